Context: an optimization exercise on an open-source flow, tuned for small area. The choices shown serve that exercise and are no tape-out recipe.
The RTL was checked by simulation tests, not by an equivalence proof against the original design.
The runs stand in the order in which they began. Some may have run side by side, so a run need not build on the results above it, and the first need not be the original design.
The series may have gaps, and a smaller design here may also do less where the tests do not look.
Power and IR drop assume default switching activity.

[flow/run.sh]
#!/bin/bash
# synth_recipe.tcl (not shown) runs the flow's synth.tcl, then flattens the netlist and writes it again
# the make line also repeats each setting of config.mk as NAME=value (left out here)
make -C /OpenROAD-flow-scripts/flow DESIGN_CONFIG=/design/flow/config.mk WORK_HOME=/design/flow/orfs CLKGATE_MAP_FILE= SYNTH_SCRIPT=/design/flow/synth_recipe.tcl finish
[flow/config.mk]
export PLATFORM = sky130hd
export DESIGN_NAME = Single_Cycle_Computer
export DESIGN_NICKNAME = Single_Cycle_Computer
export VERILOG_FILES = /design/flow/design.v
export SDC_FILE = /design/flow/constraint.sdc
export NUM_CORES = 4
export LEC_CHECK = 0
export CAP_MARGIN = 20
export CORE_MARGIN = 2
export CORE_UTILIZATION = 40
export SETUP_SLACK_MARGIN = 0.2
export SLEW_MARGIN = 20
[flow/constraint.sdc]
create_clock -name core_clock -period 11.0 [get_ports {clk}]
set_input_delay 2.2000 -clock core_clock [delete_from_list [all_inputs] [get_ports {clk}]]
set_output_delay 2.2000 -clock core_clock [all_outputs]
set_load 0.01 [all_outputs]
[flow/design.v]
module RegisterWithWE #(parameter W= 4) (clk, reset, we, load, out);
	input clk, reset, we;
	input [W-1:0] load;
	output reg [W-1:0] out;
	always @ (posedge clk)
	begin
		if(reset == 1) begin
			out <= 0;
		end else begin
			if(we == 1) begin
				out <= load;
			end
		end
	end
endmodule
module Simple_Register #(parameter W=32)(clk, reset, load, out);
	input [W-1:0] load;
	input clk, reset;
	output reg [W-1:0] out;
	always @ (posedge clk)
	begin
		if(reset == 1) begin
			out <= 0;
		end else begin
			out <= load;
		end
	end
endmodule
module Mux_2x1 #(parameter W=32) (in0, in1, s0, out);
	input s0;
	input [W-1:0] in0, in1;		
	output reg [W-1:0] out;
	always @ (*)
	begin
		if(s0 == 1) begin
			out = in1;
		end else begin
			out = in0;
		end
	end
endmodule
module Mux_4x1 #(parameter W=32) (s0,s1,in0,in1,in2,in3,out);
	input s0,s1;
	input [W-1:0] in0,in1,in2,in3;
	output reg [W-1:0] out;
	always @ (*) 
	begin
		case({s1,s0})					
			2'b00: out = in0;
			2'b01: out = in1;
			2'b10: out = in2;
			2'b11: out = in3;
			default: out = 0;
		endcase
	end
endmodule
module adder4 (adder_4_in, adder_4_out);
input [31:0] adder_4_in;
output reg [31:0] adder_4_out;
always@(*)
begin
	adder_4_out<=adder_4_in + 32'd4;
end
endmodule
module ZeroExtend(input_,output_);
	input [11:0] input_;
	output reg [31:0] output_;
	always @ (*)
	begin
		output_ = {20'b0, input_};			 
	end
endmodule
module Left_Right_Shifter(data, sh_amnt, sh_dir, out);
	input [31:0] data;
	input [31:0] sh_amnt;
	input sh_dir;
	output reg [31:0] out;
	always @(*)
	begin
		if(sh_dir) begin					 
			out = data >> sh_amnt;
		end else begin						 
			out = data << sh_amnt;
		end
	end
endmodule
module ALU #(parameter W=32)(input1, input2, ALUControl2, ALUControl1, ALUControl0, CarryOut, overflow, Negative, Zero, out);
	input [W-1:0] input1, input2;
	input ALUControl2, ALUControl1, ALUControl0;	
	output reg [W-1:0] out;
	output reg CarryOut, overflow, Negative, Zero;
	reg [W-1:0] opr_1, opr_2;
	reg [W:0] result;
	reg nz_reg, oc_reg;
	always @ (*) 
	begin
		opr_1 = input1;
		opr_2 = input2;
		result = 0;
		Negative = 0;
		Zero = 0;
		if({ALUControl2,ALUControl1,ALUControl0} > 3'b010) begin
			nz_reg = 1;
			oc_reg = 0;
		end else begin
			nz_reg = 1;
			oc_reg = 1;
		end
		if({ALUControl2,ALUControl1,ALUControl0} == 3'b000) begin
			opr_1 = input1;
			opr_2 = input2;
			result = input1 + input2;
		end else if({ALUControl2,ALUControl1,ALUControl0}== 3'b001) begin
			opr_1 = input1;
			opr_2 = ~input2 + 1'b1; 
			result = input1 + ~input2 + 1'b1;
		end else if({ALUControl2,ALUControl1,ALUControl0} == 3'b010) begin
			opr_1 = input2;
			opr_2 = ~input1 + 1'b1;
			result = input2 + ~input1 + 1'b1;
		end else if({ALUControl2,ALUControl1,ALUControl0} == 3'b011) begin
			result = input1 & ~input2;
		end else if({ALUControl2,ALUControl1,ALUControl0} == 3'b100) begin
			result = input1 & input2;
		end else if({ALUControl2,ALUControl1,ALUControl0} == 3'b101) begin
			result = input1 | input2;
		end else if({ALUControl2,ALUControl1,ALUControl0} == 3'b110) begin
			result = input1 ^ input2;
		end else if({ALUControl2,ALUControl1,ALUControl0} == 3'b111) begin
			result = ~(input1 ^ input2);
		end
		if(nz_reg == 1) begin
			if(result[W-1] == 1) begin
				Negative = 1;
			end else begin
				Negative = 0;
			end
			if(result[W-1:0] == 0) begin
				Zero = 1;
			end else begin
				Zero = 0;
			end
		end
		if(oc_reg == 1) begin
			CarryOut	= result[W];
			overflow = ((opr_1[W-1] == 0 & opr_2[W-1] == 0 & result[W-1] == 1) | (opr_1[W-1] == 1 & opr_2[W-1] == 1 & result[W-1] == 0)) ? 1 : 0;  
		end else begin
			CarryOut= 0;
			overflow = 0;
		end
		out = result[W-1:0];
	end
endmodule
module Reg_File #(parameter W=32) (clk, RegWrite, A1, A2, A3, WD3, R15_in, RD1, RD2, Reg0_out, Reg1_out, Reg2_out,Reg3_out,Reg4_out);
	input clk, RegWrite;
	input [3:0] A1, A2, A3;
	input [W-1:0] WD3, R15_in;
	output reg [W-1:0] RD1,RD2;
	output wire [W-1:0] Reg0_out, Reg1_out, Reg2_out,Reg3_out,Reg4_out;
	wire [15:0] write_enable;
	reg [15:0] decoder_out;   
	wire [W-1:0] Reg5_out, Reg6_out, Reg7_out,Reg8_out, Reg9_out, Reg10_out, Reg11_out, Reg12_out, Reg13_out, Reg14_out, Reg15_out;
	RegisterWithWE #(W) R0(clk, 0, write_enable[0], WD3, Reg0_out);
	RegisterWithWE #(W) R1(clk, 0, write_enable[1], WD3, Reg1_out);
	RegisterWithWE #(W) R2(clk, 0, write_enable[2], WD3, Reg2_out);
	RegisterWithWE #(W) R3(clk, 0, write_enable[3], WD3, Reg3_out);
	RegisterWithWE #(W) R4(clk, 0, write_enable[4], WD3, Reg4_out);
	RegisterWithWE #(W) R5(clk, 0, write_enable[5], WD3, Reg5_out);
	RegisterWithWE #(W) R6(clk, 0, write_enable[6], WD3, Reg6_out);
	RegisterWithWE #(W) R7(clk, 0, write_enable[7], WD3, Reg7_out);
	RegisterWithWE #(W) R8(clk, 0, write_enable[8], WD3, Reg8_out);
	RegisterWithWE #(W) R9(clk, 0, write_enable[9], WD3, Reg9_out);
	RegisterWithWE #(W) R10(clk, 0, write_enable[10], WD3, Reg10_out);
	RegisterWithWE #(W) R11(clk, 0, write_enable[11], WD3, Reg11_out);
	RegisterWithWE #(W) R12(clk, 0, write_enable[12], WD3, Reg12_out);
	RegisterWithWE #(W) R13(clk, 0, write_enable[13], WD3, Reg13_out);
	RegisterWithWE #(W) R14(clk, 0, write_enable[14], WD3, Reg14_out);
	RegisterWithWE #(W) R15(clk, 0, 1, R15_in, Reg15_out);
	always@(*)
	begin
		case(A3)
			4'b0000 : decoder_out<= 16'b0000_0000_0000_0001;	
			4'b0001 : decoder_out<= 16'b0000_0000_0000_0010;
			4'b0010 : decoder_out<= 16'b0000_0000_0000_0100;
			4'b0011 : decoder_out<= 16'b0000_0000_0000_1000;
			4'b0100 : decoder_out<= 16'b0000_0000_0001_0000;
			4'b0101 : decoder_out<= 16'b0000_0000_0010_0000;
			4'b0110 : decoder_out<= 16'b0000_0000_0100_0000;
			4'b0111 : decoder_out<= 16'b0000_0000_1000_0000;
			4'b1000 : decoder_out<= 16'b0000_0001_0000_0000;
			4'b1001 : decoder_out<= 16'b0000_0010_0000_0000;
			4'b1010 : decoder_out<= 16'b0000_0100_0000_0000;
			4'b1011 : decoder_out<= 16'b0000_1000_0000_0000;
			4'b1100 : decoder_out<= 16'b0001_0000_0000_0000;
			4'b1101 : decoder_out<= 16'b0010_0000_0000_0000;
			4'b1110 : decoder_out<= 16'b0100_0000_0000_0000;
			4'b1111 : decoder_out<= 16'b1000_0000_0000_0000;		
		endcase
	end
assign write_enable[0]= RegWrite && decoder_out[0]; 
assign write_enable[1]= RegWrite && decoder_out[1]; 
assign write_enable[2]= RegWrite && decoder_out[2]; 
assign write_enable[3]= RegWrite && decoder_out[3]; 
assign write_enable[4]= RegWrite && decoder_out[4]; 
assign write_enable[5]= RegWrite && decoder_out[5]; 
assign write_enable[6]= RegWrite && decoder_out[6]; 
assign write_enable[7]= RegWrite && decoder_out[7]; 
assign write_enable[8]= RegWrite && decoder_out[8]; 
assign write_enable[9]= RegWrite && decoder_out[9]; 
assign write_enable[10]= RegWrite && decoder_out[10]; 
assign write_enable[11]= RegWrite && decoder_out[11]; 
assign write_enable[12]= RegWrite && decoder_out[12]; 
assign write_enable[13]= RegWrite && decoder_out[13]; 
assign write_enable[14]= RegWrite && decoder_out[14];
assign write_enable[15]= RegWrite && decoder_out[15];  
always @ (*) 
	begin
		case({A1[3],A1[2],A1[1],A1[0]})					
			4'b0000: RD1 = Reg0_out;
			4'b0001: RD1 = Reg1_out;
			4'b0010: RD1 = Reg2_out;
			4'b0011: RD1 = Reg3_out;
			4'b0100: RD1 = Reg4_out;
			4'b0101: RD1 = Reg5_out;
			4'b0110: RD1 = Reg6_out;
			4'b0111: RD1 = Reg7_out;
			4'b1000: RD1 = Reg8_out;
			4'b1001: RD1 = Reg9_out;
			4'b1010: RD1 = Reg10_out;
			4'b1011: RD1 = Reg11_out;
			4'b1100: RD1 = Reg12_out;
			4'b1101: RD1 = Reg13_out;
			4'b1110: RD1 = Reg14_out;
			4'b1111: RD1 = Reg15_out;
			default: RD1 = 0;
		endcase
	end
always @ (*) 
	begin
		case({A2[3],A2[2],A2[1],A2[0]})					
			4'b0000: RD2 = Reg0_out;
			4'b0001: RD2 = Reg1_out;
			4'b0010: RD2 = Reg2_out;
			4'b0011: RD2 = Reg3_out;
			4'b0100: RD2 = Reg4_out;
			4'b0101: RD2 = Reg5_out;
			4'b0110: RD2 = Reg6_out;
			4'b0111: RD2 = Reg7_out;
			4'b1000: RD2 = Reg8_out;
			4'b1001: RD2 = Reg9_out;
			4'b1010: RD2 = Reg10_out;
			4'b1011: RD2 = Reg11_out;
			4'b1100: RD2 = Reg12_out;
			4'b1101: RD2 = Reg13_out;
			4'b1110: RD2 = Reg14_out;
			4'b1111: RD2 = Reg15_out;
			default: RD2 = 0;
		endcase
	end	
endmodule
module Main_Decoder(funct,Op,RD,PCS,RegisterW,MemoryW,ResultSrc,ALUSrc,RegSrc,ALUOp,sh_dir);
	input [5:0] funct;
	input [1:0] Op;
	input [3:0] RD;
	output reg [1:0] ResultSrc;
	output reg PCS, RegisterW, MemoryW, ALUSrc, RegSrc, ALUOp, sh_dir;
	always @ (*)
	begin
		ResultSrc = 2'b01;
		MemoryW = 0;
		ALUSrc = 0;
		RegisterW = 0;
		RegSrc = 0;
		ALUOp = 0;
		sh_dir = 0;
		if(Op[1:0] == 2'b00) begin
			if(funct[5] == 0 & (funct[4:1] == 4'b0100 | funct[4:1] == 4'b0010 | funct[4:1] == 4'b0000 | funct[4:1] == 4'b1100)) begin
				ResultSrc = 2'b01;
				MemoryW = 0;
				ALUSrc = 0; 
				RegisterW = 1;
				RegSrc = 0;
				ALUOp = 1;
			end else if(funct[5] == 1 & funct[4:1] == 4'b0011) begin
				ResultSrc = 2'b10;
				MemoryW = 0; 
				RegisterW = 1;
				ALUOp = 0;
				sh_dir = 0;
			end else if(funct[5] == 1 & funct[4:1] == 4'b0001) begin
				ResultSrc = 2'b10;
				MemoryW = 0; 
				RegisterW = 1;
				ALUOp = 0;
				sh_dir = 1;
			end else if(funct[5] == 0 & funct[4:1] == 4'b1010) begin
				MemoryW = 0;
				ALUSrc = 0;
				RegisterW = 0;
				RegSrc = 0;
				ALUOp = 1;
		 	end
		end else if(Op[1:0] == 2'b01) begin
			if(funct[0] == 1 & funct[5] == 0) begin
				ResultSrc = 2'b00;
				MemoryW = 0;
				ALUSrc = 1; 
				RegisterW = 1;
				ALUOp = 0;
			end else if(funct[0] == 0 & funct[5] == 0) begin
				MemoryW = 1;
				ALUSrc = 1; 
				RegisterW = 0;
				RegSrc = 1;
				ALUOp = 0;
			end
		end
	end
	always @ (*)
	begin
		if(RD == 4'b1111 & RegisterW) begin
			PCS = 1;
		end else begin
			PCS = 0;
		end
	end
endmodule
module ALU_DECODER(funct, ALU_Operation, ALU_Control, Flag_W, dontWrite);
	input [4:0] funct;
	input 		ALU_Operation;
	output reg [2:0] 	ALU_Control;
	output reg [1:0] 	Flag_W;
	output reg 			dontWrite;
	always @ (*)   
	begin
		ALU_Control = 3'b000;
		dontWrite = 0;
		Flag_W = 2'b00;
		if(!ALU_Operation) begin
			ALU_Control = 3'b000;
			dontWrite = 0;
			Flag_W = 2'b00;
		end else begin
			if(funct[4:1] == 4'b0100) begin  
				ALU_Control = 3'b000;
				dontWrite = 0;
				Flag_W = funct[0] ? 2'b11 : 2'b00;
			end else if(funct[4:1] == 4'b0010) begin 
				ALU_Control = 3'b001;
				dontWrite = 0;
				Flag_W = funct[0] ? 2'b11 : 2'b00;
			end else if(funct[4:1] == 4'b0000) begin  
				ALU_Control = 3'b100;
				dontWrite = 0;
				Flag_W = funct[0] ? 2'b10 : 2'b00;
			end else if(funct[4:1] == 4'b1100) begin  
				ALU_Control = 3'b101;
				dontWrite = 0;
				Flag_W = funct[0] ? 2'b10 : 2'b00;
			end else if(funct[4:1] == 4'b1010) begin  
				ALU_Control = 3'b001;
				dontWrite = 1;
				Flag_W = 2'b11;
			end
		end
	end	
endmodule
module Conditonal_logic_Decoder(clk, Condition, ALU_flags, FlagW, PCS, RegW, MemW, dontWrite, PCSrc, Register_Write, Memory_Write);
	input [3:0] Condition,ALU_flags;
	input [1:0] FlagW;
	input clk, PCS, RegW, MemW,dontWrite;
	output wire PCSrc, Register_Write,Memory_Write;
	wire [1:0] Flags_NZ, Flags_CV, FW;
	reg cond_execution;
	always @ (*)   
	begin
		if(Condition[3:0] == 4'b1110) begin
			cond_execution = 1;
		end else if((Condition[3:0] == 4'b0000) & Flags_NZ[0] == 1) begin
			cond_execution = 1;
		end else begin
			cond_execution = 0;
		end
	end
	and a1(FW[1], FlagW[1], cond_execution);
	and a2(FW[0], FlagW[0], cond_execution);	
	and a3(PCSrc, PCS, cond_execution);
	and a4(Memory_Write, MemW, cond_execution);
	and a5(Register_Write, ~dontWrite, RegW, cond_execution);
	RegisterWithWE #(2) nZ(clk, 0, FW[1], ALU_flags[3:2], Flags_NZ[1:0]);
	RegisterWithWE #(2) CV(clk, 0, FW[0], ALU_flags[1:0], Flags_CV[1:0]);	
endmodule
module Main_Controller_(clk, cond, ALUFlags, Funct, Op, Rd, ResultSrc, ALUSrc, RegSrc, sh_dir, ALUControl, PCSrc, Reg_W, Mem_w);
	input clk;
	input [3:0] cond, ALUFlags, Rd;
	input [5:0] Funct;
	input [1:0] Op;
	output [1:0] ResultSrc;
	output ALUSrc, RegSrc, sh_dir, PCSrc, Reg_W, Mem_w;
	output [2:0] ALUControl;
	wire PCS, RegisterW, MemoryW, ALUOp, dontWrite;
	wire [1:0] Flag_W;
	Main_Decoder inst(Funct, Op, Rd, PCS, RegisterW, MemoryW, ResultSrc, ALUSrc, RegSrc, ALUOp, sh_dir);
	ALU_DECODER inst2(Funct[4:0], ALUOp, ALUControl, Flag_W, dontWrite);
	Conditonal_logic_Decoder inst3(clk, cond, ALUFlags, Flag_W, PCS, RegisterW, MemoryW, dontWrite, PCSrc, Reg_W, Mem_w);
endmodule
module Single_Cycle_Computer(clk, rst, pc, instr, mem_addr, mem_wdata, mem_we, mem_rdata);
	input clk, rst;
	output [31:0] pc;
	input [31:0] instr;
	output [31:0] mem_addr, mem_wdata;
	output mem_we;
	input [31:0] mem_rdata;
	wire [1:0] ResultSrc;
	wire ALUSrc, RegSrc, sh_dir, PCSrc, RegWrite, MemWrite;
	wire [2:0] ALUControl;
	wire [3:0] ALUFlags;
	wire [31:0] PCNext, PCPlus4, PCPlus8, Result, SrcA, RD2, SrcB, ExtImm, ALUResult, ShiftOut;
	wire [3:0] RA2;
	wire [31:0] Reg0, Reg1, Reg2, Reg3, Reg4;
	Main_Controller_ inst1(clk, instr[31:28], ALUFlags, instr[25:20], instr[27:26], instr[15:12],
		ResultSrc, ALUSrc, RegSrc, sh_dir, ALUControl, PCSrc, RegWrite, MemWrite);
	Simple_Register #(32) pc_register(clk, rst, PCNext, pc);
	adder4 adding4(pc, PCPlus4);
	adder4 adding4_(PCPlus4, PCPlus8);
	Mux_2x1 #(32) pc_selection(PCPlus4, Result, PCSrc, PCNext);
	Mux_2x1 #(4) Register_Operation_Selection(instr[3:0], instr[15:12], RegSrc, RA2);
	Reg_File #(32) inst(clk, RegWrite, instr[19:16], RA2, instr[15:12], Result, PCPlus8,
		SrcA, RD2, Reg0, Reg1, Reg2, Reg3, Reg4);
	ZeroExtend Zero_Extending(instr[11:0], ExtImm);
	Mux_2x1 #(32) Src2_selection(RD2, ExtImm, ALUSrc, SrcB);
	ALU #(32) inst11(SrcA, SrcB, ALUControl[2], ALUControl[1], ALUControl[0],
		ALUFlags[1], ALUFlags[0], ALUFlags[3], ALUFlags[2], ALUResult);
	Left_Right_Shifter Left_And_Right_Shifting(SrcA, ExtImm, sh_dir, ShiftOut);
	Mux_4x1 #(32) Result_Selection(ResultSrc[0], ResultSrc[1], mem_rdata, ALUResult, ShiftOut, 32'b0, Result);
	assign mem_addr = ALUResult;
	assign mem_wdata = RD2;
	assign mem_we = MemWrite;
endmodule
==> results of run 1 <==
==> placed cells by master, fill, tap and decap left out, types with 49 or more instances in the layout <==
master	instances
nand2_1	246
a22o_1	83
mux2i_1	82
clkdlybuf4s50_1	154
nor2_1	234
dfxtp_1	64
buf_4	386
a31oi_1	52
a22oi_1	243
nand3b_1	49
o21ai_0	118
a221oi_1	75
inv_1	88
clkbuf_16	60
ha_1	96
nor3_1	56
a21oi_1	231
nand4_1	60
nand3_1	144
edfxtp_1	481
==> cell usage after synthesis, types with 49 or more instances <==
| library cell | count |
|---|---|
| edfxtp_1 | 481 |
| nor2_1 | 265 |
| nand2_1 | 247 |
| a22oi_1 | 243 |
| a21oi_1 | 235 |
| clkbuf_1 | 191 |
| nand3_1 | 145 |
| o21ai_0 | 119 |
| ha_1 | 98 |
| inv_1 | 88 |
| mux2i_1 | 85 |
| a22o_1 | 83 |
| a221oi_1 | 77 |
| dfxtp_1 | 64 |
| nor3_1 | 61 |
| nand4_1 | 60 |
| a31oi_1 | 52 |
| nand3b_1 | 49 |
==> critical path, stage by stage <==
cell and delay (ns):
clkdlybuf4s50_1 0.47, nor2_2 0.17, nand2_2 0.14, nor2_1 0.16, buf_4 0.20, mux2_2 0.45, nor2_4 0.32, buf_4 0.23
buf_4 0.28, a21oi_1 0.15, nand4_1 0.10, o22a_2 0.26, nand2_1 0.11, ha_2 0.42, a211oi_1 0.22, o21ai_0 0.23
nor4_2 0.47, buf_4 0.19, o31ai_1 0.11, a2111oi_0 0.42, buf_4 0.18, a21oi_1 0.04, nand4_1 0.10, o21a_1 0.27
clkdlybuf4s50_1 0.60
==> cells by family after synthesis <==
logic type	count (synthesis)	synth area share, %
simple gates	1141	16.3
compound gates	1304	26.4
buf+inv	387	4.80
xor+xnor	70	1.69
mux	131	3.94
fa+ha+maj	100	3.49
flops	545	43.4
==> layer usage <==
layer / vias to the layer above / share of wire, % / GRT usage (%)
li1: 15200 / - / -
met1: 18300 / 36 / 54.5
met2: 3405 / 39 / 58.5
met3: 918 / 16 / 18.8
met4: 22 / 8.8 / 29.2
met5: - / 0.081 / 0.155
==> area by class of cell <==
| type | count | share of cell area, % |
|---|---|---|
| multi-input cells | 2746 | 43.9 |
| flip-flops and latches | 545 | 36.0 |
| repair buffers | 565 | 11.2 |
| clock buffers | 67 | 3.50 |
| well taps | 1176 | 3.37 |
| clock inverters | 43 | 1.17 |
| inverters | 92 | 0.791 |
| diodes | 9 | 0.0516 |
==> worst paths after layout <==
check | startpoint | to | slack, ns | cells past startpoint
worst max-delay path | instr[27] | mem_addr[20] | 0.28 | 25
worst min register to register | pc_register.out[1] | inst.R15.out[1] | 0.37 | 0
worst max register to register | inst.R15.out[19] | inst.R14.out[22] | 4.73 | 16
worst min-delay path | pc_register.out[1] | inst.R15.out[1] | 0.37 | 0
==> report_power, final <==
group          switching, mW  internal [mW]
sequential           0.00769           2.48
clock                  0.918           1.20
combinational           1.66          0.800
==> repair_timing <==
action	in CTS	in global routing
setup buffers	0	6
pin swaps	0	7
resized for setup	2	28
setup endpoints to repair	2	15
==> impl_metrics.env, run 1 <==
export IMPL_crit_arrival_ns=8.52
export IMPL_stdcell_count=5243
export IMPL_synthCells=3678
export IMPL_finalSetupViolations=0
export IMPL_utilization_pct=48.6
export IMPL_place_congestion=1.13
export IMPL_portBuffers=162
export IMPL_max_slew_margin_rel_pct=24.6
export IMPL_cts_root_buf="clkbuf_16"
export IMPL_cap_violations=0
export IMPL_first_iter_violations=7276
export IMPL_h_tree_depth=2
export IMPL_synth_area_leaders="edfxtp_1, a22oi_1, dfxtp_1, ha_1, a21oi_1"
export IMPL_fillers=8407
export IMPL_nets=4175
export IMPL_fin_hold_ws_ns=0.373
export IMPL_post_route_period_util_pct=97.4
export IMPL_worst_slew_pin_slew_ns=1.12
export IMPL_status="timing/DRC/antenna clean"
export IMPL_coreArea_um2=89900
export IMPL_fp_dieH_um=305
export IMPL_yosysTopAreaCell="edfxtp_1"
export IMPL_drt_wirelength_per_cell_um=39.5
export IMPL_clock_latency_ns=0.67
export IMPL_io_pins=163
export IMPL_rsz0062_at_grt="yes"
export IMPL_synth_ff_type="edfxtp_1"
export IMPL_drt_total_wl_um=207000
export IMPL_ys_types=111
export IMPL_syn_num_nets=3844
export IMPL_synth_seq_cells=545
export IMPL_period_minus_slack_ns=10.72
export IMPL_antenna_found_initial=22
export IMPL_ff_latch_area_um2=15700
export IMPL_async_reset_ff_share_pct=0
export IMPL_ys_warnings_count=33
export IMPL_critical_path_class="primary input to primary output"
export IMPL_place_detailed_hpwl_um=154000
export IMPL_clock_path_buffers=3
export IMPL_drive_gt1_share_pct=17.9
export IMPL_startpoint_type="primary input"
export IMPL_p_leak_nw=15.5
export IMPL_drc=0
export IMPL_placedCellCount=5117
export IMPL_worstPathMaxFanout=13
export IMPL_fmax_mhz=93.3
export IMPL_grt_pass1_vias=35100
export IMPL_grt_total_usage_pct=43.0
export IMPL_skew_ns=0.0322
export IMPL_avgViaCountPerCell=7.23
export IMPL_ant_nets=0
export IMPL_cts_made_buffers=59
export IMPL_synth_seq_area_share_pct=43.4
export IMPL_stdcell_area_um2=43600
export IMPL_cp_required_ns=8.80
export IMPL_place_area_um2=41400
export IMPL_worst_slack_ns=0.281
export IMPL_grt_ovfl_total=0
export IMPL_clk_pin_slew_ns=0.07
export IMPL_dieArea_um2=93100
export IMPL_cts_tree="built"
export IMPL_pre_cts_ws_ns=0.0808
export IMPL_slew_violations=0
export IMPL_grt_pass1_wl_um=282000
export IMPL_grt_max_degree=65
export IMPL_syn_avg_cell_area_um2=9.86
export IMPL_finalPower_mw=7.07
export IMPL_firstDrtPassIters=9
export IMPL_power_density_nw_per_um2=162
export IMPL_vias=37900
export IMPL_multi_input_area_um2=19200
export IMPL_finalHoldViolCount=0
export IMPL_hold_buffers=0
export IMPL_start_util_pct=40.4
export IMPL_area_growth_synth_to_final_pct=20.4
export IMPL_synth_top_cell_area_share_pct=39.8
export IMPL_clkSinkCount=545
export IMPL_synth_edf_count=481
export IMPL_synth_area_um2=36300
export IMPL_rows=110
export IMPL_setup_tns_ns=0
export IMPL_hp_class="flip-flop to flip-flop"
export IMPL_peakVddDrop_uv=144
export IMPL_die_w_um=305
export IMPL_crit_path_end_kind="primary output"
==> run 2, diff against run 1 <==
==> flow/design.v (replaced) <==
module rf_read(all, sel, out);
	input [511:0] all;
	input [3:0] sel;
	output [31:0] out;
	reg [255:0] l1; reg [127:0] l2; reg [63:0] l3;
	integer k;
	always @(*) begin
		for (k = 0; k < 8; k = k + 1) l1[32*k +: 32] = sel[0] ? all[64*k+32 +: 32] : all[64*k +: 32];
		for (k = 0; k < 4; k = k + 1) l2[32*k +: 32] = sel[1] ? l1[64*k+32 +: 32] : l1[64*k +: 32];
		for (k = 0; k < 2; k = k + 1) l3[32*k +: 32] = sel[2] ? l2[64*k+32 +: 32] : l2[64*k +: 32];
	end
	assign out = sel[3] ? l3[63:32] : l3[31:0];
endmodule
module shifter(a, imm, left, out);
	input [31:0] a;
	input [11:0] imm;
	input left;
	output [31:0] out;
	integer k;
	reg [31:0] ar, s, so;
	always @(*) begin
		for (k = 0; k < 32; k = k + 1) ar[k] = a[31-k];
		s = (left ? ar : a) >> imm[4:0];
		for (k = 0; k < 32; k = k + 1) so[k] = s[31-k];
	end
	assign out = (|imm[11:5]) ? 32'b0 : (left ? so : s);
endmodule
module Single_Cycle_Computer(clk, rst, pc, instr, mem_addr, mem_wdata, mem_we, mem_rdata);
	input clk, rst;
	output reg [31:0] pc;
	input [31:0] instr;
	output [31:0] mem_addr, mem_wdata;
	output mem_we;
	input [31:0] mem_rdata;
	reg [32*15-1:0] regs;    
	reg [31:0] r15;          
	reg z;
	wire [3:0] cond = instr[31:28];
	wire [1:0] op   = instr[27:26];
	wire [5:0] funct = instr[25:20];
	wire [3:0] cmd  = funct[4:1];
	wire [3:0] rn = instr[19:16];
	wire [3:0] rd = instr[15:12];
	wire [3:0] rm = instr[3:0];
	wire [11:0] imm = instr[11:0];
	wire ex     = (cond == 4'b1110) | ((cond == 4'b0000) & z);
	wire dp     = (op == 2'b00) & ~funct[5];
	wire is_alu = dp & ((cmd == 4'b0100) | (cmd == 4'b0010) | (cmd == 4'b0000) | (cmd == 4'b1100));
	wire is_cmp = dp & (cmd == 4'b1010);
	wire is_sh  = (op == 2'b00) & funct[5] & ((cmd == 4'b0011) | (cmd == 4'b0001));
	wire is_mem = (op == 2'b01) & ~funct[5];
	wire is_ldr = is_mem & funct[0];
	wire is_str = is_mem & ~funct[0];
	wire wr     = ex & (is_alu | is_sh | is_ldr);
	wire br     = wr & (rd == 4'b1111);
	wire setz   = ex & (is_cmp | (is_alu & funct[0]));
	wire [3:0] ra2 = op[0] ? rd : rm;
	wire [31:0] a, b;
	rf_read port_a({r15, regs}, rn, a);
	rf_read port_b({r15, regs}, ra2, b);
	wire sub = ~op[0] & cmd[1];                        
	wire [31:0] bx = op[0] ? {20'b0, imm} : (b ^ {32{sub}});
	wire [31:0] sum = a + bx + {31'b0, sub};
	wire [31:0] lg = cmd[3] ? (a | b) : (a & b);
	wire use_lg = cmd[2] ? cmd[3] : ~cmd[1];           
	wire [31:0] alu = use_lg ? lg : sum;
	wire [31:0] sh;
	shifter shift(a, imm, cmd[1], sh);
	wire [31:0] res = op[0] ? mem_rdata : (funct[5] ? sh : alu);
	wire [28:0] inc = pc[31:3] + 29'd1;
	wire [31:0] pc4 = {pc[2] ? inc : pc[31:3], ~pc[2], pc[1:0]};
	wire [31:0] pc8 = {inc, pc[2:0]};
	integer i;
	always @(posedge clk) begin
		if (rst) pc <= 32'b0;
		else pc <= br ? res : pc4;
		r15 <= pc8;
		if (setz) z <= (alu == 32'b0);
		for (i = 0; i < 15; i = i + 1)
			if (wr & (rd == i)) regs[32*i +: 32] <= res;
	end
	assign mem_addr = sum;
	assign mem_wdata = b;
	assign mem_we = ex & is_str;
endmodule
--- a/flow/config.mk
+++ b/flow/config.mk
@@ -10,3 +10,4 @@
 export CORE_UTILIZATION = 40
 export SETUP_SLACK_MARGIN = 0.2
 export SLEW_MARGIN = 20
+export SYNTH_HIERARCHICAL = 1
==> run 2 against run 1 <==
Sequential cell count stayed put. Via count is 38% lower. Cell count is 32% lower. Highest routed layer is now met4. Critical endpoint is now mem_addr[25]. Synthesized area is 13% lower. Largest power group unchanged. Still clean.
==> impl_metrics.env, run 2 <==
export IMPL_io_pins=163
export IMPL_coreArea_um2=77700
export IMPL_grt_max_degree=74
export IMPL_worstPathMaxFanout=23
export IMPL_area_growth_synth_to_final_pct=15.6
export IMPL_synth_compound_area_share_pct=11.1
export IMPL_slew_violations=0
export IMPL_crit_arrival_ns=8.13
export IMPL_synth_area_um2=31500
export IMPL_status="timing/DRC/antenna clean"
export IMPL_clk_pin_slew_ns=0.06
export IMPL_fillers=6741
export IMPL_synth_top_cell_area_share_pct=45.9
export IMPL_finalHoldViolCount=0
export IMPL_largest_reg_flops=480
export IMPL_setup_tns_ns=0
export IMPL_async_reset_ff_share_pct=0
export IMPL_synthMostInstantiatedCell="edfxtp_1"
export IMPL_synthMuxAreaShare_pct=22.9
export IMPL_drt_total_wl_um=119000
export IMPL_yosysTopAreaCell="edfxtp_1"
export IMPL_fin_hold_ws_ns=0.444
export IMPL_p_leak_nw=12.1
export IMPL_cts_made_buffers=53
export IMPL_ys_top_cells_by_count="edfxtp_1, mux4_2, nand2_1"
export IMPL_nets=2582
export IMPL_synthCells=2335
export IMPL_largestRegisters="regs: 480 flops, pc: 32 flops, r15: 32 flops"
export IMPL_drc=0
export IMPL_die_w_um=285
export IMPL_rsz0062_at_grt="no"
export IMPL_rows=102
export IMPL_worst_slack_ns=0.669
export IMPL_syn_num_nets=2434
export IMPL_postCtsSetupBuffers=0
export IMPL_mostFrequentLayoutCell="edfxtp_1"
export IMPL_clock_latency_ns=0.60
export IMPL_cp_required_ns=8.80
export IMPL_clock_power_share_pct=33.3
export IMPL_cts_tree="built"
export IMPL_synth_seq_area_share_pct=49.9
export IMPL_hold_buffers=0
export IMPL_pwr_share_comb_pct=24.8
export IMPL_fmax_mhz=96.8
export IMPL_swShare_pct=29.7
export IMPL_avgViaCountPerCell=6.55
export IMPL_finalSetupViolations=0
export IMPL_grt_pass1_wl_um=169000
export IMPL_firstDrtPassIters=5
export IMPL_peakVddDrop_uv=121
export IMPL_post_route_period_util_pct=93.9
export IMPL_p_int_mw=3.85
export IMPL_period_minus_slack_ns=10.33
export IMPL_synth_ff_type="edfxtp_1"
export IMPL_hp_class="flip-flop to flip-flop"
export IMPL_startpoint_type="primary input"
export IMPL_grt_pass1_vias=22800
export IMPL_place_congestion=1.01
export IMPL_syn_avg_cell_area_um2=13.5
export IMPL_cts_root_buf="clkbuf_16"
export IMPL_fp_dieH_um=285
export IMPL_portBuffers=162
export IMPL_ctsResizeCount=0
export IMPL_power_density_nw_per_um2=150
export IMPL_synth_edf_count=481
export IMPL_h_tree_depth=2
export IMPL_p_switching_mw=1.63
export IMPL_ys_types=98
export IMPL_ys_warnings_count=9
export IMPL_critical_path_class="primary input to primary output"
export IMPL_utilization_pct=46.8
export IMPL_top_register="regs"
export IMPL_place_detailed_hpwl_um=81500
export IMPL_worst_slew_pin_slew_ns=1.20
export IMPL_synth_xor_area_share_pct=3.00
export IMPL_start_util_pct=40.5
export IMPL_crit_path_end_kind="primary output"
export IMPL_vias=23400
export IMPL_max_slew_margin_rel_pct=19.5
export IMPL_drt_wirelength_per_cell_um=33.3
export IMPL_pre_cts_ws_ns=0.790
export IMPL_grt_ovfl_total=0
export IMPL_synthSimpleGateAreaFrac_pct=8.23
export IMPL_antenna_found_initial=1
export IMPL_grt_total_usage_pct=28.8
export IMPL_skew_ns=0.0336
export IMPL_synth_seq_cells=545
export IMPL_drive_gt1_share_pct=22.0
export IMPL_synth_top_family_by_area="multiplexers"
export IMPL_clock_path_buffers=3
export IMPL_synth_area_leaders="edfxtp_1, mux4_2, dfxtp_1, a22oi_1, nand2_1"
export IMPL_clkSinkCount=545
export IMPL_dieArea_um2=81000
export IMPL_final_cell_mix="edfxtp_1, mux4_2, nand2_1"
export IMPL_ant_nets=0
export IMPL_cap_violations=0
export IMPL_pwr_share_seq_pct=41.9
export IMPL_synthAdderAreaFrac_pct=1.74
export IMPL_first_iter_violations=3154
run 2: changes by cell type after synthesis, moves of 97 or more:
cell | before | now
mux4_2 | 5 | 273
a21oi_1 | 235 | 94
nor2_1 | 265 | 130
a22oi_1 | 243 | 137
nand3_1 | 145 | 39
clkbuf_1 | 191 | 94
run 2: Yosys stat by module (local to each module, per instance):
module	flops+latches	times used	area, µm²
Single_Cycle_Computer	545	1	21400
rf_read	0	2	3730
shifter	0	1	2580
run 2: power by group through the flow:
stage	Combinational, mW	Sequential, mW	Clock, mW
final	1.36	2.29	1.82
after global routing	1.43	2.29	1.93
after CTS	1.34	2.29	1.84
after detailed placement	1.33	2.34	0
after global placement	1.33	2.34	0
after floorplan	0.761	2.34	0
run 2: worst paths after layout:
| kind | slack, ns | to | start | depth (start not counted) |
|---|---|---|---|---|
| worst min-delay path | 0.44 | r15[1] | pc[1] | 0 |
| worst min register to register | 0.44 | r15[1] | pc[1] | 0 |
| worst max-delay path | 0.67 | mem_addr[25] | instr[12] | 18 |
| worst max register to register | 5.26 | regs[282] | regs[96] | 17 |
run 2: final cells by class:
cell class / count / area [µm²] / area share [%]
Sequential cell: 545 / 15700 / 43.2
Clock buffer: 74 / 1550 / 4.26
Antenna cell: 1 / 2.50 / 0.00687
Inverter: 30 / 113 / 0.309
Clock inverter: 23 / 191 / 0.526
Tap cell: 1040 / 1300 / 3.57
Timing Repair Buffer: 272 / 2500 / 6.87
Multi-Input combinational cell: 1581 / 15000 / 41.3
run 2: routing by layer:
| layer | global-route usage, % | up-vias | share of wire [%] |
|---|---|---|---|
| met5 | 0 | - | 0 |
| met1 | 39.6 | 12000 | 40 |
| met3 | 6.29 | 187 | 11 |
| met2 | 45.0 | 1421 | 46 |
| met4 | 10.4 | 0 | 3.8 |
| li1 | - | 9725 | - |
run 2: cell families (layout without fill, tap and decap cells):
group / count (synthesis) / in the layout
AND/OR/NAND/NOR: 556 / 556
flip-flops: 545 / 545
AO/OA/AOI/OAI: 513 / 513
multiplexers: 359 / 359
buffers and inverters: 209 / 399
XOR/XNOR: 108 / 108
adder cells (fa/ha/maj): 45 / 45
other: 0 / 1
run 2: critical path, cell delays in order:
cell,delay (ns)
clkdlybuf4s50_1,0.58
mux2_8,0.43
buf_4,0.38
buf_4,0.24
mux4_2,0.52
a22oi_1,0.20
nand2_1,0.35
xnor2_1,0.26
nor2_1,0.06
ha_1,0.42
a21o_1,0.20
a21o_1,0.12
nand3_1,0.31
a31oi_1,0.41
o211ai_1,0.12
o21ai_1,0.20
xor2_1,0.45
clkdlybuf4s50_1,0.63
run 2: through the flow:
| step | cell area [µm²] | cells | total power, mW |
|---|---|---|---|
| floorplan | 31500 | 2335 | 3.10 |
| global placement | 34600 | 3468 | 3.67 |
| detailed placement | 34600 | 3468 | 3.67 |
| CTS | 36400 | 3565 | 5.48 |
| global route | 36400 | 3565 | 5.65 |
| finish | 36400 | 3566 | 5.48 |
==> run 3, diff against run 2 <==
--- a/flow/design.v
+++ b/flow/design.v
@@ -1,15 +1,13 @@
 module rf_read(all, sel, out);
 	input [511:0] all;
 	input [3:0] sel;
-	output [31:0] out;
-	reg [255:0] l1; reg [127:0] l2; reg [63:0] l3;
+	output reg [31:0] out;
 	integer k;
 	always @(*) begin
-		for (k = 0; k < 8; k = k + 1) l1[32*k +: 32] = sel[0] ? all[64*k+32 +: 32] : all[64*k +: 32];
-		for (k = 0; k < 4; k = k + 1) l2[32*k +: 32] = sel[1] ? l1[64*k+32 +: 32] : l1[64*k +: 32];
-		for (k = 0; k < 2; k = k + 1) l3[32*k +: 32] = sel[2] ? l2[64*k+32 +: 32] : l2[64*k +: 32];
+		out = 32'b0;
+		for (k = 0; k < 16; k = k + 1)
+			out = out | ({32{sel == k}} & all[32*k +: 32]);
 	end
-	assign out = sel[3] ? l3[63:32] : l3[31:0];
 endmodule
 module shifter(a, imm, left, out);
 	input [31:0] a;
==> flow/flow/run.sh (new file) <==
#!/bin/bash
# Standard layout, except that ABC maps the logic with flow/area.abc
# (area-oriented) instead of ORFS's speed script. Synthesis is otherwise
# synth_recipe.tcl unchanged (see flow/my_synth.tcl).
set -euo pipefail
W=$PWD
sed -e "s#SYNTH_SCRIPT=[^ ]*#SYNTH_SCRIPT=$W/flow/my_synth.tcl#" standard.sh > my_standard.sh
export MY_ABC_SCRIPT=$W/flow/area.abc
bash my_standard.sh > make.log 2>&1
==> flow/flow/area.abc (new file) <==
strash
&get -n
&st
&dch
&nf -R 1000
&put
==> flow/flow/my_synth.tcl (new file) <==
proc synth {args} { yosys synth -nofsm -noshare {*}$args }
proc abc {args} {
  if { [info exists ::env(MY_ABC_SCRIPT)] && $::env(MY_ABC_SCRIPT) ne "" } {
    set i [lsearch -exact $args -script]
    if { $i >= 0 } { set args [lreplace $args [expr {$i+1}] [expr {$i+1}] $::env(MY_ABC_SCRIPT)] }
  }
  yosys abc {*}$args
}
source $::env(SCRIPTS_DIR)/synth.tcl
# left out here: clear keep_hierarchy, flatten, clean up, hide names made inside functions, write 1_2_yosys.v
==> flow/standard.sh (new file) <==
#!/bin/bash
# synth_recipe.tcl (not shown) runs the flow's synth.tcl, then flattens the netlist and writes it again
# the make line also repeats each setting of config.mk as NAME=value (left out here)
make -C /OpenROAD-flow-scripts/flow DESIGN_CONFIG=/design/flow/config.mk WORK_HOME=/design/flow/orfs CLKGATE_MAP_FILE= SYNTH_SCRIPT=/design/flow/synth_recipe.tcl "${@:-finish}"
removed: flow/run.sh
==> run 3 against run 2 <==
Critical path type unchanged. Sequential power about the same. Largest cell class unchanged. Maximum frequency down 2.7%. Wire length down 12%. First-iteration DRC count down 0.86%. Worst setup slack worse by 0.29 ns. Non-clock buffer count up 61. Cell count up 2.9%. Synthesized cell count up 0.94%. Highest routed layer is now met5.
==> impl_metrics.env, run 3 <==
export IMPL_pwr_share_comb_pct=27.1
export IMPL_swShare_pct=30.5
export IMPL_crit_path_end_kind="primary output"
export IMPL_setup_tns_ns=0
export IMPL_fp_dieH_um=266
export IMPL_period_minus_slack_ns=10.62
export IMPL_synthMuxAreaShare_pct=3.53
export IMPL_cts_made_buffers=55
export IMPL_coreArea_um2=68300
export IMPL_synthCells=2357
export IMPL_synth_area_leaders="edfxtp_1, a221o_1, nand2_1, dfxtp_1, a21oi_1"
export IMPL_die_w_um=266
export IMPL_async_reset_ff_share_pct=0
export IMPL_finalPower_mw=5.53
export IMPL_hold_buffers=0
export IMPL_crit_arrival_ns=8.42
export IMPL_synth_seq_cells=545
export IMPL_clock_latency_ns=0.60
export IMPL_synthSimpleGateAreaFrac_pct=11.7
export IMPL_synth_ff_type="edfxtp_1"
export IMPL_crit_buf_inv=5
export IMPL_rsz0062_at_grt="yes"
export IMPL_p_leak_nw=11.6
export IMPL_synth_area_um2=27500
export IMPL_power_density_nw_per_um2=164
export IMPL_place_congestion=1.05
export IMPL_syn_avg_cell_area_um2=11.7
export IMPL_skew_ns=0.0168
export IMPL_final_cell_mix="edfxtp_1, nand2_1, a221o_1"
export IMPL_peakVddDrop_uv=135
export IMPL_top_register="regs"
export IMPL_drt_total_wl_um=105000
export IMPL_grt_ovfl_total=0
export IMPL_finalHoldViolCount=0
export IMPL_p_int_mw=3.84
export IMPL_max_slew_margin_rel_pct=28.6
export IMPL_fmax_mhz=94.1
export IMPL_p_switching_mw=1.69
export IMPL_drt_wirelength_per_cell_um=28.5
export IMPL_start_util_pct=40.2
export IMPL_worst_slew_pin_slew_ns=1.07
export IMPL_h_tree_depth=2
export IMPL_cap_violations=0
export IMPL_cp_required_ns=8.80
export IMPL_grt_max_degree=59
export IMPL_firstDrtPassIters=8
export IMPL_synth_compound_area_share_pct=22.9
export IMPL_avgViaCountPerCell=6.45
export IMPL_grt_pass1_wl_um=152000
export IMPL_reg2reg_slack_ns=4.62
export IMPL_ys_types=46
export IMPL_area_growth_synth_to_final_pct=22.4
export IMPL_drive_gt1_share_pct=11.9
export IMPL_synthMostInstantiatedCell="edfxtp_1"
export IMPL_largest_reg_flops=480
export IMPL_drc=0
export IMPL_place_area_um2=31800
export IMPL_post_route_period_util_pct=96.6
export IMPL_largestRegisters="regs: 480 flops, pc: 32 flops, r15: 32 flops"
export IMPL_finalSetupViolations=0
export IMPL_clock_power_share_pct=31.3
export IMPL_rows=96
export IMPL_place_detailed_hpwl_um=76200
export IMPL_synth_top_cell_area_share_pct=52.5
export IMPL_synth_top_family_by_area="compound AO/OA/AOI/OAI gates"
export IMPL_ys_top_cells_by_count="edfxtp_1, nand2_1, a221o_1"
export IMPL_portBuffers=162
export IMPL_fin_hold_ws_ns=0.393
export IMPL_crit_family="compound AO/OA/AOI/OAI gates"
export IMPL_slowest_stage="clkdlybuf4s50_1"
export IMPL_hp_class="flip-flop to flip-flop"
export IMPL_critical_path_class="primary input to primary output"
export IMPL_clock_path_buffers=3
export IMPL_grt_total_usage_pct=28.7
export IMPL_ant_nets=0
export IMPL_io_pins=163
export IMPL_antenna_found_initial=1
export IMPL_mostFrequentLayoutCell="edfxtp_1"
export IMPL_critPathMaxStageDelay_ns=0.64
export IMPL_grt_pass1_vias=22700
export IMPL_first_iter_violations=3127
export IMPL_yosysTopAreaCell="edfxtp_1"
export IMPL_pwr_share_seq_pct=41.7
export IMPL_slew_violations=0
export IMPL_synth_xor_area_share_pct=2.83
export IMPL_nets=2846
export IMPL_startpoint_type="primary input"
export IMPL_synthAdderAreaFrac_pct=1.56
export IMPL_cts_root_buf="clkbuf_16"
export IMPL_synth_seq_area_share_pct=57.2
export IMPL_utilization_pct=49.3
export IMPL_status="timing/DRC/antenna clean"
export IMPL_ys_warnings_count=9
export IMPL_clk_pin_slew_ns=0.06
export IMPL_crit_top_cell="a221o_1"
export IMPL_vias=23700
export IMPL_worstPathMaxFanout=31
export IMPL_stdcell_area_um2=33700
export IMPL_syn_num_nets=2456
export IMPL_synth_edf_count=481
export IMPL_cts_tree="built"
export IMPL_dieArea_um2=70900
export IMPL_clkSinkCount=545
## run 3: cell count changes after synthesis, sizes merged, moves of 37 or more
| cell | before | now |
|---|---|---|
| clkbuf | 95 | 0 |
| buf | 84 | 0 |
| a21oi | 94 | 205 |
| a221o | 2 | 320 |
| a22oi | 137 | 24 |
| o21ai | 80 | 160 |
| nand4 | 16 | 77 |
| mux4 | 283 | 1 |
| o22ai | 37 | 0 |
| nor2 | 132 | 190 |
| nand2 | 222 | 366 |
| a222oi | 1 | 64 |
## run 3: cells by family (layout without fill, tap and decap cells)
family,Yosys count,in the layout
compound gates,831,831
simple gates,746,746
flops,545,545
mux,91,91
xor+xnor,89,89
fa+ha+maj,33,33
buf+inv,22,453
other cells,0,1
## run 3: what timing repair did
item	4_1_cts	5_1_grt
pin swaps	0	1
setup buffers	0	1
endpoints found under the setup margin	5	22
resized for setup	3	40
## run 3: layer usage
layer	wire length, µm	track usage, %	vias up	share of wire [%]
li1	-	-	10600	-
met1	42800	38.0	11700	41
met2	49300	47.2	1222	47
met3	7240	3.11	182	6.9
met4	5330	13.6	2	5.1
met5	13	0	-	0.012
## run 3: power groups by stage
stage	logic, mW	clock network (mW)	registers, mW
after floorplan	0.693	0	2.35
final	1.50	1.73	2.30
after detailed placement	1.45	0	2.35
after CTS	1.45	1.75	2.30
after global placement	1.44	0	2.35
after global routing	1.57	1.82	2.30
## run 3: cell type report
class                   instances  area, µm²
diodes                          1       2.50
clock buffers                  68       1450
clock inverters                30        179
fillers                      6032      34700
inverters                      22       82.6
multi-input cells            1790      12100
flip-flops and latches        545      15700
well taps                     882       1100
repair buffers                333       3060
## run 3: metrics by stage
stage / instances / setup slack, ns
4_1_cts: 3669 / 0.214
3_3_place_gp: 3569 / 0.132
2_1_floorplan: 2357 / 0.220
5_1_grt: 3670 / 0.194
3_5_place_dp: 3571 / 0.0531
6_report: 3671 / 0.378
## run 3: final timing paths
kind | start | end | cells after the start
worst max-delay path | instr[13] | mem_addr[13] | 25
worst min-delay path | pc[0] | r15[0] | 0
worst max register to register | regs[64] | pc[30] | 26
worst min register to register | pc[0] | r15[0] | 0
## run 3: modules after synthesis (local to each module, per instance)
module,times used,cells inside,flops+latches
Single_Cycle_Computer,1,1327,545
rf_read,2,342,0
shifter,1,346,0
==> run 4, diff against run 3 <==
==> flow/flow/area.abc (replaced) <==
strash
&get -n
&st
&syn2
&dch
&nf
&put
==> run 4 against run 3 <==
Still clean on timing, DRC and antenna. Worst setup slack gained 0.00056 ns. Final area grew 0.85%. Synthesized cell count shrank 3.0%. Die area grew 1.6%. Sequential power is essentially flat. Wire length grew 7.0%. Clock power grew 18%. Clock-buffer cell count grew 5. Worst hold slack lost 0.026 ns. Sequential cell count is the same. Maximum frequency is essentially flat. Largest power group unchanged.
==> impl_metrics.env, run 4 <==
export IMPL_clk_pin_slew_ns=0.06
export IMPL_clock_latency_ns=0.63
export IMPL_cts_root_buf="clkbuf_16"
export IMPL_grt_max_degree=66
export IMPL_slowest_stage="nor3_1"
export IMPL_async_reset_ff_share_pct=0
export IMPL_start_util_pct=40.5
export IMPL_clock_power_share_pct=35.8
export IMPL_hold_start="pc[0]"
export IMPL_p_leak_nw=11.1
export IMPL_startpoint_type="primary input"
export IMPL_die_w_um=268
export IMPL_avgViaCountPerCell=6.83
export IMPL_fin_hold_ws_ns=0.368
export IMPL_crit_arrival_ns=8.42
export IMPL_worst_slack_ns=0.379
export IMPL_top_register="regs"
export IMPL_critical_path_class="primary input to primary output"
export IMPL_critPathCapture="mem_addr[27]"
export IMPL_clkSinkCount=545
export IMPL_crit_path_end_kind="primary output"
export IMPL_worstPathMaxFanout=27
export IMPL_firstDrtPassIters=10
export IMPL_slew_violations=0
export IMPL_crit_family="simple AND/OR/NAND/NOR gates"
export IMPL_ys_types=60
export IMPL_power_density_nw_per_um2=168
export IMPL_synth_seq_cells=545
export IMPL_grt_total_usage_pct=30.4
export IMPL_pwr_share_seq_pct=40.4
export IMPL_worstPathCellList="clkdlybuf4s50_1 -> mux2_1 -> and4b_1 -> buf_4 -> a222oi_1 -> nand3_1 -> or4b_1 -> xor2_1 -> mux2_1 -> ha_1 -> a21oi_1 -> o21ai_0 -> nor3_1 -> o31ai_2 -> a221oi_1 -> xnor2_1 -> clkdlybuf4s50_1"
export IMPL_setup_tns_ns=0
export IMPL_post_route_period_util_pct=96.6
export IMPL_grt_pass1_wl_um=161000
export IMPL_cts_made_buffers=54
export IMPL_pwr_share_comb_pct=23.8
export IMPL_synth_top_cell_area_share_pct=51.7
export IMPL_reg2reg_slack_ns=5.44
export IMPL_synth_edf_count=481
export IMPL_fp_dieH_um=268
export IMPL_h_tree_depth=2
export IMPL_worst_path_stages=17
export IMPL_utilization_pct=49.2
export IMPL_ys_warnings_count=9
export IMPL_fillers=6034
export IMPL_nets=2726
export IMPL_drc=0
export IMPL_reg2reg_depth=18
export IMPL_place_congestion=1.02
export IMPL_largestRegisters="regs: 480 flops, pc: 32 flops, r15: 32 flops"
export IMPL_dieArea_um2=72000
export IMPL_synth_area_um2=28000
export IMPL_yosysTopAreaCell="edfxtp_1"
export IMPL_synthMostInstantiatedCell="edfxtp_1"
export IMPL_p_int_mw=4.01
export IMPL_hold_path_depth=0
export IMPL_crit_buf_inv=3
export IMPL_synthCells=2286
export IMPL_syn_num_nets=2385
export IMPL_largest_reg_flops=480
export IMPL_clock_path_buffers=3
export IMPL_drive_gt1_share_pct=11.0
export IMPL_pre_cts_ws_ns=0.0615
export IMPL_period_minus_slack_ns=10.62
export IMPL_cp_required_ns=8.80
export IMPL_critPathMaxStageDelay_ns=0.71
export IMPL_area_growth_synth_to_final_pct=21.4
export IMPL_ys_top_cells_by_count="edfxtp_1, a22oi_1, a21oi_1"
export IMPL_synth_area_leaders="edfxtp_1, a22oi_1, dfxtp_1, a222oi_1, a21oi_1"
export IMPL_drt_total_wl_um=112000
export IMPL_peakVddDrop_uv=118
export IMPL_coreArea_um2=68900
export IMPL_cts_tree="built"
export IMPL_fmax_mhz=94.2
export IMPL_mostFrequentLayoutCell="edfxtp_1"
export IMPL_first_iter_violations=4104
export IMPL_final_cell_mix="edfxtp_1, a22oi_1, a21oi_1"
export IMPL_finalPower_mw=5.71
export IMPL_io_pins=163
export IMPL_skew_ns=0.0413
export IMPL_cap_violations=0
export IMPL_place_detailed_hpwl_um=76900
export IMPL_grt_ovfl_total=0
export IMPL_status="timing/DRC/antenna clean"
export IMPL_synth_ff_type="edfxtp_1"
export IMPL_worst_slew_pin_slew_ns=1.09
export IMPL_rsz0062_at_grt="no"
export IMPL_r2r_start="regs[417]"
export IMPL_vias=24600
export IMPL_grt_pass1_vias=23400
export IMPL_synth_seq_area_share_pct=56.2
export IMPL_syn_avg_cell_area_um2=12.2
export IMPL_p_switching_mw=1.70
export IMPL_drt_wirelength_per_cell_um=31.1
export IMPL_rr_endpoint="z"
export IMPL_hp_class="flip-flop to flip-flop"
export IMPL_portBuffers=162
export IMPL_critPathLaunch="instr[14]"
export IMPL_finalSetupViolations=0
export IMPL_antenna_found_initial=2
export IMPL_hold_buffers=0
export IMPL_max_slew_margin_rel_pct=27.2
export IMPL_rows=96
export IMPL_ant_nets=0
export IMPL_swShare_pct=29.8
export IMPL_finalHoldViolCount=0
==> run 4: cell types whose count changed after synthesis, sizes merged, moves of 54 or more <==
cell / previous run / this run
nand4: 77 / 21
o22ai: 0 / 92
o21ai: 160 / 106
nor2: 190 / 123
nand3: 19 / 101
a22oi: 24 / 390
a221o: 320 / 2
nand2: 366 / 152
==> run 4: Yosys stat by module, one instance, submodules excluded <==
module                 cells inside  area [µm²]  times used
Single_Cycle_Computer          1257       20100           1
shifter                         235        2150           1
rf_read                         397        2840           2
==> run 4: per-stage QoR <==
stage,cells,cell area (µm²)
after global routing,3604,33900
after global placement,3499,31900
final,3604,33900
after detailed placement,3500,31900
after CTS,3601,33900
after floorplan,2286,28000
==> run 4: worst register-to-register path: stages (launching register included) <==
cell	delay [ns]
edfxtp_1	0.41
a222oi_1	0.32
nand3_1	0.26
or4b_1	0.65
xor2_1	0.19
mux2_1	0.35
ha_1	0.27
nor2b_1	0.15
and4_1	0.26
nor2_1	0.09
o21ai_1	0.29
a221oi_1	0.13
buf_4	0.18
o31ai_2	0.44
xor2_1	0.19
o21ai_0	0.40
and4_1	0.33
nand4_1	0.23
nor4_1	0.28
==> run 4: worst min path at each step <==
stage	endpoint	slack, ns
after floorplan	r15[0]	0.39
after global placement	r15[0]	0.36
after detailed placement	r15[0]	0.36
after CTS	r15[0]	0.37
after global routing	r15[0]	0.38
final	r15[0]	0.37
==> run 4: layout make-up <==
type	count	area [µm²]	area share, %
sequential	545	15700	46.3
multi-input combinational	1720	12500	36.7
timing repair buffer	285	2540	7.48
clock inverter	28	373	1.10
inverter	21	78.8	0.232
clock buffer	73	1600	4.71
antenna	1	2.50	0.00737
tap	931	1160	3.43
==> run 4: repair_timing <==
item / 4_1_cts / 5_1_grt
setup buffers: 0 / 2
pin swaps: 0 / 1
setup endpoints to repair: 3 / 8
gates resized for setup: 2 / 9
==> run 4: power groups by stage <==
stage / clock network, mW / logic (mW) / registers (mW)
2_1_floorplan: 0 / 0.660 / 2.35
3_3_place_gp: 0 / 1.32 / 2.35
3_5_place_dp: 0 / 1.32 / 2.35
4_1_cts: 2.05 / 1.33 / 2.31
5_1_grt: 2.12 / 1.43 / 2.31
6_report: 2.04 / 1.36 / 2.31
==> run 4: kinds of logic (layout without fill, tap and decap cells) <==
family                     Yosys count  count (layout)  share of synthesized area, %
AOI/OAI and AO/OA                  947             947                          23.7
xor gates and xnor gates            90              90                          2.82
adders and majority gates           34              34                          1.57
buffers and inverters               21             407                         0.282
DFF                                545             545                          56.2
muxes                               91              91                          4.95
other                                0               1                             0
and+or+nand+nor                    558             558                          10.4
==> run 4: metal layers <==
metal	share of wire (%)	vias to the layer above	wire [µm]	track usage, %
met4	4.8	0	5370	12.4
met1	38	12000	43000	40.8
li1	-	10500	-	-
met3	13	296	14400	8.08
met2	44	1851	49300	46.7
met5	0	-	0	0
==> run 5, diff against run 4 <==
--- a/flow/design.v
+++ b/flow/design.v
@@ -22,6 +22,31 @@
 		for (k = 0; k < 32; k = k + 1) so[k] = s[31-k];
 	end
 	assign out = (|imm[11:5]) ? 32'b0 : (left ? so : s);
+endmodule
+module adder32(a, b, cin, s);
+	input [31:0] a, b;
+	input cin;
+	output [31:0] s;
+	reg [31:0] g, p, G, P;
+	integer i, d;
+	always @(*) begin
+		g = a & b;
+		p = a ^ b;
+		G = g;
+		P = p;
+		G[0] = g[0] | (p[0] & cin);
+		for (d = 1; d < 32; d = d * 2)
+			for (i = 2*d - 1; i < 32; i = i + 2*d) begin
+				G[i] = G[i] | (P[i] & G[i-d]);
+				P[i] = P[i] & P[i-d];
+			end
+		for (d = 8; d >= 1; d = d / 2)
+			for (i = 3*d - 1; i < 32; i = i + 2*d) begin
+				G[i] = G[i] | (P[i] & G[i-d]);
+				P[i] = P[i] & P[i-d];
+			end
+	end
+	assign s = p ^ {G[30:0], cin};
 endmodule
 module Single_Cycle_Computer(clk, rst, pc, instr, mem_addr, mem_wdata, mem_we, mem_rdata);
 	input clk, rst;
@@ -58,7 +83,8 @@
 	rf_read port_b({r15, regs}, ra2, b);
 	wire sub = ~op[0] & cmd[1];                        
 	wire [31:0] bx = op[0] ? {20'b0, imm} : (b ^ {32{sub}});
-	wire [31:0] sum = a + bx + {31'b0, sub};
+	wire [31:0] sum;
+	adder32 add(a, bx, sub, sum);
 	wire [31:0] lg = cmd[3] ? (a | b) : (a & b);
 	wire use_lg = cmd[2] ? cmd[3] : ~cmd[1];           
 	wire [31:0] alu = use_lg ? lg : sum;
==> flow/flow/run.sh (replaced) <==
#!/bin/bash
# Standard layout with two changes:
#  - ABC maps the logic with flow/area.abc (area-oriented) instead of
#    ORFS's speed script; synthesis is otherwise synth_recipe.tcl unchanged
#    (see flow/my_synth.tcl);
#  - ports are buffered with buf_1 instead of the default delay cell.
set -euo pipefail
W=$PWD
sed -e "s#SYNTH_SCRIPT=[^ ]*#SYNTH_SCRIPT=$W/flow/my_synth.tcl#" standard.sh > my_standard.sh
export MY_ABC_SCRIPT=$W/flow/area.abc
bash my_standard.sh "BUFFER_PORTS_ARGS=-buffer_cell sky130_fd_sc_hd__buf_1" finish > make.log 2>&1
==> flow/flow/area.abc (replaced) <==
strash
&get -n
&st
&dch
&nf -R 1000
&put
--- a/flow/config.mk
+++ b/flow/config.mk
@@ -8,6 +8,7 @@
 export CAP_MARGIN = 20
 export CORE_MARGIN = 2
 export CORE_UTILIZATION = 40
+export CTS_BUF_LIST = sky130_fd_sc_hd__clkbuf_4 sky130_fd_sc_hd__clkbuf_8
 export SETUP_SLACK_MARGIN = 0.2
 export SLEW_MARGIN = 20
 export SYNTH_HIERARCHICAL = 1
==> run 5 against run 4 <==
Still clean on timing, DRC and antenna. Cell count shrank 0.78%. Worst setup slack better by 0.14 ns. Sequential share of layout area is 3.4 points higher. Sequential power is essentially flat. Critical path depth rose by 11. Sequential cell count stayed put. Combinational power is 18% lower. Clock skew fell by 0.0063 ns. Clock-buffer cell count grew 45. Synthesized area decreased by 3.1%. Global-route usage shrank 3.4 points. Critical path type unchanged. Critical endpoint is now mem_addr[31].
==> impl_metrics.env, run 5 <==
export IMPL_status="timing/DRC/antenna clean"
export IMPL_place_detailed_hpwl_um=66500
export IMPL_ant_nets=0
export IMPL_worstPathMaxFanout=31
export IMPL_async_reset_ff_share_pct=0
export IMPL_clock_path_buffers=3
export IMPL_synth_edf_count=481
export IMPL_clk_pin_slew_ns=0.06
export IMPL_finalSetupViolations=0
export IMPL_finalHoldViolCount=0
export IMPL_worst_slack_ns=0.519
export IMPL_utilization_pct=47.1
export IMPL_synthAdderAreaFrac_pct=2.60
export IMPL_grt_pass1_wl_um=143000
export IMPL_start_util_pct=40.3
export IMPL_crit_top_cell="a221o_1"
export IMPL_coreArea_um2=67200
export IMPL_drc=0
export IMPL_grt_ovfl_total=0
export IMPL_period_minus_slack_ns=10.48
export IMPL_p_int_mw=3.58
export IMPL_clock_power_share_pct=33.4
export IMPL_syn_num_nets=2394
export IMPL_synth_area_leaders="edfxtp_1, a221o_1, dfxtp_1, nand2_1, a21oi_1"
export IMPL_firstDrtPassIters=8
export IMPL_r2r_start="regs[64]"
export IMPL_cts_root_buf="clkbuf_8"
export IMPL_rsz0062_at_grt="no"
export IMPL_nets=2751
export IMPL_cp_required_ns=8.80
export IMPL_hold_start="pc[1]"
export IMPL_crit_family="compound AO/OA/AOI/OAI gates"
export IMPL_hp_class="flip-flop to flip-flop"
export IMPL_synth_top_family_by_area="compound AO/OA/AOI/OAI gates"
export IMPL_avgViaCountPerCell=6.40
export IMPL_synthMostInstantiatedCell="edfxtp_1"
export IMPL_setup_tns_ns=0
export IMPL_swShare_pct=30.0
export IMPL_synth_compound_area_share_pct=22.2
export IMPL_crit_arrival_ns=8.28
export IMPL_clkSinkCount=545
export IMPL_final_cell_mix="edfxtp_1, nand2_1, a221o_1"
export IMPL_yosysTopAreaCell="edfxtp_1"
export IMPL_slowest_stage="a222oi_1"
export IMPL_post_route_period_util_pct=95.3
export IMPL_hold_path_depth=0
export IMPL_h_tree_depth=3
export IMPL_max_slew_margin_rel_pct=21.1
export IMPL_drt_total_wl_um=96800
export IMPL_critPathLaunch="instr[26]"
export IMPL_startpoint_type="primary input"
export IMPL_io_pins=163
export IMPL_synth_top_cell_area_share_pct=53.3
export IMPL_synthSimpleGateAreaFrac_pct=11.8
export IMPL_slew_violations=0
export IMPL_p_switching_mw=1.53
export IMPL_area_growth_synth_to_final_pct=16.8
export IMPL_grt_max_degree=113
export IMPL_antenna_found_initial=2
export IMPL_mostFrequentLayoutCell="edfxtp_1"
export IMPL_drive_gt1_share_pct=11.4
export IMPL_top_register="regs"
export IMPL_p_leak_nw=10.5
export IMPL_rows=95
export IMPL_power_density_nw_per_um2=162
export IMPL_largest_reg_flops=480
export IMPL_die_w_um=264
export IMPL_syn_avg_cell_area_um2=11.9
export IMPL_synthCells=2282
export IMPL_synth_area_um2=27100
export IMPL_vias=22900
export IMPL_cts_made_buffers=88
export IMPL_fp_dieH_um=264
export IMPL_fillers=6039
export IMPL_dieArea_um2=69800
export IMPL_ys_top_cells_by_count="edfxtp_1, nand2_1, a221o_1"
export IMPL_synth_seq_area_share_pct=58.0
export IMPL_clock_latency_ns=0.68
export IMPL_skew_ns=0.0351
export IMPL_grt_pass1_vias=22500
export IMPL_pwr_share_seq_pct=44.9
export IMPL_first_iter_violations=2689
export IMPL_place_congestion=0.983
export IMPL_cap_violations=0
export IMPL_ys_types=48
export IMPL_grt_total_usage_pct=27.0
export IMPL_worst_path_stages=28
export IMPL_reg2reg_depth=29
export IMPL_crit_buf_inv=5
export IMPL_pre_cts_ws_ns=0.0543
export IMPL_finalPower_mw=5.11
export IMPL_synth_ff_type="edfxtp_1"
export IMPL_pwr_share_comb_pct=21.6
export IMPL_peakVddDrop_uv=68.6
export IMPL_synth_seq_cells=545
export IMPL_critical_path_class="primary input to primary output"
export IMPL_fmax_mhz=95.4
export IMPL_synthMuxAreaShare_pct=2.46
export IMPL_drt_wirelength_per_cell_um=27.1
export IMPL_worst_slew_pin_slew_ns=1.18
export IMPL_ys_warnings_count=10
export IMPL_cts_tree="built"
export IMPL_portBuffers=162
export IMPL_critPathMaxStageDelay_ns=0.41
export IMPL_largestRegisters="regs: 480 flops, pc: 32 flops, r15: 32 flops"
export IMPL_crit_path_end_kind="primary output"
export IMPL_synth_xor_area_share_pct=2.42
-- run 5: cell count changes after synthesis, moves of 56 or more --
cell and delta:
a21oi_1 +56, a22oi_1 -363, nand3_1 -87, nor2_1 +76, nand2_1 +187, a221o_1 +318, o22ai_1 -92, nand4_1 +58
-- run 5: area by class of cell --
class / count / area [µm²] / share of cell area (%)
diodes: 2 / 5.00 / 0.0158
clock buffers: 118 / 1460 / 4.62
clock inverters: 34 / 220 / 0.696
inverters: 34 / 128 / 0.403
multi-input cells: 1703 / 11500 / 36.5
flip-flops and latches: 545 / 15700 / 49.7
well taps: 873 / 1090 / 3.45
repair buffers: 267 / 1460 / 4.60
-- run 5: kinds of logic (layout without fill, tap and decap cells) --
| kind of cell | Yosys count | after routing |
|---|---|---|
| buffers and inverters | 34 | 453 |
| multiplexers | 62 | 62 |
| XOR/XNOR | 75 | 75 |
| flip-flops | 545 | 545 |
| AND/OR/NAND/NOR | 737 | 737 |
| AO/OA/AOI/OAI | 783 | 783 |
| other | 0 | 2 |
| adder cells (fa/ha/maj) | 46 | 46 |
-- run 5: final timing paths --
path	end	slack (ns)
setup reg to reg	z	4.00
hold reg to reg	r15[1]	0.38
setup / recovery	mem_addr[31]	0.52
hold / removal	r15[1]	0.38
-- run 5: layer usage --
layer / wire length [µm] / up-vias / track usage, % / part of all wire, %
li1: - / 10200 / - / -
met1: 39300 / 11400 / 34.3 / 41
met2: 46600 / 1122 / 45.3 / 48
met3: 7130 / 198 / 4.66 / 7.4
met4: 3720 / 2 / 11.5 / 3.8
met5: 13 / - / 0 / 0.013
-- run 5: power groups by stage --
| stage | Sequential [mW] | Combinational, mW | Clock [mW] |
|---|---|---|---|
| after floorplan | 2.34 | 0.631 | 0 |
| after global placement | 2.34 | 1.06 | 0 |
| after detailed placement | 2.34 | 1.07 | 0 |
| after CTS | 2.30 | 1.08 | 1.74 |
| after global routing | 2.30 | 1.19 | 1.83 |
| final | 2.30 | 1.11 | 1.71 |
-- run 5: metrics by stage --
step	instance area (µm²)	instances	hold slack, ns
finish	31600	3576	0.383
global route	31600	3575	0.388
CTS	31600	3574	0.380
detailed placement	29900	3422	0.377
global placement	29800	3420	0.379
floorplan	27100	2282	0.394
-- run 5: modules after synthesis, one instance, submodules excluded --
module                 flops+latches  times used  area, µm²  cells inside
Single_Cycle_Computer            545           1      18700          1112
shifter                            0           1       2010           346
rf_read                            0           2       2580           342
adder32                            0           1       1200           140
-- run 5: what timing repair did --
item                                    4_1_cts  5_1_grt
endpoints found under the setup margin        3        4
setup buffers                                 0        0
hold endpoints to repair                      0        0
resized for setup                             2       10
pin swaps                                     0        4
hold buffers                                  0        0
==> run 6, diff against run 5 <==
--- a/flow/design.v
+++ b/flow/design.v
@@ -23,11 +23,12 @@
 	end
 	assign out = (|imm[11:5]) ? 32'b0 : (left ? so : s);
 endmodule
-module adder32(a, b, cin, s);
+module adder32(a, b, cin, s, g, p);
 	input [31:0] a, b;
 	input cin;
 	output [31:0] s;
-	reg [31:0] g, p, G, P;
+	output reg [31:0] g, p;    
+	reg [31:0] G, P;
 	integer i, d;
 	always @(*) begin
 		g = a & b;
@@ -83,9 +84,9 @@
 	rf_read port_b({r15, regs}, ra2, b);
 	wire sub = ~op[0] & cmd[1];                        
 	wire [31:0] bx = op[0] ? {20'b0, imm} : (b ^ {32{sub}});
-	wire [31:0] sum;
-	adder32 add(a, bx, sub, sum);
-	wire [31:0] lg = cmd[3] ? (a | b) : (a & b);
+	wire [31:0] sum, g, p;
+	adder32 add(a, bx, sub, sum, g, p);
+	wire [31:0] lg = g | (p & {32{cmd[3]}});          
 	wire use_lg = cmd[2] ? cmd[3] : ~cmd[1];           
 	wire [31:0] alu = use_lg ? lg : sum;
 	wire [31:0] sh;
==> flow/flow/run.sh (replaced) <==
#!/bin/bash
# Standard layout with two changes:
#  - ABC maps the logic with area-oriented scripts instead of ORFS's speed
#    script: flow/fast.abc for the adder (kept fast: it is on the critical
#    path), flow/area.abc for the other modules. Synthesis is otherwise
#    synth_recipe.tcl unchanged (see flow/my_synth.tcl).
#  - ports are buffered with buf_1 instead of the default delay cell.
# make's output goes to make.log; each ORFS step logs under orfs/logs.
set -euo pipefail
W=$PWD
sed -e "s#SYNTH_SCRIPT=[^ ]*#SYNTH_SCRIPT=$W/flow/my_synth.tcl#" standard.sh > my_standard.sh
export MY_ABC_SCRIPT=$W/flow/area.abc
export MY_ABC_AREA_MODS="Single_Cycle_Computer rf_read shifter"
export MY_ABC_FAST_SCRIPT=$W/flow/fast.abc
export MY_ABC_FAST_MODS="adder32"
bash my_standard.sh "BUFFER_PORTS_ARGS=-buffer_cell sky130_fd_sc_hd__buf_1" finish > make.log 2>&1
==> flow/flow/area.abc (replaced) <==
strash
&get -n
&st
&dch
&nf -R 1000
&put
strash
&get -n
&st
&dch
&nf -R 1000
&put
strash
&get -n
&st
&dch
&nf -R 1000
&put
==> flow/flow/fast.abc (new file) <==
strash
&get -n
&st
&dch
&nf
&put
==> flow/flow/my_synth.tcl (replaced) <==
# synth_recipe.tcl with one change: ABC's script is chosen per module.
# MY_ABC_SCRIPT maps the modules listed in MY_ABC_AREA_MODS (or the whole
# design if that is empty); MY_ABC_FAST_SCRIPT maps the modules listed in
# MY_ABC_FAST_MODS.
proc synth {args} { yosys synth -nofsm -noshare {*}$args }
proc abc_with_script {script argl sel} {
  set i [lsearch -exact $argl -script]
  if { $i >= 0 } { set argl [lreplace $argl [expr {$i+1}] [expr {$i+1}] $script] }
  yosys abc {*}$argl {*}$sel
}
proc abc {args} {
  set area [expr {[info exists ::env(MY_ABC_SCRIPT)] ? $::env(MY_ABC_SCRIPT) : ""}]
  set amods [expr {[info exists ::env(MY_ABC_AREA_MODS)] ? $::env(MY_ABC_AREA_MODS) : ""}]
  set fast [expr {[info exists ::env(MY_ABC_FAST_SCRIPT)] ? $::env(MY_ABC_FAST_SCRIPT) : ""}]
  set fmods [expr {[info exists ::env(MY_ABC_FAST_MODS)] ? $::env(MY_ABC_FAST_MODS) : ""}]
  if { $area eq "" } { yosys abc {*}$args; return }
  if { $fmods ne "" } { abc_with_script $fast $args $fmods }
  abc_with_script $area $args $amods
}
source $::env(SCRIPTS_DIR)/synth.tcl
# left out here: clear keep_hierarchy, flatten, clean up, hide names made inside functions, write 1_2_yosys.v
==> flow/config.mk (replaced) <==
export PLATFORM = sky130hd
export DESIGN_NAME = Single_Cycle_Computer
export DESIGN_NICKNAME = Single_Cycle_Computer
export VERILOG_FILES = /design/flow/design.v
export SDC_FILE = /design/flow/constraint.sdc
export NUM_CORES = 4
export LEC_CHECK = 0
export CAP_MARGIN = 10
export CORE_MARGIN = 2
export CORE_UTILIZATION = 70
export CTS_BUF_LIST = sky130_fd_sc_hd__clkbuf_16
export CTS_CLUSTER_DIAMETER = 60
export CTS_CLUSTER_SIZE = 20
export SETUP_SLACK_MARGIN = 0.2
export SLEW_MARGIN = 10
export SYNTH_HIERARCHICAL = 1
==> run 6 against run 5 <==
Critical path depth decreased by 4. Final area fell by 6.7%. Sequential cell count unchanged. Wire length down 1.8%. Via count is 4.1% higher. Combinational power shrank 12%. Sequential share of layout area rose by 3.6 points. Global-route usage is 21 points higher. Maximum frequency down 0.77%. Sequential power barely moved. Largest cell class unchanged.
==> impl_metrics.env, run 6 <==
export IMPL_max_slew_margin_rel_pct=8.95
export IMPL_synthSimpleGateAreaFrac_pct=9.23
export IMPL_cts_root_buf="clkbuf_16"
export IMPL_rows=70
export IMPL_synthMostInstantiatedCell="edfxtp_1"
export IMPL_wl_met2_um=42200
export IMPL_finalHoldViolCount=0
export IMPL_synth_seq_cells=545
export IMPL_drt_total_wl_um=95000
export IMPL_crit_family="compound AO/OA/AOI/OAI gates"
export IMPL_first_iter_violations=5718
export IMPL_hold_start="pc[0]"
export IMPL_ant_nets=0
export IMPL_synthAdderAreaFrac_pct=2.87
export IMPL_vias=23800
export IMPL_antenna_found_initial=2
export IMPL_portBuffers=162
export IMPL_synth_ff_type="edfxtp_1"
export IMPL_period_minus_slack_ns=10.56
export IMPL_synthMuxAreaShare_pct=2.13
export IMPL_synth_edf_count=481
export IMPL_worst_slew_pin_slew_ns=1.37
export IMPL_drt_met1_wl_um=29700
export IMPL_synth_top_family_by_area="compound AO/OA/AOI/OAI gates"
export IMPL_yosysTopAreaCell="edfxtp_1"
export IMPL_wl_met3_um=15300
export IMPL_synth_compound_area_share_pct=22.9
export IMPL_cts_tree="built"
export IMPL_startpoint_type="primary input"
export IMPL_ys_warnings_count=10
export IMPL_hold_end="r15[0]"
export IMPL_area_growth_synth_to_final_pct=12.3
export IMPL_grt_pass1_vias=22500
export IMPL_top_register="regs"
export IMPL_die_w_um=198
export IMPL_start_util_pct=71.4
export IMPL_grt_max_degree=83
export IMPL_power_density_nw_per_um2=157
export IMPL_cts_made_buffers=37
export IMPL_reg2reg_depth=22
export IMPL_finalSetupViolations=0
export IMPL_syn_num_nets=2238
export IMPL_ys_types=44
export IMPL_r2r_start="regs[96]"
export IMPL_synthCells=2122
export IMPL_synth_seq_area_share_pct=59.8
export IMPL_mostFrequentLayoutCell="edfxtp_1"
export IMPL_final_cell_mix="edfxtp_1, a22oi_1, buf_1"
export IMPL_synth_xor_area_share_pct=2.47
export IMPL_rsz0062_at_grt="no"
export IMPL_grt_pass1_wl_um=139000
export IMPL_dr_max_layer_used="met5"
export IMPL_largestRegisters="regs: 480 flops, pc: 32 flops, r15: 32 flops"
export IMPL_slew_violations=0
export IMPL_synth_area_um2=26300
export IMPL_slowest_stage="mux2_1"
export IMPL_grt_total_usage_pct=48.4
export IMPL_largest_reg_flops=480
export IMPL_post_route_period_util_pct=96.0
export IMPL_clock_latency_ns=0.57
export IMPL_rr_endpoint="regs[156]"
export IMPL_hp_class="flip-flop to flip-flop"
export IMPL_fp_dieH_um=198
export IMPL_syn_avg_cell_area_um2=12.4
export IMPL_setup_tns_ns=0
export IMPL_ys_top_cells_by_count="edfxtp_1, a22oi_1, nor2_1"
export IMPL_status="timing/DRC/antenna clean"
export IMPL_cap_violations=0
export IMPL_h_tree_depth=2
export IMPL_place_detailed_hpwl_um=60400
export IMPL_avgViaCountPerCell=8.23
export IMPL_crit_top_cell="fa_1"
export IMPL_dieArea_um2=39100
export IMPL_pre_cts_ws_ns=0.218
export IMPL_coreArea_um2=36800
export IMPL_clock_path_buffers=3
export IMPL_fmax_mhz=94.7
export IMPL_worstPathMaxFanout=7
export IMPL_hold_path_depth=0
export IMPL_async_reset_ff_share_pct=0
export IMPL_clk_pin_slew_ns=0.07
export IMPL_reg2reg_slack_ns=3.93
export IMPL_nets=2523
export IMPL_firstDrtPassIters=16
export IMPL_io_pins=163
export IMPL_worstPathCellList="buf_2 -> mux2_1 -> nand2b_1 -> nor3_2 -> a222oi_1 -> nand4_1 -> a221oi_1 -> nand3_1 -> xnor2_1 -> o21ai_0 -> clkinv_1 -> fa_1 -> clkinv_1 -> fa_1 -> nand3_1 -> nand2_1 -> a41oi_2 -> o41ai_1 -> buf_4 -> a31oi_2 -> o31ai_4 -> a31o_1 -> fa_1 -> buf_1"
export IMPL_crit_arrival_ns=8.36
export IMPL_cp_required_ns=8.80
export IMPL_clkSinkCount=545
export IMPL_crit_buf_inv=5
export IMPL_drt_wirelength_per_cell_um=32.8
export IMPL_grt_ovfl_total=0
export IMPL_critical_path_class="primary input to primary output"
export IMPL_place_congestion=1.07
export IMPL_skew_ns=0.0236
export IMPL_p_leak_nw=9.36
export IMPL_synth_area_leaders="edfxtp_1, a22oi_1, a222oi_1, dfxtp_1, a21oi_1"
export IMPL_crit_path_end_kind="primary output"
export IMPL_peakVddDrop_uv=157
export IMPL_drc=0
export IMPL_drive_gt1_share_pct=8.08
export IMPL_hold_buffers=0
export IMPL_worst_slack_ns=0.437
export IMPL_critPathMaxStageDelay_ns=0.49
export IMPL_synth_top_cell_area_share_pct=55.0
==> run 6: worst reg2reg max path: cells and delay by family, from the launching register on <==
family	cells	cell delay (ns)
AOI/OAI and AO/OA	9	3.09
xor gates and xnor gates	1	0.20
adders and majority gates	3	1.10
buffers and inverters	4	1.06
DFF	1	0.42
and+or+nand+nor	5	0.75
==> run 6: how the worst max path moves through the flow <==
| stage | start | to | slack [ns] | cells after the start |
|---|---|---|---|---|
| after floorplan | instr[26] | mem_addr[30] | 0.28 | 21 |
| after global placement | instr[26] | mem_addr[31] | 0.42 | 23 |
| after global routing | instr[26] | mem_addr[30] | 0.17 | 24 |
| after detailed placement | instr[15] | mem_addr[31] | 0.22 | 23 |
| final | instr[26] | mem_addr[30] | 0.44 | 24 |
| after CTS | instr[15] | mem_addr[30] | 0.35 | 22 |
==> run 6: stage by stage <==
step	total power, mW	cell area [µm²]	utilization, %	std cells	hold WS (ns)
detailed placement	3.26	28400	77.1	2836	0.365
floorplan	2.88	26300	-	2122	0.394
global route	4.74	29500	80.2	2894	0.388
finish	4.63	29500	80.3	2895	0.374
global placement	3.24	28400	77.1	2836	0.360
CTS	4.56	29500	80.2	2894	0.373
==> run 6: timing repair <==
item                       4_1_cts  5_1_grt
gates resized for setup          1        4
setup endpoints to repair        1        7
pin swaps                        0        0
buffers inserted                 0        0
==> run 6: cells by family after synthesis <==
| logic type | count (synthesis) |
|---|---|
| DFF | 545 |
| buffers and inverters | 41 |
| adders and majority gates | 50 |
| and+or+nand+nor | 524 |
| muxes | 53 |
| xor gates and xnor gates | 74 |
| AOI/OAI and AO/OA | 835 |
==> run 6: modules after synthesis (local to each module, per instance) <==
module                 cells inside  cell area [µm²]  flip-flops and latches
Single_Cycle_Computer          1019            18400                     545
adder32                         143             1250                       0
rf_read                         310             2340                       0
shifter                         340             1940                       0
==> run 6: power by group <==
| group | leakage [nW] | switching [mW] | total [mW] | internal (mW) |
|---|---|---|---|---|
| sequential | 4.88 | 0.00366 | 2.30 | 2.29 |
| clock | 0.573 | 0.706 | 1.36 | 0.658 |
| combinational | 3.90 | 0.684 | 0.974 | 0.290 |
| total | 9.36 | 1.39 | 4.63 | 3.24 |
==> run 6: final cells by class <==
type / instances / area (µm²)
Antenna cell: 1 / 2.50
Clock buffer: 39 / 976
Clock inverter: 19 / 149
Fill cell: 2174 / 7260
Inverter: 40 / 150
Multi-Input combinational cell: 1536 / 10700
Sequential cell: 545 / 15700
Tap cell: 468 / 586
Timing Repair Buffer: 247 / 1250
==> run 6: metal layers <==
layer / global-route usage [%] / up-vias
li1: - / 9589
met1: 61.9 / 11000
met2: 73.5 / 2665
met3: 13.3 / 619
met4: 31.4 / 2
met5: 0 / -
==> run 7, diff against run 6 <==
--- a/flow/config.mk
+++ b/flow/config.mk
@@ -8,9 +8,9 @@
 export CAP_MARGIN = 10
 export CORE_MARGIN = 2
 export CORE_UTILIZATION = 70
-export CTS_BUF_LIST = sky130_fd_sc_hd__clkbuf_16
-export CTS_CLUSTER_DIAMETER = 60
-export CTS_CLUSTER_SIZE = 20
+export CTS_BUF_LIST = sky130_fd_sc_hd__clkbuf_8
+export CTS_CLUSTER_DIAMETER = 50
+export CTS_CLUSTER_SIZE = 12
 export SETUP_SLACK_MARGIN = 0.2
 export SLEW_MARGIN = 10
 export SYNTH_HIERARCHICAL = 1
==> run 7 against run 6 <==
Still clean. Non-clock buffer count grew 2. Worst hold slack gained 0.0086 ns. Via count shrank 1.3%. Clock power shrank 14%. Final area shrank 0.63%. Clock-buffer cell count grew 16. Largest power group unchanged.
==> impl_metrics.env, run 7 <==
export IMPL_pwr_share_comb_pct=21.9
export IMPL_setup_tns_ns=0
export IMPL_fmax_mhz=95.1
export IMPL_place_area_um2=28400
export IMPL_rr_endpoint="regs[348]"
export IMPL_worstPathMaxFanout=7
export IMPL_io_pins=163
export IMPL_ys_warnings_count=10
export IMPL_synthCells=2122
export IMPL_ys_types=44
export IMPL_ys_top_cells_by_count="edfxtp_1, a22oi_1, nor2_1"
export IMPL_finalHoldViolCount=0
export IMPL_crit_arrival_ns=8.32
export IMPL_critPathLaunch="instr[26]"
export IMPL_cap_violations=0
export IMPL_clock_path_buffers=3
export IMPL_drt_wirelength_per_cell_um=31.9
export IMPL_finalSetupViolations=0
export IMPL_grt_pass1_wl_um=136000
export IMPL_synth_seq_cells=545
export IMPL_first_iter_violations=5634
export IMPL_clkSinkCount=545
export IMPL_worst_slack_ns=0.484
export IMPL_hp_class="flip-flop to flip-flop"
export IMPL_place_congestion=1.07
export IMPL_grt_total_usage_pct=47.6
export IMPL_multi_input_area_um2=10700
export IMPL_start_util_pct=71.4
export IMPL_fillers=2232
export IMPL_grt_pass1_vias=22400
export IMPL_grt_util_met3_pct=12.9
export IMPL_skew_ns=0.0563
export IMPL_max_slew_margin_rel_pct=21.4
export IMPL_utilization_pct=79.7
export IMPL_h_tree_depth=2
export IMPL_drive_gt1_share_pct=8.61
export IMPL_pwr_share_seq_pct=51.8
export IMPL_avgViaCountPerCell=8.06
export IMPL_synth_edf_count=481
export IMPL_p_int_mw=3.07
export IMPL_synth_top_cell_area_share_pct=55.0
export IMPL_use_met2_pct=71.3
export IMPL_p_leak_nw=9.33
export IMPL_synth_seq_area_share_pct=59.8
export IMPL_swShare_pct=30.7
export IMPL_cts_tree="built"
export IMPL_final_cell_mix="edfxtp_1, a22oi_1, buf_1"
export IMPL_top_register="regs"
export IMPL_met1_usage_pct=61.4
export IMPL_grt_ovfl_total=0
export IMPL_die_w_um=198
export IMPL_post_route_period_util_pct=95.6
export IMPL_reg2reg_slack_ns=3.96
export IMPL_grt_max_degree=83
export IMPL_portBuffers=162
export IMPL_drc=0
export IMPL_pre_cts_ws_ns=0.218
export IMPL_nets=2542
export IMPL_cp_required_ns=8.80
export IMPL_synth_area_leaders="edfxtp_1, a22oi_1, a222oi_1, dfxtp_1, a21oi_1"
export IMPL_period_minus_slack_ns=10.52
export IMPL_crit_path_end_kind="primary output"
export IMPL_top_usage_layer="met2"
export IMPL_synthMostInstantiatedCell="edfxtp_1"
export IMPL_dieArea_um2=39100
export IMPL_rows=70
export IMPL_vias=23500
export IMPL_stdcell_area_um2=29300
export IMPL_hold_buffers=0
export IMPL_synth_ff_type="edfxtp_1"
export IMPL_cts_root_buf="clkbuf_8"
export IMPL_place_detailed_hpwl_um=60400
export IMPL_antenna_found_initial=0
export IMPL_synth_area_um2=26300
export IMPL_finalPower_mw=4.43
export IMPL_syn_num_nets=2238
export IMPL_p_switching_mw=1.36
export IMPL_fp_dieH_um=198
export IMPL_clock_latency_ns=0.70
export IMPL_mostFrequentLayoutCell="edfxtp_1"
export IMPL_power_density_nw_per_um2=151
export IMPL_reg2reg_depth=22
export IMPL_critPathCapture="mem_addr[30]"
export IMPL_coreArea_um2=36800
export IMPL_rsz0062_at_grt="no"
export IMPL_critical_path_class="primary input to primary output"
export IMPL_startpoint_type="primary input"
export IMPL_ant_nets=0
export IMPL_cts_made_buffers=54
export IMPL_area_growth_synth_to_final_pct=11.6
export IMPL_async_reset_ff_share_pct=0
export IMPL_worst_slew_pin_slew_ns=1.18
export IMPL_r2r_start="regs[64]"
export IMPL_drt_total_wl_um=93000
export IMPL_syn_avg_cell_area_um2=12.4
export IMPL_insertedDiodeCount=0
export IMPL_clk_pin_slew_ns=0.08
export IMPL_clock_power_share_pct=26.3
export IMPL_slew_violations=0
export IMPL_status="timing/DRC/antenna clean"
export IMPL_largestRegisters="regs: 480 flops, pc: 32 flops, r15: 32 flops"
export IMPL_ff_latch_area_um2=15700
export IMPL_peakVddDrop_uv=187
export IMPL_firstDrtPassIters=13
export IMPL_largest_reg_flops=480
export IMPL_yosysTopAreaCell="edfxtp_1"
-- run 7: critical path: stages --
cell      delay (ns)
buf_2           0.23
mux2_1          0.50
nand2b_1        0.25
nor3_2          0.08
a222oi_1        0.37
nand4_1         0.16
a221oi_1        0.27
nand3_1         0.25
xnor2_1         0.19
o21ai_0         0.35
clkinv_1        0.16
fa_1            0.41
clkinv_1        0.07
fa_1            0.20
nand3_1         0.08
nand2_1         0.14
a41oi_2         0.29
o41ai_1         0.47
buf_4           0.20
a31oi_2         0.19
o31ai_4         0.41
a31o_1          0.23
fa_1            0.44
buf_1           0.15
-- run 7: layout make-up --
cell class	count	area share (%)
Sequential cell	545	53.6
Multi-Input combinational cell	1536	36.4
Timing Repair Buffer	249	4.32
Clock buffer	55	2.58
Tap cell	468	2.00
Clock inverter	26	0.546
Inverter	40	0.512
-- run 7: repair_timing --
| item | 4_1_cts | 5_1_grt |
|---|---|---|
| setup endpoints to repair | 0 | 13 |
| resized for setup | 0 | 6 |
| buffers inserted | 0 | 0 |
-- run 7: per-module statistics from Yosys, one instance, submodules excluded --
module	cells	copies in the design
Single_Cycle_Computer	1019	1
rf_read	310	2
shifter	340	1
adder32	143	1
-- run 7: logic make-up (layout without fill, tap and decap cells) --
kind of cell / count (synthesis) / after routing / synth area share, %
buffers and inverters: 41 / 370 / 0.600
xor gates and xnor gates: 74 / 74 / 2.47
AOI/OAI and AO/OA: 835 / 835 / 22.9
muxes: 53 / 53 / 2.13
adders and majority gates: 50 / 50 / 2.87
DFF: 545 / 545 / 59.8
and+or+nand+nor: 524 / 524 / 9.23
-- run 7: per-stage QoR --
| stage | std cells | hold slack, ns |
|---|---|---|
| floorplan | 2122 | 0.394 |
| global placement | 2836 | 0.360 |
| detailed placement | 2836 | 0.365 |
| CTS | 2917 | 0.382 |
| global route | 2919 | 0.398 |
| finish | 2919 | 0.383 |
-- run 7: how the worst min path moves through the flow --
stage	from	endpoint	slack (ns)	cells after the start
floorplan	pc[0]	r15[0]	0.39	0
global placement	pc[0]	r15[0]	0.36	0
detailed placement	pc[1]	r15[1]	0.37	0
CTS	pc[1]	r15[1]	0.38	0
global route	pc[0]	r15[0]	0.40	0
finish	pc[1]	r15[1]	0.38	0
-- run 7: power groups by stage --
stage          combinational, mW  clock [mW]  sequential (mW)
2_1_floorplan              0.541           0             2.34
3_3_place_gp               0.897           0             2.34
3_5_place_dp               0.916           0             2.34
4_1_cts                    0.921        1.15             2.30
5_1_grt                     1.03        1.23             2.30
6_report                   0.970        1.17             2.30
-- run 7: per-layer routing --
layer  vias to the layer above  part of all wire, %
li1                       9612                    -
met1                     10900                   32
met2                      2486                   44
met3                       517                   16
met4                         0                  8.0
met5                         -                    0
==> run 8, diff against run 7 <==
--- a/flow/config.mk
+++ b/flow/config.mk
@@ -5,12 +5,12 @@
 export SDC_FILE = /design/flow/constraint.sdc
 export NUM_CORES = 4
 export LEC_CHECK = 0
-export CAP_MARGIN = 10
+export CAP_MARGIN = 0
 export CORE_MARGIN = 2
 export CORE_UTILIZATION = 70
 export CTS_BUF_LIST = sky130_fd_sc_hd__clkbuf_8
 export CTS_CLUSTER_DIAMETER = 50
-export CTS_CLUSTER_SIZE = 12
+export CTS_CLUSTER_SIZE = 14
 export SETUP_SLACK_MARGIN = 0.2
-export SLEW_MARGIN = 10
+export SLEW_MARGIN = 0
 export SYNTH_HIERARCHICAL = 1
==> run 8 against run 7 <==
Via count is 0.40% higher. Sequential share of layout area is 0.25 points higher. Final area is 0.47% lower. Clock-buffer cell count is 7 lower. Die area stayed put. Synthesized area stayed put. Worst setup slack worse by 0.022 ns. Combinational power hardly changed. Total power is 1.5% lower. Largest cell class unchanged. Highest routed layer is now met5.
==> impl_metrics.env, run 8 <==
export IMPL_insertedDiodeCount=0
export IMPL_first_iter_violations=5611
export IMPL_async_reset_ff_share_pct=0
export IMPL_synth_edf_count=481
export IMPL_start_util_pct=71.4
export IMPL_drive_gt1_share_pct=8.29
export IMPL_fmax_mhz=94.9
export IMPL_clkSinkCount=545
export IMPL_cp_required_ns=8.80
export IMPL_ys_top_cells_by_count="edfxtp_1, a22oi_1, nor2_1"
export IMPL_skew_ns=0.0327
export IMPL_finalHoldViolCount=0
export IMPL_clock_path_buffers=3
export IMPL_status="timing/DRC/antenna clean"
export IMPL_grt_pass1_wl_um=136000
export IMPL_p_switching_mw=1.35
export IMPL_fp_dieH_um=198
export IMPL_worstPathMaxFanout=7
export IMPL_h_tree_depth=2
export IMPL_synthCells=2122
export IMPL_pwr_share_seq_pct=52.6
export IMPL_max_slew_margin_rel_pct=1.42
export IMPL_ys_warnings_count=10
export IMPL_avgViaCountPerCell=8.13
export IMPL_synth_seq_area_share_pct=59.8
export IMPL_p_int_mw=3.01
export IMPL_portBuffers=162
export IMPL_peakVddDrop_uv=180
export IMPL_synth_top_cell_area_share_pct=55.0
export IMPL_largest_reg_flops=480
export IMPL_hp_class="flip-flop to flip-flop"
export IMPL_cts_made_buffers=47
export IMPL_rsz0062_at_grt="no"
export IMPL_syn_num_nets=2238
export IMPL_drc=0
export IMPL_startpoint_type="primary input"
export IMPL_firstDrtPassIters=22
export IMPL_io_pins=163
export IMPL_slew_violations=0
export IMPL_synth_seq_cells=545
export IMPL_antenna_found_initial=4
export IMPL_worst_slew_pin_slew_ns=1.48
export IMPL_mostFrequentLayoutCell="edfxtp_1"
export IMPL_synthAdderAreaFrac_pct=2.87
export IMPL_fin_hold_ws_ns=0.380
export IMPL_swShare_pct=31.0
export IMPL_synthMostInstantiatedCell="edfxtp_1"
export IMPL_die_w_um=198
export IMPL_synthSimpleGateAreaFrac_pct=9.23
export IMPL_place_congestion=1.07
export IMPL_cts_tree="built"
export IMPL_grt_max_degree=83
export IMPL_largestRegisters="regs: 480 flops, pc: 32 flops, r15: 32 flops"
export IMPL_final_cell_mix="edfxtp_1, a22oi_1, buf_1"
export IMPL_rows=70
export IMPL_dieArea_um2=39100
export IMPL_synth_top_family_by_area="compound AO/OA/AOI/OAI gates"
export IMPL_pwr_share_comb_pct=22.2
export IMPL_cap_violations=0
export IMPL_finalSetupViolations=0
export IMPL_synth_xor_area_share_pct=2.47
export IMPL_grt_ovfl_total=0
export IMPL_ant_nets=0
export IMPL_crit_path_end_kind="primary output"
export IMPL_setup_tns_ns=0
export IMPL_syn_avg_cell_area_um2=12.4
export IMPL_clock_power_share_pct=25.2
export IMPL_top_register="regs"
export IMPL_place_detailed_hpwl_um=60400
export IMPL_synth_area_um2=26300
export IMPL_grt_total_usage_pct=47.5
export IMPL_drt_total_wl_um=93500
export IMPL_post_route_period_util_pct=95.8
export IMPL_clk_pin_slew_ns=0.08
export IMPL_synth_area_leaders="edfxtp_1, a22oi_1, a222oi_1, dfxtp_1, a21oi_1"
export IMPL_fillers=2247
export IMPL_vias=23600
export IMPL_synthMuxAreaShare_pct=2.13
export IMPL_power_density_nw_per_um2=150
export IMPL_area_growth_synth_to_final_pct=11.1
export IMPL_drt_wirelength_per_cell_um=32.2
export IMPL_yosysTopAreaCell="edfxtp_1"
export IMPL_period_minus_slack_ns=10.54
export IMPL_crit_arrival_ns=8.34
export IMPL_grt_pass1_vias=22300
export IMPL_synth_compound_area_share_pct=22.9
export IMPL_coreArea_um2=36800
export IMPL_synth_ff_type="edfxtp_1"
export IMPL_critical_path_class="primary input to primary output"
export IMPL_clock_latency_ns=0.68
export IMPL_nets=2533
export IMPL_cts_root_buf="clkbuf_8"
export IMPL_ys_types=44
export IMPL_p_leak_nw=9.24
[run 8: kinds of logic (layout without fill, tap and decap cells)]
kind of cell	after synthesis	count (layout)
xor+xnor	74	74
buf+inv	41	357
compound gates	835	835
flops	545	545
simple gates	524	524
fa+ha+maj	50	50
mux	53	53
[run 8: cell type report]
class | instances | area, µm² | area share, %
repair buffers | 247 | 1250 | 4.30
clock buffers | 48 | 661 | 2.26
multi-input cells | 1536 | 10700 | 36.6
inverters | 40 | 150 | 0.514
well taps | 468 | 586 | 2.01
clock inverters | 22 | 140 | 0.480
flip-flops and latches | 545 | 15700 | 53.9
[run 8: per-layer routing]
metal | track usage [%] | vias to the layer above | share of wire, %
met2 | 71.7 | 2541 | 44
met5 | 0.511 | - | 0.043
met1 | 61.7 | 11000 | 32
li1 | - | 9563 | -
met3 | 13.0 | 539 | 16
met4 | 29.4 | 6 | 7.8
[run 8: final timing paths]
path         startpoint      endpoint  slack (ns)  cells after the start
min               pc[1]        r15[1]        0.38                      0
max            instr[3]  mem_addr[30]        0.46                     24
max reg2reg    regs[96]     regs[348]        3.97                     22
min reg2reg       pc[1]        r15[1]        0.38                      0
[run 8: power groups by stage]
stage	sequential, mW	clock [mW]	combinational, mW
floorplan	2.34	0	0.541
global placement	2.34	0	0.897
detailed placement	2.34	0	0.916
CTS	2.30	1.08	0.922
global route	2.30	1.16	1.03
finish	2.30	1.10	0.970
[run 8: repair_timing]
action	in CTS	in global routing
gates resized for setup	1	4
setup endpoints to repair	1	7
buffers inserted	0	0
hold buffers	0	0
[run 8: stage by stage]
step	setup slack [ns]	total power, mW	area (µm²)	util [%]	std cells
2_1_floorplan	0.277	2.88	26300	-	2122
3_3_place_gp	0.424	3.24	28400	77.1	2836
3_5_place_dp	0.218	3.26	28400	77.1	2836
4_1_cts	0.402	4.30	29200	79.3	2906
5_1_grt	0.211	4.48	29200	79.4	2906
6_report	0.463	4.37	29200	79.4	2906
[run 8: per-module statistics from Yosys, one instance, submodules excluded]
module	cells	times used
Single_Cycle_Computer	1019	1
rf_read	310	2
shifter	340	1
adder32	143	1
[run 8: worst max-delay path, cell delays in order]
cell,delay (ns)
buf_1,0.34
mux2_1,0.43
nand2b_1,0.28
nor2_2,0.07
a222oi_1,0.27
nand4_1,0.16
a221oi_1,0.28
nand3_1,0.24
xnor2_1,0.19
o21ai_0,0.32
clkinv_1,0.15
fa_1,0.41
clkinv_1,0.07
fa_1,0.20
nand3_1,0.08
nand2_1,0.14
a41oi_2,0.30
o41ai_1,0.46
buf_4,0.20
a31oi_2,0.18
o31ai_2,0.51
a31o_1,0.25
fa_1,0.44
buf_1,0.15

[what the ideal ports hide]
No port has a modelled driver above. Below, the same layouts with a new extraction and two added sets of constraints. Step 1 sets driving cells, clkbuf_16 on the clock port and buf_2 on the other inputs (assumed; they add their load-dependent delay and slew). Step 2 times the ports against the registers' clock, not the clock port: input delays grow and output delays shrink by t, the midpoint of the rising clock arrivals with the driver on. Three values: no drivers, after step 1, after step 2; two values: the first two.
run | t (ns) | setup WS [ns] | worst setup path after step 2 | worst slew at a driven data input, ns | cell pins on the clock port's net
run 1 | 0.733 | 0.281 / 0.259 / 0.259 | input to output | 0.07 | 1
run 2 | 0.648 | 0.669 / 0.638 / 0.638 | input to output | 0.08 | 1
run 3 | 0.659 | 0.378 / 0.335 / 0.335 | input to output | 0.07 | 1
run 4 | 0.676 | 0.379 / 0.341 / 0.341 | input to output | 0.22 | 1
run 5 | 0.723 | 0.519 / 0.489 / 0.489 | input to output | 0.07 | 1
run 6 | 0.617 | 0.437 / 0.414 / 0.414 | input to output | 0.04 | 1
run 7 | 0.723 | 0.484 / 0.461 / 0.461 | input to output | 0.05 | 1
run 8 | 0.719 | 0.463 / 0.435 / 0.435 | input to output | 0.05 | 1
After both steps setup and hold are still met in every run listed. For run 3, which loses most, drivers alone change the setup slack by -0.043 ns; drivers and shift together by -0.043 ns.
